Source: an optimization exercise on an open RTL-to-GDS flow (aim: a short achievable clock period and few clock cycles). Production flows keep margins and buffers that such runs may drop.
In this exercise RTL edits were held to simulation tests only and were not proved equivalent to the original.
The runs stand in the order in which they began. Some may have run side by side, so a run need not build on the results above it, and the first need not be the original design.
The series may have gaps, and a smaller design here may also do less where the tests do not look.
Power figures rest on the tool's default switching activity, not on a simulated workload.

==> design.v <==
`default_nettype none
module cpu_alu (
    input wire [31:0] src_a,
    input wire [31:0] src_b,
    input wire [ 3:0] control,
    output reg signed [31:0] result,
    output reg carry,
    output reg borrow,
    output wire zero,
    output reg overflow,
    output wire neg,
    output reg lt
);
  wire signed [31:0] src_a_signed = src_a;
  wire signed [31:0] src_b_signed = src_b;
  wire [4:0] shamt = src_b[4:0];
  always @(*) begin
    carry    = 0;
    borrow   = 0;
    overflow = 0;
    lt       = 0;
    casez (control)
      4'b0000: {carry, result} = {1'b0, src_a} + {1'b0, src_b};
      4'b1000: begin
        {carry, result} = {1'b1, src_a} - {1'b0, src_b};
        borrow = ~carry;
        overflow = (src_a[31] != src_b[31]) && (result[31] != src_a[31]);
        lt = (result[31] ^ overflow);
      end
      4'b0001: result = src_a << shamt;
      4'b0010: result = {31'b0, src_a_signed < src_b_signed};
      4'b0011: result = {31'b0, src_a < src_b};
      4'b0100: result = src_a ^ src_b;
      4'b0101: result = src_a >> shamt;
      4'b1101: result = src_a_signed >>> shamt;
      4'b0110: result = src_a | src_b;
      4'b0111: result = src_a & src_b;
      4'b1001: result = src_a;
      4'b1010: result = src_b;
      4'b1111: result = 32'b0;
      default: result = 32'b0;
    endcase
  end
  assign zero = (result == 0);
  assign neg  = result[31];
endmodule
`default_nettype none
module cpu_imm_extend (
    input  wire [24:0] data,
    input  wire [ 2:0] imm_src,
    output reg  [31:0] imm_ext
);
  wire [11:0] imm_i = data[24:13];
  wire [11:0] imm_s = {data[24:18], data[4:0]};
  wire [12:0] imm_b = {data[24], data[0], data[23:18], data[4:1], 1'b0};
  wire [31:0] imm_u = {data[24:5], {12{1'b0}}};
  wire [20:0] imm_j = {data[24], data[12:5], data[13], data[23:14], 1'b0};
  always @(*) begin
    case (imm_src)
      3'd0: imm_ext = {{20{imm_i[11]}}, imm_i};
      3'd1: imm_ext = {{20{imm_s[11]}}, imm_s};
      3'd2: imm_ext = {{19{imm_b[12]}}, imm_b};
      3'd3: imm_ext = imm_u;
      3'd4: imm_ext = {{11{imm_j[20]}}, imm_j};
      default: imm_ext = 32'b0;
    endcase
  end
endmodule
`default_nettype none
module cpu_register_file (
    input wire clk,
    input wire rst_n,
    input wire [4:0] a1,
    input wire [4:0] a2,
    input wire [4:0] a3,
    input wire [31:0] wd3,
    input wire we3,
    output wire [31:0] rd1,
    output wire [31:0] rd2
);
  localparam REGS_SIZE = 32;
  reg [31:0] regs[0:REGS_SIZE-1];
  integer i;
  always @(negedge clk or negedge rst_n) begin
    if (!rst_n) begin
      for (i = 0; i < REGS_SIZE; i = i + 1) begin
        regs[i] <= 0;
      end
    end else begin
      if (we3 && a3 != 0) begin
        regs[a3] <= wd3;
      end
    end
  end
  assign rd1 = (a1 == 0) ? 0 : regs[a1];
  assign rd2 = (a2 == 0) ? 0 : regs[a2];
  generate
    genvar idx;
    for (idx = 0; idx < 32; idx = idx + 1) begin : g_register
      wire [31:0] val = regs[idx];
    end
  endgenerate
endmodule
`default_nettype none
module cpu_data_extend (
    input  wire [31:0] data,
    input  wire [ 2:0] control,
    output reg  [31:0] data_ext
);
  always @(*) begin
    case (control)
      3'b000:  data_ext = {{24{data[7]}}, data[7:0]};
      3'b001:  data_ext = {{16{data[15]}}, data[15:0]};
      3'b010:  data_ext = data;
      3'b100:  data_ext = {{24{1'b0}}, data[7:0]};
      3'b101:  data_ext = {{16{1'b0}}, data[15:0]};
      default: data_ext = 32'b0;
    endcase
  end
endmodule
`default_nettype none
module pl_control (
    input wire [6:0] op,
    input wire [2:0] funct3,
    input wire [6:0] funct7,
    input wire alu_zero,
    input wire alu_lt,
    input wire alu_borrow,
    output reg [2:0] branch_type,
    output reg [1:0] result_src,
    output reg [2:0] data_ext_control,
    output reg [3:0] mem_write,
    output reg [3:0] alu_control,
    output reg alu_src,
    output reg [2:0] imm_src,
    output reg reg_write
);
  always @(*) begin
    branch_type = 3'd0;
    data_ext_control = 3'b000;
    result_src = 2'd0;
    mem_write = 4'b0000;
    alu_control = 4'b1111;
    alu_src = 1'b0;
    imm_src = 3'd0;
    reg_write = 0;
    case (op)
      7'b0000011: begin   
        imm_src = 3'd0;
        alu_src = 1'b1;
        alu_control = 4'b0000;
        result_src = 2'd1;
        reg_write = 1;
        data_ext_control = funct3;
      end
      7'b0010011: begin   
        imm_src = 3'd0;
        alu_src = 1'b1;
        alu_control = {(funct3 == 3'b101) ? funct7[5] : 1'b0, funct3};
        result_src = 2'd0;
        reg_write = 1;
      end
      7'b0010111: begin   
        imm_src = 3'd3;
        result_src = 2'd2;
        reg_write = 1;
      end
      7'b0100011: begin   
        imm_src = 3'd1;
        alu_src = 1'b1;
        alu_control = 4'b0000;
        result_src = 2'd0;
        case (funct3)
          3'b000:  mem_write = 4'b0001;
          3'b001:  mem_write = 4'b0011;
          3'b010:  mem_write = 4'b1111;
          default: mem_write = 4'b0000;
        endcase
      end
      7'b0110011: begin   
        alu_src = 1'b0;
        alu_control = {funct7[5], funct3};
        result_src = 2'd0;
        reg_write = 1;
      end
      7'b0110111: begin   
        imm_src = 3'd3;
        alu_src = 1'b1;
        alu_control = 4'b1010;
        result_src = 2'd0;
        reg_write = 1;
      end
      7'b1100011: begin   
        imm_src = 3'd2;
        alu_src = 1'b0;
        alu_control = 4'b1000;
        branch_type = 3'd4;
      end
      7'b1100111: begin   
        imm_src = 3'd0;
        alu_src = 1'b1;
        alu_control = 4'b0000;
        branch_type = 3'd1;
        result_src = 2'd3;
        reg_write = 1;
      end
      7'b1101111: begin   
        imm_src = 3'd4;
        branch_type = 3'd2;
        result_src = 2'd3;
        reg_write = 1;
      end
      default: begin
        branch_type = 3'd3;
      end
    endcase
  end
endmodule
module pl_branch_logic (
    input wire [2:0] branch_type,
    input wire [2:0] funct3,
    input wire alu_zero,
    input wire alu_lt,
    input wire alu_borrow,
    output reg [1:0] pc_src
);
  always @(*) begin
    case (branch_type)
      3'd0: pc_src = 2'd0;
      3'd1: pc_src = 2'd2;
      3'd2: pc_src = 2'd1;
      3'd3: pc_src = 2'd3;
      3'd4: begin
        pc_src = 2'd0;
        case (funct3)
          3'b000:  if (alu_zero) pc_src = 2'd1;   
          3'b001:  if (!alu_zero) pc_src = 2'd1;   
          3'b100:  if (alu_lt) pc_src = 2'd1;   
          3'b101:  if (!alu_lt) pc_src = 2'd1;   
          3'b110:  if (alu_borrow) pc_src = 2'd1;   
          3'b111:  if (!alu_borrow) pc_src = 2'd1;   
          default: pc_src = 2'd0;
        endcase
      end
      default: pc_src = 2'd0;
    endcase
  end
endmodule
module pl_hazard_unit (
    input wire [4:0] rs1_e,
    input wire [4:0] rs2_e,
    input wire [4:0] rd_m,
    input wire [4:0] rd_w,
    input wire reg_write_m,
    input wire reg_write_w,
    output reg [1:0] forward_a_e,
    output reg [1:0] forward_b_e,
    input wire [4:0] rs1_d,
    input wire [4:0] rs2_d,
    input wire [4:0] rd_e,
    input wire [1:0] result_src_e,
    output wire stall_f,
    output wire stall_d,
    output wire flush_e,
    input wire [1:0] pc_src_e,
    output wire flush_d
);
  wire lw_stall = result_src_e == 2'd1 && (rs1_d == rd_e || rs2_d == rd_e);
  always @(*) begin
    forward_a_e = 2'd0;
    forward_b_e = 2'd0;
    if (rs1_e == rd_m && reg_write_m && rs1_e != 0) begin
      forward_a_e = 2'd2;
    end else if (rs1_e == rd_w && reg_write_w && rs1_e != 0) begin
      forward_a_e = 2'd1;
    end
    if (rs2_e == rd_m && reg_write_m && rs2_e != 0) begin
      forward_b_e = 2'd2;
    end else if (rs2_e == rd_w && reg_write_w && rs2_e != 0) begin
      forward_b_e = 2'd1;
    end
  end
  assign stall_f = lw_stall;
  assign stall_d = lw_stall;
  assign flush_d = pc_src_e != 2'd0;
  assign flush_e = lw_stall || pc_src_e != 2'd0;
endmodule
module pipelined_cpu (
    input wire clk,
    input wire rst_n,
    output wire [31:0] instr_addr,
    input  wire [31:0] instr_data,
    output wire [31:0] data_addr,
    output wire [31:0] data_wdata,
    output wire [ 3:0] data_wenable,
    input  wire [31:0] data_rdata
);
  wire [1:0] forward_a_e;
  wire [1:0] forward_b_e;
  wire stall_f;
  wire stall_d;
  wire flush_e;
  wire flush_d;
  pl_hazard_unit hazard_unit (
      .rs1_e(rs1_e),
      .rs2_e(rs2_e),
      .rd_m(rd_m),
      .rd_w(rd_w),
      .reg_write_m(reg_write_m),
      .reg_write_w(reg_write_w),
      .forward_a_e(forward_a_e),
      .forward_b_e(forward_b_e),
      .rs1_d(rs1_d),
      .rs2_d(rs2_d),
      .rd_e(rd_e),
      .result_src_e(result_src_e),
      .stall_f(stall_f),
      .stall_d(stall_d),
      .flush_e(flush_e),
      .pc_src_e(pc_src_e),
      .flush_d (flush_d)
  );
  reg [31:0] pc_f;
  always @(posedge clk or negedge rst_n) begin
    if (!rst_n) begin
      pc_f <= 0;
    end else if (!stall_f) begin
      pc_f <= pc_next;
    end
  end
  reg [31:0] pc_next;
  always @(*) begin
    case (pc_src_e)
      2'd0:    pc_next = pc_plus_4_f;
      2'd1:    pc_next = pc_target_e;
      2'd2:     pc_next = alu_result_e & ~1;
      2'd3: pc_next = pc_f;
      default:         pc_next = 32'b0;
    endcase
  end
  assign instr_addr = pc_f;
  wire [31:0] pc_plus_4_f = pc_f + 4;
  reg  [31:0] instr_d;
  reg  [31:0] pc_d;
  reg  [31:0] pc_plus_4_d;
  always @(posedge clk or negedge rst_n) begin
    if (!rst_n) begin
      instr_d <= 32'h00000013;   
      pc_d <= 32'b0;
      pc_plus_4_d <= 32'b0;
    end else if (flush_d) begin
      instr_d <= 32'h00000013;   
      pc_d <= 32'b0;
      pc_plus_4_d <= 32'b0;
    end else if (!stall_d) begin
      instr_d <= instr_data;
      pc_d <= pc_f;
      pc_plus_4_d <= pc_plus_4_f;
    end
  end
  wire [2:0] funct3_d = instr_d[14:12];
  wire [1:0] pc_src_d;
  wire [2:0] branch_type_d;
  wire [1:0] result_src_d;
  wire [3:0] mem_write_d;
  wire [2:0] data_ext_control_d;
  wire [3:0] alu_control_d;
  wire alu_src_d;
  wire [2:0] imm_src_d;
  wire reg_write_d;
  wire [4:0] rs1_d = instr_d[19:15];
  wire [4:0] rs2_d = instr_d[24:20];
  wire [4:0] rd_d = instr_d[11:7];
  wire [31:0] imm_ext_d;
  wire [31:0] rd1_d;
  wire [31:0] rd2_d;
  pl_control control (
      .op(instr_d[6:0]),
      .funct3(funct3_d),
      .funct7(instr_d[31:25]),
      .branch_type(branch_type_d),
      .result_src(result_src_d),
      .mem_write(mem_write_d),
      .data_ext_control(data_ext_control_d),
      .alu_control(alu_control_d),
      .alu_src(alu_src_d),
      .imm_src(imm_src_d),
      .reg_write(reg_write_d)
  );
  cpu_register_file register_file (
      .clk(clk),
      .rst_n(rst_n),
      .a1(rs1_d),
      .a2(rs2_d),
      .a3(rd_w),
      .we3(reg_write_w),
      .wd3(result_w),
      .rd1(rd1_d),
      .rd2(rd2_d)
  );
  cpu_imm_extend imm_extend (
      .data(instr_d[31:7]),
      .imm_src(imm_src_d),
      .imm_ext(imm_ext_d)
  );
  reg reg_write_e;
  reg [1:0] result_src_e;
  reg [3:0] mem_write_e;
  reg [2:0] data_ext_control_e;
  reg [3:0] alu_control_e;
  reg alu_src_e;
  reg [31:0] rd1_e;
  reg [31:0] rd2_e;
  reg [31:0] pc_e;
  reg [4:0] rs1_e;
  reg [4:0] rs2_e;
  reg [4:0] rd_e;
  reg [31:0] imm_ext_e;
  reg [31:0] pc_plus_4_e;
  reg [2:0] branch_type_e;
  reg [2:0] funct3_e;
  always @(posedge clk or negedge rst_n) begin
    if (!rst_n) begin
      reg_write_e <= 0;
      result_src_e <= 2'd0;
      mem_write_e <= 0;
      data_ext_control_e <= 4'b0000;
      alu_control_e <= 4'b0000;
      alu_src_e <= 1'b0;
      rd1_e <= 5'b0;
      rd2_e <= 5'b0;
      pc_e <= 32'b0;
      rs1_e <= 32'b0;
      rs2_e <= 32'b0;
      rd_e <= 5'b0;
      imm_ext_e <= 32'b0;
      pc_plus_4_e <= 32'b0;
      branch_type_e <= 3'd0;
      funct3_e <= 3'b000;
    end else if (flush_e) begin
      reg_write_e <= 0;
      result_src_e <= 2'd0;
      mem_write_e <= 0;
      data_ext_control_e <= 4'b0000;
      alu_control_e <= 4'b0000;
      alu_src_e <= 1'b0;
      rd1_e <= 5'b0;
      rd2_e <= 5'b0;
      pc_e <= 32'b0;
      rs1_e <= 32'b0;
      rs2_e <= 32'b0;
      rd_e <= 5'b0;
      imm_ext_e <= 32'b0;
      pc_plus_4_e <= 32'b0;
      branch_type_e <= 3'd0;
      funct3_e <= 3'b000;
    end else begin
      reg_write_e <= reg_write_d;
      result_src_e <= result_src_d;
      mem_write_e <= mem_write_d;
      data_ext_control_e <= data_ext_control_d;
      alu_control_e <= alu_control_d;
      alu_src_e <= alu_src_d;
      rd1_e <= rd1_d;
      rd2_e <= rd2_d;
      pc_e <= pc_d;
      rs1_e <= rs1_d;
      rs2_e <= rs2_d;
      rd_e <= rd_d;
      imm_ext_e <= imm_ext_d;
      pc_plus_4_e <= pc_plus_4_d;
      branch_type_e <= branch_type_d;
      funct3_e <= funct3_d;
    end
  end
  wire [31:0] pc_target_e = pc_e + imm_ext_e;
  wire [31:0] alu_result_e;
  wire alu_zero_e;
  wire alu_borrow_e;
  wire alu_lt_e;
  wire [1:0] pc_src_e;
  pl_branch_logic branch_logic (
      .branch_type(branch_type_e),
      .funct3(funct3_e),
      .alu_zero(alu_zero_e),
      .alu_borrow(alu_borrow_e),
      .alu_lt(alu_lt_e),
      .pc_src(pc_src_e)
  );
  reg [31:0] alu_src_a_e;
  reg [31:0] write_data_e;
  always @(*) begin
    case (forward_a_e)
      2'd0:      alu_src_a_e = rd1_e;
      2'd1: alu_src_a_e = result_w;
      2'd2: begin
        case (result_src_m)
          2'd0:       alu_src_a_e = alu_result_m;
          2'd2: alu_src_a_e = pc_target_m;
          2'd3:   alu_src_a_e = pc_plus_4_m;
          default:               alu_src_a_e = 32'b0;
        endcase
      end
      default:            alu_src_a_e = 32'b0;
    endcase
    case (forward_b_e)
      2'd0:      write_data_e = rd2_e;
      2'd1: write_data_e = result_w;
      2'd2: begin
        case (result_src_m)
          2'd0:       write_data_e = alu_result_m;
          2'd2: write_data_e = pc_target_m;
          2'd3:   write_data_e = pc_plus_4_m;
          default:               write_data_e = 32'b0;
        endcase
      end
      default:            write_data_e = 32'b0;
    endcase
  end
  wire [31:0] alu_src_b_e = alu_src_e == 1'b1 ? imm_ext_e : write_data_e;
  cpu_alu alu (
      .src_a  (alu_src_a_e),
      .src_b  (alu_src_b_e),
      .control(alu_control_e),
      .result(alu_result_e),
      .zero(alu_zero_e),
      .borrow(alu_borrow_e),
      .lt(alu_lt_e)
  );
  reg reg_write_m;
  reg [1:0] result_src_m;
  reg [3:0] mem_write_m;
  reg [2:0] data_ext_control_m;
  reg [31:0] alu_result_m;
  reg [31:0] write_data_m;
  reg [4:0] rd_m;
  reg [31:0] pc_target_m;
  reg [31:0] pc_plus_4_m;
  always @(posedge clk or negedge rst_n) begin
    if (!rst_n) begin
      reg_write_m <= 0;
      result_src_m <= 2'd0;
      mem_write_m <= 4'b0000;
      data_ext_control_m <= 4'b0000;
      alu_result_m <= 32'b0;
      write_data_m <= 32'b0;
      rd_m <= 5'b0;
      pc_target_m <= 32'b0;
      pc_plus_4_m <= 32'b0;
    end else begin
      reg_write_m <= reg_write_e;
      result_src_m <= result_src_e;
      mem_write_m <= mem_write_e;
      data_ext_control_m <= data_ext_control_e;
      alu_result_m <= alu_result_e;
      write_data_m <= write_data_e;
      rd_m <= rd_e;
      pc_target_m <= pc_target_e;
      pc_plus_4_m <= pc_plus_4_e;
    end
  end
  wire [31:0] read_data_m;
  assign data_addr = alu_result_m;
  assign data_wdata = write_data_m;
  assign data_wenable = mem_write_m;
  cpu_data_extend data_extend (
      .data(data_rdata),
      .control(data_ext_control_m),
      .data_ext(read_data_m)
  );
  reg reg_write_w;
  reg [1:0] result_src_w;
  reg [31:0] alu_result_w;
  reg [31:0] read_data_w;
  reg [4:0] rd_w;
  reg [31:0] pc_target_w;
  reg [31:0] pc_plus_4_w;
  always @(posedge clk or negedge rst_n) begin
    if (!rst_n) begin
      reg_write_w <= 0;
      result_src_w <= 2'd0;
      alu_result_w <= 32'b0;
      read_data_w <= 32'b0;
      rd_w <= 5'b0;
      pc_target_w <= 32'b0;
      pc_plus_4_w <= 32'b0;
    end else begin
      reg_write_w <= reg_write_m;
      result_src_w <= result_src_m;
      alu_result_w <= alu_result_m;
      read_data_w <= read_data_m;
      rd_w <= rd_m;
      pc_target_w <= pc_target_m;
      pc_plus_4_w <= pc_plus_4_m;
    end
  end
  reg [31:0] result_w;
  always @(*) begin
    case (result_src_w)
      2'd0:       result_w = alu_result_w;
      2'd1:      result_w = read_data_w;
      2'd2: result_w = pc_target_w;
      2'd3:   result_w = pc_plus_4_w;
      default:               result_w = 32'b0;
    endcase
  end
endmodule
==> run.sh <==
#!/bin/bash
# synth_recipe.tcl (not shown) runs the flow's synth.tcl, then flattens the netlist and writes it again
# the make line also repeats each setting of config.mk as NAME=value (left out here)
make -C /OpenROAD-flow-scripts/flow DESIGN_CONFIG=/design/flow/config.mk WORK_HOME=/design/flow/orfs CLKGATE_MAP_FILE= SYNTH_SCRIPT=/design/flow/synth_recipe.tcl finish
==> config.mk <==
export PLATFORM = sky130hd
export DESIGN_NAME = pipelined_cpu
export DESIGN_NICKNAME = pipelined_cpu
export VERILOG_FILES = /design/flow/design.v
export SDC_FILE = /design/flow/constraint.sdc
export NUM_CORES = 4
export LEC_CHECK = 0
export CAP_MARGIN = 20
export CORE_MARGIN = 2
export CORE_UTILIZATION = 40
export PLACE_DENSITY = 0.6
export SLEW_MARGIN = 20
==> constraint.sdc <==
create_clock -name core_clock -period 11.0 [get_ports {clk}]
set_input_delay 2.2000 -clock core_clock [delete_from_list [all_inputs] [get_ports {clk}]]
set_output_delay 2.2000 -clock core_clock [all_outputs]
set_load 0.01 [all_outputs]
==> results of run 1 <==
## sequential cells by signal (all words and copies together), names as in the netlist, 4 cells and up
signal and count:
pc_target_m 32, instr_d 32, alu_control_e 4, pc_d 30, alu_result_w 32, imm_ext_e 32
pc_plus_4_m 32, pc_e 30, rs1_e 5, pc_target_w 32, read_data_w 32, pc_plus_4_d 32
register_file.regs 992, alu_result_m 32, write_data_m 32, pc_plus_4_e 32, rs2_e 5, pc_plus_4_w 32
rd_w 5, rd_m 5, rd2_e 32, rd1_e 32, rd_e 5, pc_f 32
## power groups by stage
stage               Sequential (mW)  Clock, mW  Combinational (mW)
floorplan                      7.33          0                5.04
global placement               7.86          0                9.22
detailed placement             7.87          0                9.23
CTS                            7.77       5.96                9.26
global route                   7.87       6.19                10.1
finish                         7.82       5.94                9.83
## per-stage QoR
| stage | util | cell area [um2] |
|---|---|---|
| after CTS | 0.455 | 90800 |
| after detailed placement | 0.427 | 85100 |
| final | 0.456 | 91000 |
| after global placement | 0.427 | 85100 |
| after global routing | 0.456 | 90900 |
| after floorplan | - | 80100 |
## layout make-up
| cell class | count | area share |
|---|---|---|
| Sequential cell | 1589 | 0.437 |
| Multi-Input combinational cell | 6151 | 0.416 |
| Clock buffer | 237 | 0.0540 |
| Timing Repair Buffer | 429 | 0.0422 |
| Tap cell | 2656 | 0.0365 |
| Clock inverter | 73 | 0.00859 |
| Inverter | 121 | 0.00499 |
| Antenna cell | 30 | 0.000825 |
## worst max-delay path: cells and delay by family (launching register included)
family	cells	cell delay, ns
AO/OA/AOI/OAI	23	5.30
adder cells (fa/ha/maj)	3	1.23
buffers and inverters	3	1.01
flip-flops	1	0.43
multiplexers	1	0.20
AND/OR/NAND/NOR	8	2.31
## path summary, 6_finish.rpt
| kind | end | slack, ns | cells past startpoint |
|---|---|---|---|
| worst max register to register | pc_f[12] | 0.39 | 38 |
| worst min register to register | pc_plus_4_m[25] | 0.35 | 0 |
| min in group asynchronous | rd2_e[8] | 2.04 | 2 |
| worst max-delay path | pc_f[12] | 0.39 | 38 |
| max in group asynchronous | register_file.regs[1][23] | 2.83 | 2 |
| worst min-delay path | pc_plus_4_m[25] | 0.35 | 0 |
## what timing repair did
action / 4_1_cts / 5_1_grt
endpoints found under the setup margin: 0 / 99
buffers inserted: 0 / 0
hold endpoints to repair: 0 / 0
resized for setup: 0 / 5
## cells in the mapped netlist, drive strengths merged, types with 14 or more instances
cell type | number | area (um2)
inv | 118 | 443
and3 | 116 | 726
nor3 | 159 | 796
a221oi | 289 | 2540
o22ai | 44 | 275
nand3 | 202 | 1010
o2bb2ai | 33 | 289
o21bai | 14 | 105
o31ai | 27 | 203
or2 | 18 | 113
dfrtp | 594 | 14900
a22o | 257 | 2250
nor2b | 99 | 619
xor2 | 23 | 201
nand2b | 29 | 181
clkbuf | 680 | 2550
a22oi | 367 | 2760
ha | 133 | 1660
o21ai | 1243 | 6240
a21o | 19 | 143
nor2 | 446 | 1680
o221ai | 15 | 131
dfrtn | 992 | 24800
a31oi | 61 | 382
buf | 90 | 422
o211ai | 51 | 412
nand2 | 1297 | 4870
mux2 | 40 | 450
nor4 | 19 | 119
o21a | 19 | 143
a222oi | 80 | 801
mux2i | 192 | 1930
a21oi | 303 | 1520
nand4 | 164 | 1030
o211a | 37 | 370
xnor2 | 80 | 701
a211oi | 44 | 330
or3 | 51 | 319
## metal layers
metal / part of all wire / vias to the layer above / global-route usage
met4: 0.086 / 26 / 0.271
met1: 0.38 / 38100 / 0.511
met2: 0.40 / 6655 / 0.533
met3: 0.14 / 1976 / 0.148
li1: - / 31400 / -
met5: 0.00068 / - / 0.00396
## cells by family (layout without fill, tap and decap cells)
family	count (synthesis)	in the layout	share of synthesized area
other	0	30	0
buffers and inverters	891	860	0.0428
XOR/XNOR	103	103	0.0113
AND/OR/NAND/NOR	2648	2649	0.148
AO/OA/AOI/OAI	3028	3028	0.250
multiplexers	234	234	0.0302
flip-flops	1589	1589	0.496
adder cells (fa/ha/maj)	137	137	0.0218
==> impl_metrics.csv, run 1 <==
group,metric,value,unit
detailed_routing,drc,0,
sta,drv_slew,0,
power_and_ir_drop,pwr_density_cell,259,mW/mm2
floorplanning,dieArea,0.204,mm2
power_and_ir_drop,power_leakage,39.3,nW
power_and_ir_drop,ir_worst_vdd,179,uV
global_routing,grt_pass1_wl,569000,um
critical_path,path_common_cell,"a21oi_1",
sta,setup-tns-final,0,ns
floorplanning,row_count,164,
detailed_routing,vias_per_cell,6.92,
critical_path,worst_path_max_delay_cell,"or4_4",
placement,dp.cells,10900,
cells_and_area,seq_area,0.0398,mm2
power_and_ir_drop,power.share.switching,0.458,
floorplanning,die_w,452,um
critical_path,crit_start,"rs2_e[1]",
cts,clk_path_buf_depth,3,
flow_run,drv_cap,0,
detailed_routing,wl_per_cell,36.4,um
floorplanning,die_h,452,um
cells_and_area,multiInputGateArea,0.0378,mm2
sta,clock_skew,0.121,ns
placement,io_buffer_count,165,
logic_synthesis,yosysWarnings,9,
cts,numCtsBuffers,167,
logic_synthesis,async_flop_share,1.00,
sta,post-route-period-util,0.965,
logic_synthesis,synth-edff-count,0,
cells_and_area,syn2layout_area_growth,13.5,%
placement,hpwl,260000,um
global_routing,antenna_found_initial,28,
critical_path,worstReg2RegStart,"rs2_e[1]",
cells_and_area,final_common_cell,"nand2_1",
floorplanning,start_util,0.402,
cells_and_area,fillCellCount,19000,
detailed_routing,drt_iter0_drc,14800,
min_path,hp-class,"reg -> reg",
logic_synthesis,ys.flop_type,"dfrtn_1",
floorplanning,coreArea,0.199,mm2
cts,clock_latency,0.86,ns
sta,setup_viol,0,
min_path,min_from,"pc_plus_4_e[25]",
global_routing,grt_max_degree,179,
power_and_ir_drop,pwr-share-comb,0.417,
sta,min_period,10.61,ns
cts,clock_sinks,1589,
critical_path,worst-setup-path-type,"reg -> reg",
detailed_routing,num_vias,78100,
critical_path,start_kind,"flip-flop",
status,status,"finished clean",
cts,cts_tree,"yes",
power_and_ir_drop,pwr-share-seq,0.332,
power_and_ir_drop,intPower,12.8,mW
critical_path,crit_required,11.70,ns
sta,fmax,94.2,MHz
placement,dpl_worst_slack,0.641,ns
critical_path,slowest_delay,0.59,ns
placement,gp_congestion,0.992,
global_routing,grt_pass1_vias,72400,
sta,fin_hold_ws,0.346,ns
cts,htreeDepth,4,
power_and_ir_drop,p_sw,10.8,mW
sta,hold_viol,0,
cts,cts_root_buf,"clkbuf_16",
critical_path,endpoint_kind,"flip-flop",
global_routing,overflow,0,
logic_synthesis,ys_ff_latch,1589,
logic_synthesis,synth_cell_types,99,
power_and_ir_drop,clock_power_share,0.252,
power_and_ir_drop,total_power,23.6,mW
cells_and_area,layout-drive-gt1-share,0.0884,
global_routing,globalRouteTotalUtil,0.392,
logic_synthesis,syn_area_per_cell,9.29,um2
sta,slew_headroom,0.0877,
logic_synthesis,netlist_instances,8630,
sta,rsz0062_at_grt,"no",
sta,fin_ws,0.386,ns
cells_and_area,fin_cells,11300,
logic_synthesis,netlist_area,0.0801,mm2
floorplanning,ios,166,
sta,worst_slew_pin_slew,1.37,ns
detailed_routing,ant_nets,0,
cells_and_area,final_cell_mix,"nand2_1 (1277), o21ai_0 (1211), dfrtn_1 (992)",
detailed_routing,dr.pass1.iters,14,
detailed_routing,wl,411000,um
critical_path,cp.arrival,11.32,ns
cts,postCtsHoldBufs,0,
cts,clkSlewWorstSetupHoldPaths,0.06,ns
critical_path,cp_max_fo,41,
logic_synthesis,ys_seq_area_frac,0.496,
cells_and_area,fin_nets,8662,
Testbench counts, summed over its fixed seeds: cycles 586,315.
==> run 2: changes to the inputs <==
==> design.v (replaced) <==
`default_nettype none
module cpu_alu (
    input wire [31:0] src_a,
    input wire [31:0] src_b,
    input wire [ 3:0] control,
    output reg signed [31:0] result,
    output reg carry,
    output reg borrow,
    output wire zero,
    output reg overflow,
    output wire neg,
    output reg lt
);
  wire signed [31:0] src_a_signed = src_a;
  wire signed [31:0] src_b_signed = src_b;
  wire [4:0] shamt = src_b[4:0];
  always @(*) begin
    carry    = 0;
    borrow   = 0;
    overflow = 0;
    lt       = 0;
    casez (control)
      4'b0000: {carry, result} = {1'b0, src_a} + {1'b0, src_b};
      4'b1000: begin
        {carry, result} = {1'b1, src_a} - {1'b0, src_b};
        borrow = ~carry;
        overflow = (src_a[31] != src_b[31]) && (result[31] != src_a[31]);
        lt = (result[31] ^ overflow);
      end
      4'b0001: result = src_a << shamt;
      4'b0010: result = {31'b0, src_a_signed < src_b_signed};
      4'b0011: result = {31'b0, src_a < src_b};
      4'b0100: result = src_a ^ src_b;
      4'b0101: result = src_a >> shamt;
      4'b1101: result = src_a_signed >>> shamt;
      4'b0110: result = src_a | src_b;
      4'b0111: result = src_a & src_b;
      4'b1001: result = src_a;
      4'b1010: result = src_b;
      4'b1111: result = 32'b0;
      default: result = 32'b0;
    endcase
  end
  assign zero = (result == 0);
  assign neg  = result[31];
endmodule
`default_nettype none
module cpu_imm_extend (
    input  wire [24:0] data,
    input  wire [ 2:0] imm_src,
    output reg  [31:0] imm_ext
);
  wire [11:0] imm_i = data[24:13];
  wire [11:0] imm_s = {data[24:18], data[4:0]};
  wire [12:0] imm_b = {data[24], data[0], data[23:18], data[4:1], 1'b0};
  wire [31:0] imm_u = {data[24:5], {12{1'b0}}};
  wire [20:0] imm_j = {data[24], data[12:5], data[13], data[23:14], 1'b0};
  always @(*) begin
    case (imm_src)
      3'd0: imm_ext = {{20{imm_i[11]}}, imm_i};
      3'd1: imm_ext = {{20{imm_s[11]}}, imm_s};
      3'd2: imm_ext = {{19{imm_b[12]}}, imm_b};
      3'd3: imm_ext = imm_u;
      3'd4: imm_ext = {{11{imm_j[20]}}, imm_j};
      default: imm_ext = 32'b0;
    endcase
  end
endmodule
`default_nettype none
module cpu_register_file (
    input wire clk,
    input wire rst_n,
    input wire [4:0] a1,
    input wire [4:0] a2,
    input wire [4:0] a3,
    input wire [31:0] wd3,
    input wire we3,
    output wire [31:0] rd1,
    output wire [31:0] rd2
);
  localparam REGS_SIZE = 32;
  reg [31:0] regs[0:REGS_SIZE-1];
  integer i;
  always @(negedge clk or negedge rst_n) begin
    if (!rst_n) begin
      for (i = 0; i < REGS_SIZE; i = i + 1) begin
        regs[i] <= 0;
      end
    end else begin
      if (we3 && a3 != 0) begin
        regs[a3] <= wd3;
      end
    end
  end
  assign rd1 = (a1 == 0) ? 0 : regs[a1];
  assign rd2 = (a2 == 0) ? 0 : regs[a2];
  generate
    genvar idx;
    for (idx = 0; idx < 32; idx = idx + 1) begin : g_register
      wire [31:0] val = regs[idx];
    end
  endgenerate
endmodule
`default_nettype none
module cpu_data_extend (
    input  wire [31:0] data,
    input  wire [ 2:0] control,
    output reg  [31:0] data_ext
);
  always @(*) begin
    case (control)
      3'b000:  data_ext = {{24{data[7]}}, data[7:0]};
      3'b001:  data_ext = {{16{data[15]}}, data[15:0]};
      3'b010:  data_ext = data;
      3'b100:  data_ext = {{24{1'b0}}, data[7:0]};
      3'b101:  data_ext = {{16{1'b0}}, data[15:0]};
      default: data_ext = 32'b0;
    endcase
  end
endmodule
`default_nettype none
module pipelined_cpu (
    input wire clk,
    input wire rst_n,
    output wire [31:0] instr_addr,
    input  wire [31:0] instr_data,
    output wire [31:0] data_addr,
    output wire [31:0] data_wdata,
    output wire [ 3:0] data_wenable,
    input  wire [31:0] data_rdata
);
  localparam BTB_N = 16;
  localparam BTB_IW = 4;
  localparam BTB_TW = 8;
  reg  [29:0] pc_f;
  reg         v_d;
  reg  [31:0] instr_d;
  reg  [29:0] pc_d;
  reg         pt_d;
  reg  [29:0] ptgt_d;
  reg         v_e;
  reg  [31:0] a_e, b_e, sd_e;
  reg         fa_m_e, fa_w_e, fb_m_e, fb_w_e, fs_m_e, fs_w_e;
  reg         sub_e;
  reg         sel_add_e, sel_sll_e, sel_sr_e, sel_slt_e, sel_sltu_e;
  reg         sel_xor_e, sel_or_e, sel_and_e, sel_link_e;
  reg         sra_e;
  reg         br_e, jal_e, jalr_e;
  reg  [ 2:0] f3_e;
  reg         ld_e;
  reg  [ 3:0] st_e;
  reg  [ 4:0] rd_e;
  reg         wr_e;
  reg  [29:0] pc_e;
  reg  [29:0] link_e;
  reg  [29:0] tgt_e;
  reg         pt_e;
  reg  [29:0] ptgt_e;
  reg  [31:0] res_m;
  reg  [31:0] sd_m;
  reg  [ 3:0] wen_m;
  reg         ld_m;
  reg  [ 2:0] ldf_m;
  reg  [ 4:0] rd_m;
  reg         wr_m;
  reg         redir_m;
  reg         jalr_m;
  reg         taken_m;
  reg  [29:0] jt_m;
  reg  [29:0] tgt_m;
  reg  [29:0] link_m;
  reg         ctl_m;
  reg  [29:0] pc_m;
  reg  [31:0] res_w;
  reg  [ 4:0] rd_w;
  reg         wr_w;
  reg  [BTB_N-1:0] btb_v;
  reg  [BTB_TW-1:0] btb_tag[0:BTB_N-1];
  reg  [29:0] btb_tgt[0:BTB_N-1];
  reg  [ 1:0] btb_ctr[0:BTB_N-1];
  wire [BTB_IW-1:0] bi_f = pc_f[BTB_IW-1:0];
  wire [BTB_TW-1:0] bt_f = pc_f[BTB_IW+BTB_TW-1:BTB_IW];
  wire bhit_f = btb_v[bi_f] && btb_tag[bi_f] == bt_f && btb_ctr[bi_f][1];
  wire [29:0] btgt_f = btb_tgt[bi_f];
  wire [BTB_IW-1:0] bi_m = pc_m[BTB_IW-1:0];
  wire [BTB_TW-1:0] bt_m = pc_m[BTB_IW+BTB_TW-1:BTB_IW];
  wire bmatch_m = btb_v[bi_m] && btb_tag[bi_m] == bt_m;
  wire [1:0] bctr_m = btb_ctr[bi_m];
  genvar gi;
  generate
    for (gi = 0; gi < BTB_N; gi = gi + 1) begin : g_btb
      always @(posedge clk or negedge rst_n) begin
        if (!rst_n) begin
          btb_v[gi] <= 1'b0;
          btb_tag[gi] <= {BTB_TW{1'b0}};
          btb_tgt[gi] <= 30'b0;
          btb_ctr[gi] <= 2'b00;
        end else if (ctl_m && bi_m == gi) begin
          if (taken_m) begin
            btb_v[gi] <= 1'b1;
            btb_tag[gi] <= bt_m;
            btb_tgt[gi] <= tgt_m;
            if (bmatch_m) btb_ctr[gi] <= (bctr_m == 2'b11) ? 2'b11 : bctr_m + 2'b01;
            else btb_ctr[gi] <= 2'b10;
          end else if (bmatch_m) begin
            btb_ctr[gi] <= (bctr_m == 2'b00) ? 2'b00 : bctr_m - 2'b01;
          end
        end
      end
    end
  endgenerate
  wire stall_d;
  wire [29:0] pc4_f = pc_f + 30'd1;
  wire [29:0] pred_f = bhit_f ? btgt_f : pc4_f;
  wire [29:0] redir_pc = jalr_m ? jt_m : (taken_m ? tgt_m : link_m);
  always @(posedge clk or negedge rst_n) begin
    if (!rst_n) pc_f <= 30'b0;
    else if (redir_m) pc_f <= redir_pc;
    else if (!stall_d) pc_f <= pred_f;
  end
  assign instr_addr = {pc_f, 2'b00};
  always @(posedge clk or negedge rst_n) begin
    if (!rst_n) begin
      v_d <= 1'b0;
      instr_d <= 32'b0;
      pc_d <= 30'b0;
      pt_d <= 1'b0;
      ptgt_d <= 30'b0;
    end else if (redir_m) begin
      v_d <= 1'b0;
    end else if (!stall_d) begin
      v_d <= 1'b1;
      instr_d <= instr_data;
      pc_d <= pc_f;
      pt_d <= bhit_f;
      ptgt_d <= btgt_f;
    end
  end
  wire [6:0] op_d = instr_d[6:0];
  wire [2:0] f3_d = instr_d[14:12];
  wire       f7b_d = instr_d[30];
  wire [4:0] rs1_d = instr_d[19:15];
  wire [4:0] rs2_d = instr_d[24:20];
  wire [4:0] rd_d = instr_d[11:7];
  wire is_load = op_d == 7'b0000011;
  wire is_store = op_d == 7'b0100011;
  wire is_opimm = op_d == 7'b0010011;
  wire is_op = op_d == 7'b0110011;
  wire is_lui = op_d == 7'b0110111;
  wire is_auipc = op_d == 7'b0010111;
  wire is_br = op_d == 7'b1100011;
  wire is_jal = op_d == 7'b1101111;
  wire is_jalr = op_d == 7'b1100111;
  wire use1_d = is_load | is_store | is_opimm | is_op | is_br | is_jalr;
  wire use2_d = is_op | is_br | is_store;
  wire wr_d = v_d & (is_load | is_opimm | is_op | is_lui | is_auipc | is_jal | is_jalr) & (rd_d != 5'd0);
  wire [31:0] imm_i = {{20{instr_d[31]}}, instr_d[31:20]};
  wire [31:0] imm_s = {{20{instr_d[31]}}, instr_d[31:25], instr_d[11:7]};
  wire [31:0] imm_b = {{19{instr_d[31]}}, instr_d[31], instr_d[7], instr_d[30:25], instr_d[11:8], 1'b0};
  wire [31:0] imm_u = {instr_d[31:12], 12'b0};
  wire [31:0] imm_j = {{11{instr_d[31]}}, instr_d[31], instr_d[19:12], instr_d[20], instr_d[30:21], 1'b0};
  wire [31:0] imm_d = is_store ? imm_s : (is_lui | is_auipc) ? imm_u : imm_i;
  wire [31:0] boff_d = is_jal ? imm_j : imm_b;
  wire [31:0] tgt_d = {pc_d, 2'b00} + boff_d;
  reg [31:0] rf[1:31];
  generate
    for (gi = 1; gi < 32; gi = gi + 1) begin : g_rf
      always @(posedge clk or negedge rst_n) begin
        if (!rst_n) rf[gi] <= 32'b0;
        else if (wr_w && rd_w == gi) rf[gi] <= res_w;
      end
    end
  endgenerate
  wire [31:0] rf1 = (rs1_d == 5'd0) ? 32'b0 : rf[rs1_d];
  wire [31:0] rf2 = (rs2_d == 5'd0) ? 32'b0 : rf[rs2_d];
  wire [31:0] rv1_d = (wr_w && rd_w == rs1_d) ? res_w : rf1;
  wire [31:0] rv2_d = (wr_w && rd_w == rs2_d) ? res_w : rf2;
  wire m1_e = wr_e && rd_e == rs1_d;
  wire m2_e = wr_e && rd_e == rs2_d;
  wire m1_m = wr_m && rd_m == rs1_d;
  wire m2_m = wr_m && rd_m == rs2_d;
  assign stall_d = v_d && ld_e && ((use1_d && m1_e) || (use2_d && m2_e));
  wire a_rs1 = !(is_lui | is_auipc | is_jal);
  wire b_rs2 = is_op | is_br;
  wire alu_sub = is_br | (is_op & f7b_d & f3_d == 3'b000) | ((is_op | is_opimm) & (f3_d == 3'b010 || f3_d == 3'b011));
  wire alu_class = is_op | is_opimm;
  always @(posedge clk or negedge rst_n) begin
    if (!rst_n) begin
      v_e <= 1'b0;
      a_e <= 32'b0;
      b_e <= 32'b0;
      sd_e <= 32'b0;
      fa_m_e <= 1'b0;
      fa_w_e <= 1'b0;
      fb_m_e <= 1'b0;
      fb_w_e <= 1'b0;
      fs_m_e <= 1'b0;
      fs_w_e <= 1'b0;
      sub_e <= 1'b0;
      sel_add_e <= 1'b0;
      sel_sll_e <= 1'b0;
      sel_sr_e <= 1'b0;
      sel_slt_e <= 1'b0;
      sel_sltu_e <= 1'b0;
      sel_xor_e <= 1'b0;
      sel_or_e <= 1'b0;
      sel_and_e <= 1'b0;
      sel_link_e <= 1'b0;
      sra_e <= 1'b0;
      br_e <= 1'b0;
      jal_e <= 1'b0;
      jalr_e <= 1'b0;
      f3_e <= 3'b0;
      ld_e <= 1'b0;
      st_e <= 4'b0;
      rd_e <= 5'b0;
      wr_e <= 1'b0;
      pc_e <= 30'b0;
      link_e <= 30'b0;
      tgt_e <= 30'b0;
      pt_e <= 1'b0;
      ptgt_e <= 30'b0;
    end else begin
      a_e <= is_lui ? 32'b0 : (is_auipc | is_jal) ? {pc_d, 2'b00} : rv1_d;
      b_e <= b_rs2 ? rv2_d : imm_d;
      sd_e <= rv2_d;
      fa_m_e <= a_rs1 & m1_e;
      fa_w_e <= a_rs1 & !m1_e & m1_m;
      fb_m_e <= b_rs2 & m2_e;
      fb_w_e <= b_rs2 & !m2_e & m2_m;
      fs_m_e <= m2_e;
      fs_w_e <= !m2_e & m2_m;
      sub_e <= alu_sub;
      sel_add_e <= (!alu_class & !is_jal & !is_jalr) | (alu_class & f3_d == 3'b000);
      sel_sll_e <= alu_class & f3_d == 3'b001;
      sel_sr_e <= alu_class & f3_d == 3'b101;
      sel_slt_e <= alu_class & f3_d == 3'b010;
      sel_sltu_e <= alu_class & f3_d == 3'b011;
      sel_xor_e <= alu_class & f3_d == 3'b100;
      sel_or_e <= alu_class & f3_d == 3'b110;
      sel_and_e <= alu_class & f3_d == 3'b111;
      sel_link_e <= is_jal | is_jalr;
      sra_e <= f7b_d;
      f3_e <= f3_d;
      ld_e <= is_load;
      st_e <= !is_store ? 4'b0000 : f3_d[1] ? 4'b1111 : f3_d[0] ? 4'b0011 : 4'b0001;
      rd_e <= rd_d;
      pc_e <= pc_d;
      link_e <= pc_d + 30'd1;
      tgt_e <= tgt_d[31:2];
      ptgt_e <= ptgt_d;
      if (redir_m || stall_d || !v_d) begin
        v_e <= 1'b0;
        wr_e <= 1'b0;
        br_e <= 1'b0;
        jal_e <= 1'b0;
        jalr_e <= 1'b0;
        pt_e <= 1'b0;
        st_e <= 4'b0;
        ld_e <= 1'b0;
      end else begin
        v_e <= 1'b1;
        wr_e <= wr_d;
        br_e <= is_br;
        jal_e <= is_jal;
        jalr_e <= is_jalr;
        pt_e <= pt_d;
      end
    end
  end
  wire [31:0] opa = fa_m_e ? res_m : fa_w_e ? res_w : a_e;
  wire [31:0] opb = fb_m_e ? res_m : fb_w_e ? res_w : b_e;
  wire [31:0] opsd = fs_m_e ? res_m : fs_w_e ? res_w : sd_e;
  wire [31:0] opbx = opb ^ {32{sub_e}};
  wire [32:0] sum = {1'b0, opa} + {1'b0, opbx} + {32'b0, sub_e};
  wire ltu = !sum[32];
  wire lt = (opa[31] ^ opb[31]) ? opa[31] : ltu;
  wire eq = opa == opb;
  wire [4:0] shamt = opb[4:0];
  wire [31:0] sll = opa << shamt;
  wire signed [32:0] sr_in = {sra_e & opa[31], opa};
  wire [32:0] sr_out = sr_in >>> shamt;
  wire [31:0] sr = sr_out[31:0];
  wire [31:0] res_e =
      ({32{sel_add_e}} & sum[31:0]) |
      ({32{sel_sll_e}} & sll) |
      ({32{sel_sr_e}} & sr) |
      ({32{sel_slt_e}} & {31'b0, lt}) |
      ({32{sel_sltu_e}} & {31'b0, ltu}) |
      ({32{sel_xor_e}} & (opa ^ opb)) |
      ({32{sel_or_e}} & (opa | opb)) |
      ({32{sel_and_e}} & (opa & opb)) |
      ({32{sel_link_e}} & {link_e, 2'b00});
  reg cond_e;
  always @(*) begin
    case (f3_e)
      3'b000:  cond_e = eq;
      3'b001:  cond_e = !eq;
      3'b100:  cond_e = lt;
      3'b101:  cond_e = !lt;
      3'b110:  cond_e = ltu;
      3'b111:  cond_e = !ltu;
      default: cond_e = 1'b0;
    endcase
  end
  wire taken_e = jal_e | (br_e & cond_e);
  wire tgt_ok_e = ptgt_e == tgt_e;
  wire mis_e = v_e & (jalr_e | (taken_e ? !(pt_e & tgt_ok_e) : pt_e));
  always @(posedge clk or negedge rst_n) begin
    if (!rst_n) begin
      res_m <= 32'b0;
      sd_m <= 32'b0;
      wen_m <= 4'b0;
      ld_m <= 1'b0;
      ldf_m <= 3'b0;
      rd_m <= 5'b0;
      wr_m <= 1'b0;
      redir_m <= 1'b0;
      jalr_m <= 1'b0;
      taken_m <= 1'b0;
      jt_m <= 30'b0;
      tgt_m <= 30'b0;
      link_m <= 30'b0;
      ctl_m <= 1'b0;
      pc_m <= 30'b0;
    end else begin
      res_m <= res_e;
      sd_m <= opsd;
      ld_m <= ld_e;
      ldf_m <= f3_e;
      rd_m <= rd_e;
      jalr_m <= jalr_e;
      taken_m <= taken_e;
      jt_m <= sum[31:2];
      tgt_m <= tgt_e;
      link_m <= link_e;
      pc_m <= pc_e;
      if (redir_m) begin
        wen_m <= 4'b0;
        wr_m <= 1'b0;
        redir_m <= 1'b0;
        ctl_m <= 1'b0;
      end else begin
        wen_m <= st_e;
        wr_m <= wr_e;
        redir_m <= mis_e;
        ctl_m <= v_e & (br_e | jal_e);
      end
    end
  end
  assign data_addr = res_m;
  assign data_wdata = sd_m;
  assign data_wenable = wen_m;
  reg [31:0] ldv_m;
  always @(*) begin
    case (ldf_m)
      3'b000:  ldv_m = {{24{data_rdata[7]}}, data_rdata[7:0]};
      3'b001:  ldv_m = {{16{data_rdata[15]}}, data_rdata[15:0]};
      3'b100:  ldv_m = {24'b0, data_rdata[7:0]};
      3'b101:  ldv_m = {16'b0, data_rdata[15:0]};
      default: ldv_m = data_rdata;
    endcase
  end
  always @(posedge clk or negedge rst_n) begin
    if (!rst_n) begin
      res_w <= 32'b0;
      rd_w <= 5'b0;
      wr_w <= 1'b0;
    end else begin
      res_w <= ld_m ? ldv_m : res_m;
      rd_w <= rd_m;
      wr_w <= wr_m;
    end
  end
endmodule
--- a/config.mk
+++ b/config.mk
@@ -7,2 +7,3 @@
 export LEC_CHECK = 0
+export ABC_CLOCK_PERIOD_IN_PS = 3500
 export CAP_MARGIN = 20
@@ -11,2 +12,3 @@
 export PLACE_DENSITY = 0.6
+export SETUP_SLACK_MARGIN = 5
 export SLEW_MARGIN = 20
==> impl_metrics.csv, run 2 <==
group,metric,value,unit
status,status,"finished clean",
logic_synthesis,synth_area_leaders,"dfrtp_1 (50%), mux2_2 (17%), a22oi_1 (3.8%), mux2i_1 (2.7%), nand2_1 (2.6%)",
sta,fmax,197,MHz
logic_synthesis,netlist_instances,9741,
placement,gp_congestion,0.966,
global_routing,antenna_found_initial,26,
placement,io_buffer_count,163,
logic_synthesis,synth_cell_types,97,
sta,drv_slew,0,
sta,post-route-period-util,0.462,
placement,hpwl,295000,um
floorplanning,coreArea,0.276,mm2
critical_path,worst_path_max_delay_cell,"a21oi_1",
floorplanning,start_util,0.402,
cells_and_area,syn2layout_area_growth,12.5,%
global_routing,grt_pass1_vias,88900,
cts,htreeDepth,4,
sta,slew_headroom,0.107,
critical_path,cp.arrival,5.89,ns
flow_run,drv_cap,0,
sta,fin_hold_ws,0.347,ns
detailed_routing,wl,505000,um
cells_and_area,final_cell_area,0.125,mm2
critical_path,crit_required,11.81,ns
power_and_ir_drop,power_leakage,57.3,nW
cells_and_area,final_cell_mix,"dfrtp_1 (2201), mux2_2 (1677), nand2_1 (753)",
cts,clock_sinks,2226,
cts,postCtsHoldBufs,0,
critical_path,path_delay_family,"simple AND/OR/NAND/NOR gates",
logic_synthesis,yosysWarnings,37,
power_and_ir_drop,ir_worst_vdd,158,uV
logic_synthesis,ys_seq_area_frac,0.501,
critical_path,worstPathCellList,"buf_4, nand2b_1, nor2_4, buf_4, a222oi_1, nand3_1, nor3_1, a21oi_1, mux2_2, nor2_1, a21oi_1",
sta,rsz0062_at_grt,"no",
global_routing,grt_pass1_wl,701000,um
critical_path,slowest_delay,0.94,ns
logic_synthesis,ys.flop_type,"dfrtp_1",
critical_path,cp_max_fo,22,
cells_and_area,top_register,"rf",
cells_and_area,top_regs,"rf (992), btb_tgt (480), btb_tag (128)",
global_routing,grt_max_degree,182,
logic_synthesis,synth-edff-count,0,
sta,setup_viol,0,
logic_synthesis,synth_most_common_cell,"dfrtp_1",
sta,min_period,5.08,ns
logic_synthesis,syn_area_per_cell,11.4,um2
logic_synthesis,synth_largest_area_cell,"dfrtp_1",
logic_synthesis,yosysTopAreaCellShare,0.501,
cells_and_area,fin_nets,9711,
cts,postCtsSetupBuffers,0,
cts,clock_latency,0.97,ns
sta,clock_skew,0.108,ns
detailed_routing,vias_per_cell,6.89,
floorplanning,die_h,531,um
logic_synthesis,async_flop_share,1.00,
detailed_routing,wl_per_cell,37.6,um
floorplanning,die_w,531,um
critical_path,cp_num_buf_inv,2,
logic_synthesis,synth_common_cells,"dfrtp_1 (2226), mux2_2 (1677), nand2_1 (767)",
placement,placed_area,0.117,mm2
cells_and_area,layout-drive-gt1-share,0.264,
floorplanning,row_count,193,
cts,numCtsBuffers,243,
cts,cts_root_buf,"clkbuf_16",
cts,cts_tree,"yes",
detailed_routing,dr.pass1.iters,10,
critical_path,rrSetupSlack,5.92,ns
min_path,hp-class,"reg -> reg",
cells_and_area,final_common_cell,"dfrtp_1",
floorplanning,ios,166,
detailed_routing,drc,0,
logic_synthesis,netlist_area,0.111,mm2
detailed_routing,num_vias,92500,
cells_and_area,largest_reg_flops,992,
cts,clkSlewWorstSetupHoldPaths,0.07,ns
sta,setup-tns-final,0,ns
logic_synthesis,ys_ff_latch,2226,
critical_path,endpoint_kind,"flip-flop",
global_routing,globalRouteTotalUtil,0.349,
sta,hold_viol,0,
detailed_routing,drt_iter0_drc,15700,
power_and_ir_drop,pwr_density_cell,184,mW/mm2
cts,clk_path_buf_depth,4,
detailed_routing,ant_nets,0,
critical_path,start_kind,"flip-flop",
floorplanning,dieArea,0.282,mm2
cts,cts.repair.resized,0,
sta,worst_slew_pin_slew,1.34,ns
global_routing,overflow,0,
critical_path,worst-setup-path-type,"reg -> reg",
run 2: cell count changes in the layout (fill, tap and decap cells not counted), sizes merged, moves of 104 or more:
cell,delta
a22oi,+192
mux2i,+110
o21ai,-968
dfrtp,+1632
nand2,-530
dfrtn,-992
mux2,+1648
clkbuf,+104
run 2: where the power goes:
group / internal [mW] / switching (mW) / leakage [nW]
registers: 8.84 / 1.24 / 30.1
clock network: 4.95 / 3.57 / 4.02
logic: 1.29 / 3.15 / 23.2
total: 15.1 / 7.97 / 57.3
run 2: cell type report:
class                      count  area (um2)
tap                         3705        4640
clock buffer                 341        6950
inverter                     113         424
antenna                       15        37.5
timing repair buffer         418        3690
fill                       25400      151000
multi-input combinational   6511       52300
clock inverter                93        1230
sequential                  2226       55700
run 2: logic make-up (layout without fill, tap and decap cells):
logic type,Yosys count,count (layout),share of synthesized area
AOI/OAI and AO/OA,2332,2332,0.154
DFF,2226,2226,0.501
muxes,2007,2007,0.202
and+or+nand+nor,1840,1840,0.0770
buffers and inverters,1005,965,0.0356
xor gates and xnor gates,198,198,0.0156
adders and majority gates,132,132,0.0150
other,1,17,0.0000337
run 2: worst paths after layout:
| check | start | to | depth (start not counted) |
|---|---|---|---|
| max | instr_d[20] | b_e[12] | 11 |
| min | pc_e[9] | pc_m[9] | 0 |
| max reg2reg | instr_d[20] | b_e[12] | 11 |
| min reg2reg | pc_e[9] | pc_m[9] | 0 |
| max in group asynchronous | rst_n | res_w[28] | 3 |
| min in group asynchronous | rst_n | rf[30][14] | 1 |
run 2: per-stage QoR:
step,util,power [mW],instances,setup slack (ns)
3_3_place_gp,0.422,14.4,13000,6.04
2_1_floorplan,-,12.0,9742,6.53
5_1_grt,0.452,23.6,13400,5.53
3_5_place_dp,0.422,14.4,13000,6.01
6_report,0.452,23.1,13400,5.92
4_1_cts,0.452,22.9,13400,5.96
run 2: routing by layer:
layer	track usage	up-vias	share of wire
met2	0.489	7382	0.41
met1	0.461	47300	0.39
li1	-	35900	-
met3	0.122	1929	0.13
met5	0.00222	-	0.00027
met4	0.210	16	0.075
run 2: worst register-to-register path: stages, from the launching register on:
cell and delay [ns]:
dfrtp_2 0.34, buf_4 0.43, nand2b_1 0.55, nor2_4 0.84, buf_4 0.77, a222oi_1 0.23
nand3_1 0.12, nor3_1 0.05, a21oi_1 0.94, mux2_2 0.46, nor2_1 0.07, a21oi_1 0.14
Testbench counts for the RTL of run 2, summed over its fixed seeds: cycles 492,762.
==> run 3: changes to the inputs <==
--- a/design.v
+++ b/design.v
@@ -137,2 +137,3 @@
   reg  [31:0] instr_d;
+  reg  [31:1] rs1oh_d, rs2oh_d;
   reg  [29:0] pc_d;
@@ -142,3 +143,4 @@
   reg  [31:0] a_e, b_e, sd_e;
-  reg         fa_m_e, fa_w_e, fb_m_e, fb_w_e, fs_m_e, fs_w_e;
+  reg  [31:0] sha_e;
+  reg  [ 4:0] shb_e;
   reg         sub_e;
@@ -173,2 +175,4 @@
   reg  [29:0] pc_m;
+  wire [31:0] res_e;
+  wire [31:0] wnext_m;
   reg  [31:0] res_w;
@@ -221,2 +225,6 @@
   assign instr_addr = {pc_f, 2'b00};
+  wire [31:0] rs1oh_full = 32'b1 << instr_data[19:15];
+  wire [31:0] rs2oh_full = 32'b1 << instr_data[24:20];
+  wire [31:1] rs1oh_f = rs1oh_full[31:1];
+  wire [31:1] rs2oh_f = rs2oh_full[31:1];
   always @(posedge clk or negedge rst_n) begin
@@ -225,2 +233,4 @@
       instr_d <= 32'b0;
+      rs1oh_d <= 31'b0;
+      rs2oh_d <= 31'b0;
       pc_d <= 30'b0;
@@ -233,2 +243,4 @@
       instr_d <= instr_data;
+      rs1oh_d <= rs1oh_f;
+      rs2oh_d <= rs2oh_f;
       pc_d <= pc_f;
@@ -262,4 +274,5 @@
   wire [31:0] imm_d = is_store ? imm_s : (is_lui | is_auipc) ? imm_u : imm_i;
-  wire [31:0] boff_d = is_jal ? imm_j : imm_b;
-  wire [31:0] tgt_d = {pc_d, 2'b00} + boff_d;
+  wire [31:0] tgtb_d = {pc_d, 2'b00} + imm_b;
+  wire [31:0] tgtj_d = {pc_d, 2'b00} + imm_j;
+  wire [31:0] tgt_d = is_jal ? tgtj_d : tgtb_d;
   reg [31:0] rf[1:31];
@@ -273,4 +286,12 @@
   endgenerate
-  wire [31:0] rf1 = (rs1_d == 5'd0) ? 32'b0 : rf[rs1_d];
-  wire [31:0] rf2 = (rs2_d == 5'd0) ? 32'b0 : rf[rs2_d];
+  reg [31:0] rf1, rf2;
+  integer ri;
+  always @(*) begin
+    rf1 = 32'b0;
+    rf2 = 32'b0;
+    for (ri = 1; ri < 32; ri = ri + 1) begin
+      rf1 = rf1 | ({32{rs1oh_d[ri]}} & rf[ri]);
+      rf2 = rf2 | ({32{rs2oh_d[ri]}} & rf[ri]);
+    end
+  end
   wire [31:0] rv1_d = (wr_w && rd_w == rs1_d) ? res_w : rf1;
@@ -286,2 +307,3 @@
   wire alu_class = is_op | is_opimm;
+  wire is_shift = alu_class & (f3_d == 3'b001 || f3_d == 3'b101);
   always @(posedge clk or negedge rst_n) begin
@@ -292,8 +314,4 @@
       sd_e <= 32'b0;
-      fa_m_e <= 1'b0;
-      fa_w_e <= 1'b0;
-      fb_m_e <= 1'b0;
-      fb_w_e <= 1'b0;
-      fs_m_e <= 1'b0;
-      fs_w_e <= 1'b0;
+      sha_e <= 32'b0;
+      shb_e <= 5'b0;
       sub_e <= 1'b0;
@@ -323,11 +341,7 @@
     end else begin
-      a_e <= is_lui ? 32'b0 : (is_auipc | is_jal) ? {pc_d, 2'b00} : rv1_d;
-      b_e <= b_rs2 ? rv2_d : imm_d;
-      sd_e <= rv2_d;
-      fa_m_e <= a_rs1 & m1_e;
-      fa_w_e <= a_rs1 & !m1_e & m1_m;
-      fb_m_e <= b_rs2 & m2_e;
-      fb_w_e <= b_rs2 & !m2_e & m2_m;
-      fs_m_e <= m2_e;
-      fs_w_e <= !m2_e & m2_m;
+      a_e <= (a_rs1 & m1_e) ? res_e : is_lui ? 32'b0 : (is_auipc | is_jal) ? {pc_d, 2'b00} : m1_m ? wnext_m : rv1_d;
+      b_e <= (b_rs2 & m2_e) ? res_e : !b_rs2 ? imm_d : m2_m ? wnext_m : rv2_d;
+      sd_e <= m2_e ? res_e : m2_m ? wnext_m : rv2_d;
+      sha_e <= !is_shift ? 32'b0 : m1_e ? res_e : m1_m ? wnext_m : rv1_d;
+      shb_e <= !is_shift ? 5'b0 : !b_rs2 ? imm_d[4:0] : m2_e ? res_e[4:0] : m2_m ? wnext_m[4:0] : rv2_d[4:0];
       sub_e <= alu_sub;
@@ -370,5 +384,5 @@
   end
-  wire [31:0] opa = fa_m_e ? res_m : fa_w_e ? res_w : a_e;
-  wire [31:0] opb = fb_m_e ? res_m : fb_w_e ? res_w : b_e;
-  wire [31:0] opsd = fs_m_e ? res_m : fs_w_e ? res_w : sd_e;
+  wire [31:0] opa = a_e;
+  wire [31:0] opb = b_e;
+  wire [31:0] opsd = sd_e;
   wire [31:0] opbx = opb ^ {32{sub_e}};
@@ -378,8 +392,8 @@
   wire eq = opa == opb;
-  wire [4:0] shamt = opb[4:0];
-  wire [31:0] sll = opa << shamt;
-  wire signed [32:0] sr_in = {sra_e & opa[31], opa};
+  wire [4:0] shamt = shb_e;
+  wire [31:0] sll = sha_e << shamt;
+  wire signed [32:0] sr_in = {sra_e & sha_e[31], sha_e};
   wire [32:0] sr_out = sr_in >>> shamt;
   wire [31:0] sr = sr_out[31:0];
-  wire [31:0] res_e =
+  assign res_e =
       ({32{sel_add_e}} & sum[31:0]) |
@@ -463,2 +477,3 @@
   end
+  assign wnext_m = ld_m ? ldv_m : res_m;
   always @(posedge clk or negedge rst_n) begin
@@ -469,3 +484,3 @@
     end else begin
-      res_w <= ld_m ? ldv_m : res_m;
+      res_w <= wnext_m;
       rd_w <= rd_m;
==> flow/run.sh (new file) <==
#!/bin/bash
set -euo pipefail
bash standard.sh SETUP_SLACK_MARGIN=7 finish > standard_flow.log 2>&1
==> standard.sh (new file) <==
#!/bin/bash
# synth_recipe.tcl (not shown) runs the flow's synth.tcl, then flattens the netlist and writes it again
# the make line also repeats each setting of config.mk as NAME=value (left out here)
make -C /OpenROAD-flow-scripts/flow DESIGN_CONFIG=/design/flow/config.mk WORK_HOME=/design/flow/orfs CLKGATE_MAP_FILE= SYNTH_SCRIPT=/design/flow/synth_recipe.tcl "${@:-finish}"
--- a/config.mk
+++ b/config.mk
@@ -12,3 +12,2 @@
 export PLACE_DENSITY = 0.6
-export SETUP_SLACK_MARGIN = 5
 export SLEW_MARGIN = 20
removed: run.sh
==> impl_metrics.csv, run 3 <==
group,metric,value,unit
power_and_ir_drop,ir_worst_vdd,171,uV
floorplanning,coreArea,0.282,mm2
sta,post-route-period-util,0.385,
floorplanning,die_h,536,um
critical_path,cp_num_buf_inv,2,
critical_path,cp.arrival,5.04,ns
critical_path,path_common_cell,"o21ai_0",
cells_and_area,final_cell_area,0.128,mm2
sta,drv_slew,0,
logic_synthesis,syn_area_per_cell,11.7,um2
placement,gp_congestion,0.996,
sta,setup_viol,0,
cts,numCtsBuffers,244,
logic_synthesis,async_flop_share,1.00,
floorplanning,dieArea,0.287,mm2
detailed_routing,drc,0,
cells_and_area,largest_reg_flops,992,
critical_path,cp.depth,12,
cts,cts_tree,"yes",
sta,min_period,4.24,ns
logic_synthesis,synth-edff-count,0,
critical_path,worstReg2RegStart,"instr_d[24]",
detailed_routing,vias_per_cell,6.93,
logic_synthesis,netlist_instances,9673,
logic_synthesis,ys.flop_type,"dfrtp_1",
critical_path,worst_path_max_delay_cell,"dfrtp_1",
cts,clock_sinks,2319,
logic_synthesis,synth_largest_area_cell,"dfrtp_1",
critical_path,endpoint_kind,"flip-flop",
power_and_ir_drop,power_leakage,59.0,nW
critical_path,reg2reg_depth,12,
power_and_ir_drop,pwr_density_cell,181,mW/mm2
detailed_routing,dr.pass1.iters,11,
cells_and_area,top_register,"rf",
critical_path,crit_start,"instr_d[24]",
global_routing,overflow,0,
logic_synthesis,ys_seq_area_frac,0.513,
critical_path,worstReg2RegEnd,"b_e[16]",
placement,dpl_worst_slack,5.44,ns
cts,clock_latency,0.98,ns
floorplanning,die_w,536,um
logic_synthesis,synth_cell_types,92,
critical_path,crit_required,11.80,ns
critical_path,cp-endpoint,"b_e[16]",
critical_path,start_kind,"flip-flop",
placement,placed_area,0.118,mm2
cells_and_area,top_regs,"rf (992), btb_tgt (480), btb_tag (128)",
cts,clkSlewWorstSetupHoldPaths,0.06,ns
detailed_routing,ant_nets,0,
logic_synthesis,synth_most_common_cell,"dfrtp_1",
sta,rsz0062_at_grt,"yes",
logic_synthesis,yosysTopAreaCellShare,0.513,
critical_path,slowest_delay,0.62,ns
sta,fmax,236,MHz
logic_synthesis,yosysWarnings,5,
cells_and_area,fin_cells,13400,
placement,io_buffer_count,163,
critical_path,cp_max_fo,35,
min_path,hp-class,"reg -> reg",
logic_synthesis,synth_area_leaders,"dfrtp_1 (51%), mux2_2 (17%), a221oi_1 (3.5%), a22o_1 (3.5%), clkbuf_1 (2.2%)",
sta,fin_ws,6.76,ns
cts,cts_root_buf,"clkbuf_16",
cts,htreeDepth,4,
global_routing,grt_pass1_vias,90100,
logic_synthesis,netlist_area,0.113,mm2
placement,dp.cells,12900,
detailed_routing,drt_iter0_drc,15100,
floorplanning,ios,166,
floorplanning,start_util,0.402,
detailed_routing,num_vias,93200,
detailed_routing,wl,508000,um
cells_and_area,syn2layout_area_growth,13.4,%
logic_synthesis,ys_ff_latch,2319,
critical_path,worst-setup-path-type,"reg -> reg",
cells_and_area,layout-drive-gt1-share,0.284,
cells_and_area,final_common_cell,"dfrtp_1",
cells_and_area,final_cell_mix,"dfrtp_1 (2199), mux2_2 (1669), nand2_1 (627)",
sta,worst_slew_pin_slew,1.30,ns
global_routing,globalRouteTotalUtil,0.345,
logic_synthesis,synth_common_cells,"dfrtp_1 (2319), mux2_2 (1669), clkbuf_1 (660)",
placement,hpwl,294000,um
sta,clock_skew,0.0972,ns
critical_path,worstPathCellList,"xor2_1, nor4_1, nand3_4, buf_4, buf_8, nand4_1, o22ai_4, nor2_1, a21oi_1, o21ai_0, o211ai_1, o21ai_0",
sta,setup-tns-final,0,ns
detailed_routing,wl_per_cell,37.8,um
flow_run,drv_cap,0,
sta,slew_headroom,0.131,
global_routing,grt_max_degree,183,
global_routing,antenna_found_initial,27,
critical_path,path_delay_family,"compound AO/OA/AOI/OAI gates",
sta,hold_viol,0,
cts,clk_path_buf_depth,4,
critical_path,rrSetupSlack,6.76,ns
floorplanning,row_count,195,
power_and_ir_drop,total_power,23.3,mW
global_routing,grt_pass1_wl,709000,um
cells_and_area,fin_nets,9697,
status,status,"finished clean",
[run 3: cell types whose count changed in the layout (fill, tap and decap cells not counted), moves of 61 or more]
| cell | delta |
|---|---|
| a22o_1 | +197 |
| clkdlybuf4s50_1 | -98 |
| nor2_4 | -65 |
| a22oi_1 | -274 |
| and3_1 | +61 |
| mux2i_1 | -145 |
| nand2_1 | -126 |
| a221oi_1 | +169 |
| o22ai_1 | +74 |
| a21oi_1 | -100 |
| nor2_1 | +109 |
| dlygate4sd2_1 | +88 |
[run 3: final cells by class]
cell class | count | area (um2)
Antenna cell | 18 | 45.0
Clock buffer | 344 | 7140
Clock inverter | 90 | 1140
Fill cell | 25500 | 153000
Inverter | 151 | 569
Multi-Input combinational cell | 6331 | 52200
Sequential cell | 2319 | 58300
Tap cell | 3743 | 4680
Timing Repair Buffer | 453 | 4340
[run 3: per-stage QoR]
step,util,hold WS (ns)
2_1_floorplan,-,0.331
3_3_place_gp,0.420,0.334
3_5_place_dp,0.420,0.335
4_1_cts,0.453,0.337
5_1_grt,0.455,0.343
6_report,0.456,0.341
[run 3: logic make-up after synthesis]
family / count (synthesis) / synth area share
buffers and inverters: 1027 / 0.0347
flip-flops: 2319 / 0.513
adder cells (fa/ha/maj): 131 / 0.0146
AND/OR/NAND/NOR: 1792 / 0.0757
AO/OA/AOI/OAI: 2329 / 0.156
XOR/XNOR: 187 / 0.0145
other: 1 / 0.0000331
multiplexers: 1887 / 0.192
[run 3: metal layers]
layer,track usage,up-vias,share of wire
met1,0.455,47700,0.38
met2,0.486,7347,0.41
met4,0.220,8,0.081
met3,0.115,2109,0.13
met5,0.00416,-,0.00017
li1,-,36100,-
[run 3: report_power, final]
group          total [mW]  switching (mW)  internal [mW]
Clock                8.67            3.73           4.94
Sequential           10.5            1.30           9.18
Combinational        4.11            2.78           1.33
[run 3: timing repair]
item,in CTS,in global routing
endpoints found under the setup margin,462,271
pin swaps,10,11
resized for setup,280,87
gates cloned,8,0
buffers inserted,52,28
hold buffers,0,0
[run 3: how the worst min path moves through the flow]
stage | from | to | slack, ns | cells past startpoint
after floorplan | pc_e[0] | pc_m[0] | 0.33 | 0
after global placement | pc_e[3] | pc_m[3] | 0.33 | 0
after detailed placement | pc_e[1] | pc_m[1] | 0.33 | 0
after CTS | ptgt_d[0] | ptgt_e[0] | 0.34 | 0
after global routing | sd_e[6] | sd_m[6] | 0.34 | 0
final | sd_e[4] | sd_m[4] | 0.34 | 0
Testbench counts for the RTL of run 3, summed over its fixed seeds: cycles 492,762.
==> run 4: changes to the inputs <==
--- a/design.v
+++ b/design.v
@@ -137,2 +137,3 @@
   reg  [31:0] instr_d;
+  reg  [29:0] off_d;
   reg  [31:1] rs1oh_d, rs2oh_d;
@@ -161,2 +162,3 @@
   reg  [31:0] res_m;
+  reg  [31:0] addr_m;
   reg  [31:0] sd_m;
@@ -166,2 +168,3 @@
   reg  [ 4:0] rd_m;
+  reg  [31:1] rdoh_m;
   reg         wr_m;
@@ -177,5 +180,2 @@
   wire [31:0] wnext_m;
-  reg  [31:0] res_w;
-  reg  [ 4:0] rd_w;
-  reg         wr_w;
   reg  [BTB_N-1:0] btb_v;
@@ -184,6 +184,15 @@
   reg  [ 1:0] btb_ctr[0:BTB_N-1];
-  wire [BTB_IW-1:0] bi_f = pc_f[BTB_IW-1:0];
+  reg  [BTB_N-1:0] bsel_f;
   wire [BTB_TW-1:0] bt_f = pc_f[BTB_IW+BTB_TW-1:BTB_IW];
-  wire bhit_f = btb_v[bi_f] && btb_tag[bi_f] == bt_f && btb_ctr[bi_f][1];
-  wire [29:0] btgt_f = btb_tgt[bi_f];
+  reg  [BTB_N-1:0] bh_f;
+  reg  [29:0] btgt_f;
+  integer bj;
+  always @(*) begin
+    btgt_f = 30'b0;
+    for (bj = 0; bj < BTB_N; bj = bj + 1) begin
+      bh_f[bj] = bsel_f[bj] && btb_v[bj] && btb_ctr[bj][1] && btb_tag[bj] == bt_f;
+      btgt_f = btgt_f | ({30{bh_f[bj]}} & btb_tgt[bj]);
+    end
+  end
+  wire bhit_f = |bh_f;
   wire [BTB_IW-1:0] bi_m = pc_m[BTB_IW-1:0];
@@ -219,8 +228,23 @@
   wire [29:0] redir_pc = jalr_m ? jt_m : (taken_m ? tgt_m : link_m);
+  wire [29:0] pc_next = redir_m ? redir_pc : pred_f;
+  wire [BTB_N-1:0] bsel_next = {{(BTB_N-1){1'b0}}, 1'b1} << pc_next[BTB_IW-1:0];
   always @(posedge clk or negedge rst_n) begin
-    if (!rst_n) pc_f <= 30'b0;
-    else if (redir_m) pc_f <= redir_pc;
-    else if (!stall_d) pc_f <= pred_f;
+    if (!rst_n) begin
+      pc_f <= 30'b0;
+      bsel_f <= {{(BTB_N-1){1'b0}}, 1'b1};
+    end else if (redir_m || !stall_d) begin
+      pc_f <= pc_next;
+      bsel_f <= bsel_next;
+    end
+  end
+  reg [29:0] iaddr_q;
+  always @(posedge clk) begin
+    if (!rst_n) iaddr_q <= 30'b0;
+    else if (redir_m || !stall_d) iaddr_q <= pc_next;
   end
-  assign instr_addr = {pc_f, 2'b00};
+  assign instr_addr = {iaddr_q, 2'b00};
+  wire [31:0] offb_f = {{19{instr_data[31]}}, instr_data[31], instr_data[7], instr_data[30:25], instr_data[11:8], 1'b0};
+  wire [31:0] offj_f = {{11{instr_data[31]}}, instr_data[31], instr_data[19:12], instr_data[20], instr_data[30:21], 1'b0};
+  wire [31:0] off_full_f = instr_data[3] ? offj_f : offb_f;
+  wire [29:0] off_f = off_full_f[31:2];
   wire [31:0] rs1oh_full = 32'b1 << instr_data[19:15];
@@ -233,2 +257,3 @@
       instr_d <= 32'b0;
+      off_d <= 30'b0;
       rs1oh_d <= 31'b0;
@@ -243,2 +268,3 @@
       instr_d <= instr_data;
+      off_d <= off_f;
       rs1oh_d <= rs1oh_f;
@@ -274,5 +300,3 @@
   wire [31:0] imm_d = is_store ? imm_s : (is_lui | is_auipc) ? imm_u : imm_i;
-  wire [31:0] tgtb_d = {pc_d, 2'b00} + imm_b;
-  wire [31:0] tgtj_d = {pc_d, 2'b00} + imm_j;
-  wire [31:0] tgt_d = is_jal ? tgtj_d : tgtb_d;
+  wire [29:0] tgt_d = pc_d + off_d;
   reg [31:0] rf[1:31];
@@ -282,3 +306,3 @@
         if (!rst_n) rf[gi] <= 32'b0;
-        else if (wr_w && rd_w == gi) rf[gi] <= res_w;
+        else if (wr_m && rdoh_m[gi]) rf[gi] <= wnext_m;
       end
@@ -296,4 +320,4 @@
   end
-  wire [31:0] rv1_d = (wr_w && rd_w == rs1_d) ? res_w : rf1;
-  wire [31:0] rv2_d = (wr_w && rd_w == rs2_d) ? res_w : rf2;
+  wire [31:0] rv1_d = rf1;
+  wire [31:0] rv2_d = rf2;
   wire m1_e = wr_e && rd_e == rs1_d;
@@ -342,3 +366,3 @@
       a_e <= (a_rs1 & m1_e) ? res_e : is_lui ? 32'b0 : (is_auipc | is_jal) ? {pc_d, 2'b00} : m1_m ? wnext_m : rv1_d;
-      b_e <= (b_rs2 & m2_e) ? res_e : !b_rs2 ? imm_d : m2_m ? wnext_m : rv2_d;
+      b_e <= (b_rs2 & m2_e) ? (res_e ^ {32{alu_sub}}) : (!b_rs2 ? imm_d : m2_m ? wnext_m : rv2_d) ^ {32{alu_sub}};
       sd_e <= m2_e ? res_e : m2_m ? wnext_m : rv2_d;
@@ -363,3 +387,3 @@
       link_e <= pc_d + 30'd1;
-      tgt_e <= tgt_d[31:2];
+      tgt_e <= tgt_d;
       ptgt_e <= ptgt_d;
@@ -384,2 +408,3 @@
   end
+  wire [31:0] rdoh_e = 32'b1 << rd_e;
   wire [31:0] opa = a_e;
@@ -387,7 +412,6 @@
   wire [31:0] opsd = sd_e;
-  wire [31:0] opbx = opb ^ {32{sub_e}};
-  wire [32:0] sum = {1'b0, opa} + {1'b0, opbx} + {32'b0, sub_e};
+  wire [32:0] sum = {1'b0, opa} + {1'b0, opb} + {32'b0, sub_e};
   wire ltu = !sum[32];
-  wire lt = (opa[31] ^ opb[31]) ? opa[31] : ltu;
-  wire eq = opa == opb;
+  wire lt = (opa[31] ^ opb[31]) ? ltu : opa[31];
+  wire eq = &(opa ^ opb);
   wire [4:0] shamt = shb_e;
@@ -425,3 +449,2 @@
       res_m <= 32'b0;
-      sd_m <= 32'b0;
       wen_m <= 4'b0;
@@ -430,2 +453,3 @@
       rd_m <= 5'b0;
+      rdoh_m <= 31'b0;
       wr_m <= 1'b0;
@@ -441,3 +465,2 @@
       res_m <= res_e;
-      sd_m <= opsd;
       ld_m <= ld_e;
@@ -445,2 +468,3 @@
       rd_m <= rd_e;
+      rdoh_m <= rdoh_e[31:1];
       jalr_m <= jalr_e;
@@ -464,3 +488,7 @@
   end
-  assign data_addr = res_m;
+  always @(posedge clk) begin
+    if (ld_e || st_e != 4'b0) addr_m <= sum[31:0];
+    sd_m <= opsd;
+  end
+  assign data_addr = addr_m;
   assign data_wdata = sd_m;
@@ -478,13 +506,2 @@
   assign wnext_m = ld_m ? ldv_m : res_m;
-  always @(posedge clk or negedge rst_n) begin
-    if (!rst_n) begin
-      res_w <= 32'b0;
-      rd_w <= 5'b0;
-      wr_w <= 1'b0;
-    end else begin
-      res_w <= wnext_m;
-      rd_w <= rd_m;
-      wr_w <= wr_m;
-    end
-  end
 endmodule
==> flow/run.sh (replaced) <==
#!/bin/bash
set -euo pipefail
bash standard.sh SETUP_SLACK_MARGIN=7.3 finish > standard_flow.log 2>&1
==> impl_metrics.csv, run 4 <==
group,metric,value,unit
status,status,"finished clean",
logic_synthesis,ys.flop_type,"dfrtp_1",
sta,slew_headroom,0.102,
sta,hold_viol,0,
cts,cts_root_buf,"clkbuf_16",
sta,drv_slew,0,
global_routing,globalRouteTotalUtil,0.365,
detailed_routing,wl_per_cell,36.8,um
power_and_ir_drop,p_sw,12.7,mW
power_and_ir_drop,power_leakage,60.0,nW
logic_synthesis,synth_common_cells,"dfrtp_1 (2307), nand2_1 (1654), o21ai_0 (1226)",
critical_path,cp-endpoint,"b_e[9]",
floorplanning,row_count,195,
logic_synthesis,yosysTopAreaCellShare,0.508,
critical_path,cp.depth,11,
power_and_ir_drop,clock_power_share,0.292,
cells_and_area,final_common_cell,"dfrtp_1",
logic_synthesis,syn_area_per_cell,10.5,um2
cts,clkSlewWorstSetupHoldPaths,0.06,ns
logic_synthesis,ys_seq_area_frac,0.527,
logic_synthesis,synth-edff-count,32,
floorplanning,dieArea,0.289,mm2
placement,hpwl,333000,um
detailed_routing,dr.pass1.iters,15,
cells_and_area,final_core_util,0.464,
logic_synthesis,netlist_area,0.114,mm2
placement,gp_congestion,1.01,
critical_path,start_kind,"flip-flop",
critical_path,worstReg2RegEnd,"b_e[9]",
power_and_ir_drop,pwr-share-seq,0.430,
detailed_routing,wl,539000,um
cts,clock_sinks,2402,
critical_path,cp_num_buf_inv,2,
logic_synthesis,synth_largest_area_cell,"dfrtp_1",
logic_synthesis,async_flop_share,0.961,
logic_synthesis,ys_ff_latch,2402,
detailed_routing,drt_iter0_drc,16400,
placement,io_buffer_count,163,
global_routing,grt_pass1_wl,746000,um
flow_run,drv_cap,0,
logic_synthesis,synth_area_leaders,"dfrtp_1 (51%), mux2_2 (6.6%), nand2_1 (5.5%), o21ai_0 (5.4%), a22oi_1 (3.1%)",
global_routing,grt_pass1_vias,94900,
sta,worst_slew_pin_slew,1.34,ns
cts,cts_tree,"yes",
sta,fin_hold_ws,0.344,ns
sta,fmax,259,MHz
cts,clk_path_buf_depth,4,
sta,clock_skew,0.107,ns
floorplanning,ios,166,
cells_and_area,fillCellCount,25800,
logic_synthesis,synth_cell_types,100,
power_and_ir_drop,intPower,19.4,mW
critical_path,worst-setup-path-type,"reg -> reg",
critical_path,slowest_delay,0.80,ns
power_and_ir_drop,total_power,32.1,mW
critical_path,cp_max_fo,14,
cells_and_area,top_regs,"rf (992), btb_tgt (480), btb_tag (128)",
floorplanning,die_w,537,um
critical_path,endpoint_kind,"flip-flop",
critical_path,rrSetupSlack,7.14,ns
floorplanning,start_util,0.403,
global_routing,antenna_found_initial,44,
sta,post-route-period-util,0.351,
floorplanning,die_h,537,um
critical_path,reg2reg_depth,11,
cells_and_area,multiInputGateArea,0.0515,mm2
critical_path,crit_start,"rs2oh_d[5]",
detailed_routing,num_vias,99400,
global_routing,overflow,0,
critical_path,worst_path_max_delay_cell,"nor3_1",
logic_synthesis,synth_most_common_cell,"dfrtp_1",
sta,setup-tns-final,0,ns
logic_synthesis,yosysWarnings,5,
power_and_ir_drop,pwr-share-comb,0.279,
min_path,min_path_cells,0,
cells_and_area,final_cell_mix,"dfrtp_1 (2227), nand2_1 (1614), o21ai_0 (1186)",
global_routing,grt_max_degree,188,
critical_path,worstPathCellList,"buf_4, buf_4, a22o_1, a221oi_1, nand3_1, nor3_1, mux2i_1, nand2_1, nor3_1, a211oi_1, nand2_1",
critical_path,crit_required,11.70,ns
sta,rsz0062_at_grt,"yes",
floorplanning,coreArea,0.283,mm2
cells_and_area,fin_nets,10900,
cts,numCtsBuffers,271,
cells_and_area,largest_reg_flops,992,
power_and_ir_drop,ir_worst_vdd,151,uV
detailed_routing,drc,0,
cells_and_area,layout-drive-gt1-share,0.190,
cells_and_area,seq_area,0.0601,mm2
min_path,hp-class,"reg -> reg",
logic_synthesis,netlist_instances,10800,
critical_path,worstReg2RegStart,"rs2oh_d[5]",
detailed_routing,vias_per_cell,6.78,
critical_path,cp.arrival,4.56,ns
cells_and_area,fin_cells,14700,
cts,htreeDepth,5,
power_and_ir_drop,pwr_density_cell,245,mW/mm2
critical_path,path_delay_family,"simple AND/OR/NAND/NOR gates",
power_and_ir_drop,power.share.switching,0.397,
placement,dp.cells,14100,
sta,setup_viol,0,
cells_and_area,syn2layout_area_growth,15.1,%
cells_and_area,top_register,"rf",
cts,clock_latency,0.91,ns
sta,min_period,3.86,ns
detailed_routing,ant_nets,0,
[run 4: final cells by class]
cell class                 instances  share of cell area
antenna                           30            0.000573
clock buffer                     389              0.0610
clock inverter                    80             0.00766
inverter                         142             0.00417
multi-input combinational       7337               0.393
sequential                      2402               0.459
tap                             3743              0.0358
timing repair buffer             539              0.0383
timing repair inverter             1           0.0000382
[run 4: layer usage]
layer	vias up	track usage	part of all wire
met4	18	0.227	0.078
li1	39400	-	-
met3	2252	0.141	0.14
met2	8000	0.513	0.41
met5	-	0.00987	0.00026
met1	49700	0.469	0.37
[run 4: cell families (layout without fill, tap and decap cells)]
| family | Yosys count | in the layout | share of synthesized area |
|---|---|---|---|
| compound gates | 3156 | 3160 | 0.189 |
| xor+xnor | 322 | 322 | 0.0248 |
| fa+ha+maj | 98 | 98 | 0.0110 |
| buf+inv | 1065 | 1151 | 0.0374 |
| flops | 2402 | 2402 | 0.527 |
| mux | 951 | 951 | 0.100 |
| other cells | 1 | 32 | 0.0000330 |
| simple gates | 2803 | 2804 | 0.111 |
[run 4: power by group through the flow]
stage                     Clock [mW]  Combinational, mW  Sequential [mW]
after floorplan                    0               4.69             12.4
after global placement             0               7.81             13.6
after detailed placement           0               7.96             13.7
after CTS                       9.40               8.32             13.6
after global routing            9.77               9.38             13.9
final                           9.37               8.94             13.8
[run 4: worst min-delay path by stage]
stage	from	endpoint	slack, ns
floorplan	sd_e[0]	sd_m[0]	0.32
finish	sd_e[7]	sd_m[7]	0.34
global route	sd_e[7]	sd_m[7]	0.35
CTS	sd_e[7]	sd_m[7]	0.34
detailed placement	sd_e[2]	sd_m[2]	0.33
global placement	sd_e[0]	sd_m[0]	0.33
[run 4: timing repair]
item,in CTS,in global routing
endpoints found under the setup margin,862,1017
setup buffers,30,35
resized for setup,510,163
pin swaps,15,20
hold buffers,0,0
cloned,8,6
[run 4: per-stage QoR]
stage | setup slack, ns | instance area, um2
CTS | 7.19 | 130000
detailed placement | 5.98 | 119000
global route | 7.19 | 131000
finish | 7.14 | 131000
global placement | 6.00 | 119000
floorplan | 7.13 | 114000
[run 4: worst register-to-register path: stages, from the launching register on]
cell and delay [ns]:
dfrtp_2 0.70, buf_4 0.37, buf_4 0.32, a22o_1 0.32, a221oi_1 0.25, nand3_1 0.12, nor3_1 0.80, mux2i_1 0.27
nand2_1 0.17, nor3_1 0.07, a211oi_1 0.25, nand2_1 0.09
Testbench counts for the RTL of run 4, summed over its fixed seeds: cycles 492,762.
==> run 5: changes to the inputs <==
--- a/design.v
+++ b/design.v
@@ -134,2 +134,3 @@
   localparam BTB_TW = 8;
+  localparam BTB_GW = 12;   
   reg  [29:0] pc_f;
@@ -139,2 +140,3 @@
   reg  [31:1] rs1oh_d, rs2oh_d;
+  reg  [31:1] rs1oh_hi_d, rs2oh_hi_d;
   reg  [29:0] pc_d;
@@ -182,4 +184,7 @@
   reg  [BTB_TW-1:0] btb_tag[0:BTB_N-1];
-  reg  [29:0] btb_tgt[0:BTB_N-1];
+  reg  [BTB_GW-1:0] btb_tgt[0:BTB_N-1];
   reg  [ 1:0] btb_ctr[0:BTB_N-1];
+  reg  [ 4:0] btb_cur[0:BTB_N-1];
+  reg  [ 4:0] btb_trip[0:BTB_N-1];
+  reg  [BTB_N-1:0] btb_conf;
   reg  [BTB_N-1:0] bsel_f;
@@ -187,9 +192,13 @@
   reg  [BTB_N-1:0] bh_f;
-  reg  [29:0] btgt_f;
+  reg  [BTB_GW-1:0] btgt_lo_f;
+  reg  [BTB_N-1:0] bsel_tgt_f;
   integer bj;
   always @(*) begin
-    btgt_f = 30'b0;
+    btgt_lo_f = {BTB_GW{1'b0}};
+    bsel_tgt_f = {BTB_N{1'b0}};
     for (bj = 0; bj < BTB_N; bj = bj + 1) begin
-      bh_f[bj] = bsel_f[bj] && btb_v[bj] && btb_ctr[bj][1] && btb_tag[bj] == bt_f;
-      btgt_f = btgt_f | ({30{bh_f[bj]}} & btb_tgt[bj]);
+      bh_f[bj] = bsel_f[bj] && btb_v[bj] && btb_ctr[bj][1] &&
+                 !(btb_conf[bj] && btb_cur[bj] == btb_trip[bj]) && btb_tag[bj] == bt_f;
+      btgt_lo_f = btgt_lo_f | ({BTB_GW{bh_f[bj]}} & btb_tgt[bj]);
+      bsel_tgt_f = bsel_tgt_f | ({BTB_N{bh_f[bj]}} & ({{(BTB_N-1){1'b0}}, 1'b1} << btb_tgt[bj][BTB_IW-1:0]));
     end
@@ -197,6 +206,25 @@
   wire bhit_f = |bh_f;
+  wire [29:0] btgt_f = {pc_f[29:BTB_GW], btgt_lo_f};
   wire [BTB_IW-1:0] bi_m = pc_m[BTB_IW-1:0];
   wire [BTB_TW-1:0] bt_m = pc_m[BTB_IW+BTB_TW-1:BTB_IW];
-  wire bmatch_m = btb_v[bi_m] && btb_tag[bi_m] == bt_m;
-  wire [1:0] bctr_m = btb_ctr[bi_m];
+  wire [BTB_IW-1:0] bi_e = pc_e[BTB_IW-1:0];
+  wire [BTB_TW-1:0] bt_e = pc_e[BTB_IW+BTB_TW-1:BTB_IW];
+  wire bmatch_e = btb_v[bi_e] && btb_tag[bi_e] == bt_e;
+  wire [1:0] bctr_e = btb_ctr[bi_e];
+  reg bmatch_m;
+  reg [1:0] bctr_m;
+  reg [4:0] bcur_m, btrip_m;
+  always @(posedge clk or negedge rst_n) begin
+    if (!rst_n) begin
+      bmatch_m <= 1'b0;
+      bctr_m <= 2'b00;
+      bcur_m <= 5'b0;
+      btrip_m <= 5'b0;
+    end else begin
+      bmatch_m <= bmatch_e;
+      bctr_m <= bctr_e;
+      bcur_m <= btb_cur[bi_e];
+      btrip_m <= btb_trip[bi_e];
+    end
+  end
   genvar gi;
@@ -208,4 +236,7 @@
           btb_tag[gi] <= {BTB_TW{1'b0}};
-          btb_tgt[gi] <= 30'b0;
+          btb_tgt[gi] <= {BTB_GW{1'b0}};
           btb_ctr[gi] <= 2'b00;
+          btb_cur[gi] <= 5'b0;
+          btb_trip[gi] <= 5'b0;
+          btb_conf[gi] <= 1'b0;
         end else if (ctl_m && bi_m == gi) begin
@@ -214,7 +245,17 @@
             btb_tag[gi] <= bt_m;
-            btb_tgt[gi] <= tgt_m;
-            if (bmatch_m) btb_ctr[gi] <= (bctr_m == 2'b11) ? 2'b11 : bctr_m + 2'b01;
-            else btb_ctr[gi] <= 2'b10;
+            btb_tgt[gi] <= tgt_m[BTB_GW-1:0];
+            if (bmatch_m) begin
+              btb_ctr[gi] <= (bctr_m == 2'b11) ? 2'b11 : bctr_m + 2'b01;
+              btb_cur[gi] <= (bcur_m == 5'd31) ? 5'd31 : bcur_m + 5'd1;
+            end else begin
+              btb_ctr[gi] <= 2'b10;
+              btb_cur[gi] <= 5'd1;
+              btb_trip[gi] <= 5'd0;
+              btb_conf[gi] <= 1'b0;
+            end
           end else if (bmatch_m) begin
             btb_ctr[gi] <= (bctr_m == 2'b00) ? 2'b00 : bctr_m - 2'b01;
+            btb_cur[gi] <= 5'd0;
+            btb_trip[gi] <= bcur_m;
+            btb_conf[gi] <= bcur_m == btrip_m;
           end
@@ -228,4 +269,10 @@
   wire [29:0] redir_pc = jalr_m ? jt_m : (taken_m ? tgt_m : link_m);
-  wire [29:0] pc_next = redir_m ? redir_pc : pred_f;
-  wire [BTB_N-1:0] bsel_next = {{(BTB_N-1){1'b0}}, 1'b1} << pc_next[BTB_IW-1:0];
+  wire flush_f;
+  wire mis_fast;
+  wire [29:0] fast_pc;
+  wire [BTB_N-1:0] bsel_fast;
+  wire [29:0] pc_next = redir_m ? redir_pc : mis_fast ? fast_pc : pred_f;
+  wire [BTB_N-1:0] bsel_redir = {{(BTB_N-1){1'b0}}, 1'b1} << redir_pc[BTB_IW-1:0];
+  wire [BTB_N-1:0] bsel_step = {bsel_f[BTB_N-2:0], bsel_f[BTB_N-1]};
+  wire [BTB_N-1:0] bsel_next = redir_m ? bsel_redir : mis_fast ? bsel_fast : bhit_f ? bsel_tgt_f : bsel_step;
   always @(posedge clk or negedge rst_n) begin
@@ -234,3 +281,3 @@
       bsel_f <= {{(BTB_N-1){1'b0}}, 1'b1};
-    end else if (redir_m || !stall_d) begin
+    end else if (flush_f || !stall_d) begin
       pc_f <= pc_next;
@@ -242,3 +289,3 @@
     if (!rst_n) iaddr_q <= 30'b0;
-    else if (redir_m || !stall_d) iaddr_q <= pc_next;
+    else if (flush_f || !stall_d) iaddr_q <= pc_next;
   end
@@ -253,2 +300,8 @@
   wire [31:1] rs2oh_f = rs2oh_full[31:1];
+  always @(posedge clk) begin
+    if (!stall_d) begin
+      rs1oh_hi_d <= rs1oh_f;
+      rs2oh_hi_d <= rs2oh_f;
+    end
+  end
   always @(posedge clk or negedge rst_n) begin
@@ -263,13 +316,14 @@
       ptgt_d <= 30'b0;
-    end else if (redir_m) begin
-      v_d <= 1'b0;
-    end else if (!stall_d) begin
-      v_d <= 1'b1;
-      instr_d <= instr_data;
-      off_d <= off_f;
-      rs1oh_d <= rs1oh_f;
-      rs2oh_d <= rs2oh_f;
-      pc_d <= pc_f;
-      pt_d <= bhit_f;
-      ptgt_d <= btgt_f;
+    end else begin
+      if (flush_f) v_d <= 1'b0;
+      else if (!stall_d) v_d <= 1'b1;
+      if (!stall_d) begin
+        instr_d <= instr_data;
+        off_d <= off_f;
+        rs1oh_d <= rs1oh_f;
+        rs2oh_d <= rs2oh_f;
+        pc_d <= pc_f;
+        pt_d <= bhit_f;
+        ptgt_d <= btgt_f;
+      end
     end
@@ -316,4 +370,4 @@
     for (ri = 1; ri < 32; ri = ri + 1) begin
-      rf1 = rf1 | ({32{rs1oh_d[ri]}} & rf[ri]);
-      rf2 = rf2 | ({32{rs2oh_d[ri]}} & rf[ri]);
+      rf1 = rf1 | ({{16{rs1oh_hi_d[ri]}}, {16{rs1oh_d[ri]}}} & rf[ri]);
+      rf2 = rf2 | ({{16{rs2oh_hi_d[ri]}}, {16{rs2oh_d[ri]}}} & rf[ri]);
     end
@@ -322,7 +376,31 @@
   wire [31:0] rv2_d = rf2;
-  wire m1_e = wr_e && rd_e == rs1_d;
-  wire m2_e = wr_e && rd_e == rs2_d;
-  wire m1_m = wr_m && rd_m == rs1_d;
-  wire m2_m = wr_m && rd_m == rs2_d;
-  assign stall_d = v_d && ld_e && ((use1_d && m1_e) || (use2_d && m2_e));
+  reg m1_e, m2_e, m1_m, m2_m, stall_q;
+  wire [6:0] op_f = instr_data[6:0];
+  wire [4:0] rs1_f = instr_data[19:15];
+  wire [4:0] rs2_f = instr_data[24:20];
+  wire use1_f = op_f == 7'b0000011 || op_f == 7'b0100011 || op_f == 7'b0010011 ||
+                op_f == 7'b0110011 || op_f == 7'b1100011 || op_f == 7'b1100111;
+  wire use2_f = op_f == 7'b0110011 || op_f == 7'b1100011 || op_f == 7'b0100011;
+  always @(posedge clk or negedge rst_n) begin
+    if (!rst_n) begin
+      m1_e <= 1'b0;
+      m2_e <= 1'b0;
+      m1_m <= 1'b0;
+      m2_m <= 1'b0;
+      stall_q <= 1'b0;
+    end else if (stall_d) begin
+      m1_e <= 1'b0;
+      m2_e <= 1'b0;
+      m1_m <= wr_e && rd_e == rs1_d;
+      m2_m <= wr_e && rd_e == rs2_d;
+      stall_q <= 1'b0;
+    end else begin
+      m1_e <= wr_d && rd_d == rs1_f;
+      m2_e <= wr_d && rd_d == rs2_f;
+      m1_m <= wr_e && rd_e == rs1_f;
+      m2_m <= wr_e && rd_e == rs2_f;
+      stall_q <= wr_d && is_load && ((use1_f && rd_d == rs1_f) || (use2_f && rd_d == rs2_f));
+    end
+  end
+  assign stall_d = stall_q && v_d;
   wire a_rs1 = !(is_lui | is_auipc | is_jal);
@@ -389,3 +467,3 @@
       ptgt_e <= ptgt_d;
-      if (redir_m || stall_d || !v_d) begin
+      if (flush_f || stall_d || !v_d) begin
         v_e <= 1'b0;
@@ -446,2 +524,10 @@
   wire mis_e = v_e & (jalr_e | (taken_e ? !(pt_e & tgt_ok_e) : pt_e));
+  wire late_e = jalr_e | (br_e & f3_e[2]);
+  wire taken_fast = jal_e | (br_e & (eq ^ f3_e[0]));
+  assign mis_fast = !redir_m & v_e & !late_e & (taken_fast ? !(pt_e & tgt_ok_e) : pt_e);
+  assign flush_f = redir_m | mis_fast;
+  assign fast_pc = taken_fast ? tgt_e : link_e;
+  wire [BTB_N-1:0] bsel_ftgt = {{(BTB_N-1){1'b0}}, 1'b1} << tgt_e[BTB_IW-1:0];
+  wire [BTB_N-1:0] bsel_flink = {{(BTB_N-1){1'b0}}, 1'b1} << link_e[BTB_IW-1:0];
+  assign bsel_fast = taken_fast ? bsel_ftgt : bsel_flink;
   always @(posedge clk or negedge rst_n) begin
@@ -483,3 +569,3 @@
         wr_m <= wr_e;
-        redir_m <= mis_e;
+        redir_m <= mis_e & late_e;
         ctl_m <= v_e & (br_e | jal_e);
@@ -489,3 +575,3 @@
   always @(posedge clk) begin
-    if (ld_e || st_e != 4'b0) addr_m <= sum[31:0];
+    addr_m <= sum[31:0];
     sd_m <= opsd;
==> flow/run.sh (replaced) <==
#!/bin/bash
set -euo pipefail
bash standard.sh SETUP_SLACK_MARGIN=7.4 finish > standard_flow.log 2>&1
--- a/config.mk
+++ b/config.mk
@@ -7,7 +7,6 @@
 export LEC_CHECK = 0
-export ABC_CLOCK_PERIOD_IN_PS = 3500
 export CAP_MARGIN = 20
 export CORE_MARGIN = 2
-export CORE_UTILIZATION = 40
-export PLACE_DENSITY = 0.6
+export CORE_UTILIZATION = 45
+export PLACE_DENSITY = 0.65
 export SLEW_MARGIN = 20
==> impl_metrics.csv, run 5 <==
group,metric,value,unit
status,status,"finished clean",
power_and_ir_drop,p_sw,8.35,mW
logic_synthesis,netlist_instances,11200,
critical_path,cp_num_buf_inv,2,
min_path,min_from,"sd_e[10]",
critical_path,crit_start,"pc_f[9]",
placement,io_buffer_count,163,
sta,slew_headroom,0.0864,
power_and_ir_drop,pwr_density_cell,192,mW/mm2
min_path,hp-class,"reg -> reg",
cells_and_area,fin_nets,11300,
sta,post-route-period-util,0.343,
logic_synthesis,async_flop_share,0.934,
sta,fmax,265,MHz
cts,htreeDepth,5,
floorplanning,die_h,506,um
floorplanning,coreArea,0.251,mm2
cts,cts_tree,"yes",
global_routing,globalRouteTotalUtil,0.404,
cells_and_area,fin_cells,14700,
detailed_routing,ant_nets,0,
sta,clock_skew,0.0790,ns
critical_path,endpoint_kind,"flip-flop",
detailed_routing,drc,0,
cts,clock_latency,0.98,ns
sta,worst_slew_pin_slew,1.36,ns
cells_and_area,layout-drive-gt1-share,0.174,
logic_synthesis,ys.flop_type,"dfrtp_1",
cts,clock_sinks,2347,
power_and_ir_drop,power_leakage,57.9,nW
critical_path,worstPathCellList,"buf_6, xnor2_1, nand4_1, or2_2, nor3_4, buf_4, nand2_1, nor2_2, a32oi_1, nand3_1, nor3_1, o21ai_0",
logic_synthesis,netlist_area,0.113,mm2
placement,placed_area,0.118,mm2
power_and_ir_drop,total_power,24.9,mW
placement,gp_congestion,1.04,
cells_and_area,final_common_cell,"dfrtp_1",
detailed_routing,dr.pass1.iters,10,
cells_and_area,largest_reg_flops,992,
logic_synthesis,synth_common_cells,"dfrtp_1 (2190), nand2_1 (1635), o21ai_0 (1347)",
cts,numCtsBuffers,275,
sta,drv_slew,0,
logic_synthesis,ys_ff_latch,2347,
placement,dp.cells,14100,
detailed_routing,drt_iter0_drc,17700,
global_routing,antenna_found_initial,49,
floorplanning,row_count,184,
logic_synthesis,synth_most_common_cell,"dfrtp_1",
global_routing,overflow,0,
power_and_ir_drop,intPower,16.5,mW
power_and_ir_drop,power.share.switching,0.335,
logic_synthesis,synth_cell_types,98,
detailed_routing,wl,533000,um
critical_path,cp_max_fo,21,
logic_synthesis,synth-edff-count,62,
detailed_routing,vias_per_cell,6.98,
cts,postCtsHoldBufs,0,
logic_synthesis,synth_largest_area_cell,"dfrtp_1",
logic_synthesis,synth_area_leaders,"dfrtp_1 (48%), o21ai_0 (5.9%), nand2_1 (5.4%), mux2_2 (5.1%), a22oi_1 (3.3%)",
critical_path,worst-setup-path-type,"reg -> reg",
cells_and_area,final_cell_mix,"dfrtp_1 (2168), nand2_1 (1586), o21ai_0 (1317)",
floorplanning,ios,166,
floorplanning,dieArea,0.256,mm2
critical_path,slowest_delay,0.53,ns
power_and_ir_drop,pwr-share-comb,0.198,
critical_path,cp.arrival,4.66,ns
placement,hpwl,341000,um
cts,clkSlewWorstSetupHoldPaths,0.06,ns
logic_synthesis,syn_area_per_cell,10.1,um2
cells_and_area,final_cell_area,0.130,mm2
cts,clk_path_buf_depth,4,
critical_path,path_delay_family,"simple AND/OR/NAND/NOR gates",
sta,rsz0062_at_grt,"yes",
detailed_routing,num_vias,103000,
power_and_ir_drop,clock_power_share,0.365,
logic_synthesis,ys_seq_area_frac,0.517,
global_routing,grt_max_degree,176,
critical_path,worstReg2RegStart,"pc_f[9]",
global_routing,grt_pass1_wl,743000,um
power_and_ir_drop,pwr-share-seq,0.437,
floorplanning,start_util,0.452,
logic_synthesis,yosysTopAreaCellShare,0.484,
sta,setup-tns-final,0,ns
cts,cts_root_buf,"clkbuf_16",
logic_synthesis,yosysWarnings,7,
placement,dpl_worst_slack,5.56,ns
critical_path,start_kind,"flip-flop",
flow_run,drv_cap,0,
cells_and_area,syn2layout_area_growth,14.5,%
cells_and_area,top_regs,"rf (992), btb_tgt (192), btb_tag (128)",
detailed_routing,wl_per_cell,36.2,um
cells_and_area,top_register,"rf",
floorplanning,die_w,506,um
sta,hold_viol,0,
sta,fin_ws,7.22,ns
sta,setup_viol,0,
power_and_ir_drop,ir_worst_vdd,169,uV
critical_path,crit_required,11.88,ns
sta,min_period,3.78,ns
critical_path,worst_path_max_delay_cell,"nor2_2",
global_routing,grt_pass1_vias,97900,
run 5: worst paths after layout:
path | endpoint | slack (ns) | cells past startpoint
min in group asynchronous | btb_trip[5][4] | 1.16 | 1
max in group asynchronous | rf[9][28] | 7.63 | 3
min | sd_m[10] | 0.34 | 0
min reg2reg | sd_m[10] | 0.34 | 0
max reg2reg | bsel_f[6] | 7.22 | 12
max | bsel_f[6] | 7.22 | 12
run 5: final cells by class:
type | instances | area, um2
Tap cell | 3348 | 4190
Fill cell | 22200 | 121000
Multi-Input combinational cell | 7779 | 52300
Timing Repair Buffer | 566 | 5130
Clock inverter | 79 | 927
Sequential cell | 2347 | 58700
Antenna cell | 54 | 135
Clock buffer | 390 | 7820
Inverter | 140 | 538
run 5: logic make-up (layout without fill, tap and decap cells):
kind of cell / Yosys count / after routing / share of synthesized area
AO/OA/AOI/OAI: 3416 / 3421 / 0.199
AND/OR/NAND/NOR: 3110 / 3112 / 0.123
flip-flops: 2347 / 2347 / 0.517
buffers and inverters: 1125 / 1175 / 0.0392
multiplexers: 732 / 733 / 0.0787
XOR/XNOR: 411 / 411 / 0.0318
adder cells (fa/ha/maj): 100 / 100 / 0.0112
other: 1 / 56 / 0.0000331
run 5: per-layer routing:
metal / track usage / vias to the layer above / part of all wire
met1: 0.500 / 50600 / 0.35
met3: 0.159 / 2720 / 0.14
li1: - / 40700 / -
met2: 0.570 / 8580 / 0.41
met5: 0.00926 / - / 0.00064
met4: 0.291 / 22 / 0.092
run 5: metrics by stage:
stage	hold WS (ns)	utilization
after floorplan	0.324	-
after global placement	0.326	0.471
after detailed placement	0.329	0.472
after CTS	0.337	0.511
after global routing	0.348	0.517
final	0.341	0.517
run 5: repair_timing:
action                     CTS  global route
pin swaps                   19            43
setup endpoints to repair  525          1290
buffers inserted            39            38
gates resized for setup    686           197
cloned                       4            10
run 5: power groups by stage:
stage	logic, mW	clock network [mW]	registers, mW
floorplan	2.55	0	10.3
global placement	4.36	0	10.8
detailed placement	4.44	0	10.9
CTS	4.52	9.10	10.8
global route	5.14	9.48	10.9
finish	4.93	9.10	10.9
Testbench counts for the RTL of run 5, summed over its fixed seeds: cycles 478,929.
==> run 6: changes to the inputs <==
==> flow/run.sh (replaced) <==
#!/bin/bash
set -euo pipefail
bash standard.sh SETUP_SLACK_MARGIN=8 finish > standard_flow.log 2>&1
==> impl_metrics.csv, run 6 <==
group,metric,value,unit
status,status,"finished clean",
critical_path,cp.arrival,4.50,ns
placement,dpl_worst_slack,5.60,ns
sta,post-route-period-util,0.336,
logic_synthesis,yosysWarnings,7,
logic_synthesis,synth_xor_area_frac,0.0318,
critical_path,endpoint_kind,"flip-flop",
detailed_routing,wl_per_cell,37.1,um
global_routing,grt_pass1_wl,776000,um
critical_path,rrSetupSlack,7.30,ns
sta,min_period,3.70,ns
logic_synthesis,synth_common_cells,"dfrtp_1 (2190), nand2_1 (1635), o21ai_0 (1347)",
logic_synthesis,synthSimpleGateAreaFrac,0.123,
floorplanning,coreArea,0.251,mm2
sta,drv_slew,0,
cells_and_area,largest_reg_flops,992,
power_and_ir_drop,clock_power_share,0.346,
power_and_ir_drop,intPower,17.4,mW
sta,slew_headroom,0.0636,
logic_synthesis,ys.flop_type,"dfrtp_1",
placement,io_buffer_count,163,
logic_synthesis,synth_area_leaders,"dfrtp_1 (48%), o21ai_0 (5.9%), nand2_1 (5.4%), mux2_2 (5.1%), a22oi_1 (3.3%)",
logic_synthesis,synth_top_family_by_area,"compound AO/OA/AOI/OAI gates",
logic_synthesis,synth-edff-count,62,
cts,clock_sinks,2347,
global_routing,globalRouteTotalUtil,0.423,
placement,hpwl,339000,um
cts,htreeDepth,5,
global_routing,grt_max_degree,153,
critical_path,cp_max_fo,11,
detailed_routing,drc,0,
logic_synthesis,ys_seq_area_frac,0.517,
logic_synthesis,netlist_area,0.113,mm2
critical_path,worst_path_max_delay_cell,"nor3_1",
min_path,hp-class,"reg -> reg",
floorplanning,ios,166,
floorplanning,die_h,506,um
sta,setup_viol,0,
logic_synthesis,synth_compound_area_frac,0.199,
sta,fmax,270,MHz
logic_synthesis,async_flop_share,0.934,
cells_and_area,top_regs,"rf (992), btb_tgt (192), btb_tag (128)",
power_and_ir_drop,total_power,26.5,mW
critical_path,start_kind,"flip-flop",
power_and_ir_drop,power.share.switching,0.344,
global_routing,grtUsageMet3,0.186,
sta,clock_skew,0.0860,ns
cts,clk_path_buf_depth,4,
critical_path,worstPathCellList,"buf_4, a22o_1, a221oi_1, nand4_1, nor3_1, a21oi_2, mux2_4, a21o_1, xnor2_1",
detailed_routing,drt_iter0_drc,18700,
logic_synthesis,netlist_instances,11200,
sta,worst_slew_pin_slew,1.39,ns
power_and_ir_drop,pwr-share-seq,0.413,
floorplanning,row_count,184,
detailed_routing,num_vias,107000,
flow_run,drv_cap,0,
placement,gp_congestion,1.02,
cts,clkSlewWorstSetupHoldPaths,0.06,ns
power_and_ir_drop,pwr-share-comb,0.241,
cells_and_area,fin_nets,11700,
logic_synthesis,ys_ff_latch,2347,
cells_and_area,syn2layout_area_growth,23.3,%
global_routing,antenna_found_initial,41,
global_routing,use_met2,0.590,
cts,cts_tree,"yes",
critical_path,path_delay_family,"simple AND/OR/NAND/NOR gates",
critical_path,slowest_delay,1.09,ns
power_and_ir_drop,pwr_density_cell,190,mW/mm2
sta,hold_viol,0,
logic_synthesis,synth_cell_types,98,
logic_synthesis,synth_most_common_cell,"dfrtp_1",
placement,placed_area,0.119,mm2
cts,numCtsBuffers,276,
sta,fin_hold_ws,0.342,ns
global_routing,grt_pass1_vias,101000,
global_routing,overflow,0,
critical_path,crit_required,11.80,ns
power_and_ir_drop,ir_worst_vdd,200,uV
sta,fin_ws,7.30,ns
logic_synthesis,synth_largest_area_cell,"dfrtp_1",
power_and_ir_drop,p_sw,9.12,mW
cells_and_area,top_register,"rf",
logic_synthesis,yosysTopAreaCellShare,0.484,
detailed_routing,ant_nets,0,
detailed_routing,wl,561000,um
cells_and_area,final_common_cell,"dfrtp_1",
cts,clock_latency,0.98,ns
cts,cts_root_buf,"clkbuf_16",
sta,rsz0062_at_grt,"yes",
power_and_ir_drop,power_leakage,62.0,nW
sta,setup-tns-final,0,ns
global_routing,grt.busiest_layer,"met2",
logic_synthesis,syn_area_per_cell,10.1,um2
critical_path,worst-setup-path-type,"reg -> reg",
logic_synthesis,synthMuxAreaShare,0.0787,
logic_synthesis,synthAdderAreaFrac,0.0112,
cells_and_area,final_cell_area,0.140,mm2
floorplanning,start_util,0.452,
cells_and_area,layout-drive-gt1-share,0.261,
floorplanning,die_w,506,um
critical_path,cp_num_buf_inv,1,
cells_and_area,final_cell_mix,"dfrtp_1 (2139), nand2_1 (1531), o21ai_0 (848)",
detailed_routing,dr.pass1.iters,11,
floorplanning,dieArea,0.256,mm2
detailed_routing,vias_per_cell,7.07,
cts,postCtsHoldBufs,0,
global_routing,global_route.usage.met1,0.517,
## run 6: cell counts after synthesis
No cell type changed its count.
## run 6: worst paths after layout
| kind | from | end | depth (start not counted) |
|---|---|---|---|
| max reg2reg | rs2oh_hi_d[4] | b_e[16] | 9 |
| min in group asynchronous | rst_n | pc_f[1] | 1 |
| min reg2reg | sd_e[27] | sd_m[27] | 0 |
| min | sd_e[27] | sd_m[27] | 0 |
| max in group asynchronous | rst_n | b_e[19] | 3 |
| max | rs2oh_hi_d[4] | b_e[16] | 9 |
## run 6: area by class of cell
class,count,area [um2]
tap,3348,4190
fill,21100,111000
timing repair inverter,1,20.0
inverter,140,563
sequential,2347,58800
clock inverter,74,831
antenna,34,85.1
clock buffer,391,7990
timing repair buffer,997,10200
multi-input combinational,7796,57200
## run 6: stage by stage
step                utilization  std cells
detailed placement        0.473      14100
floorplan                     -      11200
CTS                       0.543      15000
finish                    0.557      15100
global route              0.557      15100
global placement          0.473      14100
## run 6: cells by family after synthesis
| logic type | after synthesis |
|---|---|
| xor gates and xnor gates | 411 |
| other | 1 |
| and+or+nand+nor | 3110 |
| buffers and inverters | 1125 |
| muxes | 732 |
| adders and majority gates | 100 |
| AOI/OAI and AO/OA | 3416 |
| DFF | 2347 |
## run 6: timing repair
action | in CTS | in global routing
endpoints found under the setup margin | 2656 | 1225
pin swaps | 361 | 272
cloned | 42 | 13
gates resized for setup | 1693 | 508
setup buffers | 362 | 125
## run 6: per-layer routing
metal	part of all wire	up-vias
met5	0.0014	-
met4	0.095	40
met3	0.15	3061
met2	0.41	9568
met1	0.35	52500
li1	-	41800
## run 6: power groups by stage
| stage | Clock, mW | Combinational, mW | Sequential [mW] |
|---|---|---|---|
| after floorplan | 0 | 2.79 | 10.3 |
| after global placement | 0 | 4.46 | 10.8 |
| after detailed placement | 0 | 4.51 | 10.9 |
| after CTS | 9.13 | 5.55 | 10.8 |
| after global routing | 9.52 | 6.58 | 11.0 |
| final | 9.17 | 6.40 | 10.9 |
==> run 7: changes to the inputs <==
==> flow/run.sh (replaced) <==
#!/bin/bash
set -euo pipefail
bash standard.sh SETUP_SLACK_MARGIN=8 MATCH_CELL_FOOTPRINT=0 finish > standard_flow.log 2>&1
==> impl_metrics.csv, run 7 <==
group,metric,value,unit
min_path,min_path_cells,0,
critical_path,reg2reg_depth,18,
power_and_ir_drop,power_leakage,61.2,nW
logic_synthesis,syn_area_per_cell,10.1,um2
cells_and_area,fillCellCount,21300,
sta,setup-tns-final,0,ns
sta,fin_hold_ws,0.277,ns
floorplanning,die_w,506,um
logic_synthesis,async_flop_share,0.934,
floorplanning,start_util,0.452,
detailed_routing,wl,554000,um
detailed_routing,wl_per_cell,36.8,um
power_and_ir_drop,p_sw,8.96,mW
logic_synthesis,yosysWarnings,7,
global_routing,globalRouteTotalUtil,0.419,
logic_synthesis,ys_seq_area_frac,0.517,
cts,numCtsBuffers,239,
sta,setup_viol,0,
detailed_routing,num_vias,105000,
critical_path,cp.arrival,1.49,ns
critical_path,worstPathCellList,"buf_6",
detailed_routing,ant_nets,0,
placement,hpwl,339000,um
power_and_ir_drop,power.share.switching,0.344,
logic_synthesis,ys_ff_latch,2347,
cells_and_area,fin_nets,11600,
sta,hold_viol,0,
flow_run,drv_cap,0,
critical_path,worst-setup-path-type,"reg -> out",
cells_and_area,final_common_cell,"dfrtp_1",
cts,clkSlewWorstSetupHoldPaths,0.07,ns
global_routing,grt_pass1_vias,101000,
cells_and_area,top_regs,"rf (992), btb_tgt (192), btb_tag (128)",
logic_synthesis,synth-edff-count,62,
critical_path,endpoint_kind,"output pin",
cells_and_area,final_core_util,0.550,
sta,clock_skew,0.0889,ns
sta,slew_headroom,0.140,
critical_path,cp_num_buf_inv,1,
status,status,"finished clean",
cells_and_area,largest_reg_flops,992,
critical_path,cp.depth,1,
critical_path,path_delay_family,"flip-flops",
cts,clock_sinks,2347,
placement,dp.cells,14100,
floorplanning,row_count,184,
critical_path,slowest_delay,0.44,ns
detailed_routing,drc,0,
sta,min_period,3.69,ns
logic_synthesis,synth_cell_types,98,
detailed_routing,dr.pass1.iters,13,
logic_synthesis,synth_largest_area_cell,"dfrtp_1",
cells_and_area,syn2layout_area_growth,21.9,%
global_routing,overflow,0,
detailed_routing,drt_iter0_drc,17800,
min_path,hp-class,"reg -> reg",
power_and_ir_drop,pwr-share-comb,0.238,
power_and_ir_drop,ir_worst_vdd,184,uV
critical_path,start_kind,"flip-flop",
critical_path,worst_path_max_delay_cell,"dfxtp_4",
cells_and_area,top_register,"rf",
cts,cts_root_buf,"clkbuf_16",
cts,clk_path_buf_depth,3,
floorplanning,die_h,506,um
logic_synthesis,ys.flop_type,"dfrtp_1",
detailed_routing,vias_per_cell,6.99,
floorplanning,coreArea,0.251,mm2
global_routing,grt_max_degree,134,
global_routing,grt_pass1_wl,769000,um
logic_synthesis,netlist_area,0.113,mm2
cells_and_area,final_cell_mix,"dfrtp_1 (2142), nand2_1 (1546), o21ai_0 (1050)",
logic_synthesis,synth_area_leaders,"dfrtp_1 (48%), o21ai_0 (5.9%), nand2_1 (5.4%), mux2_2 (5.1%), a22oi_1 (3.3%)",
sta,fin_ws,7.31,ns
floorplanning,dieArea,0.256,mm2
logic_synthesis,synth_common_cells,"dfrtp_1 (2190), nand2_1 (1635), o21ai_0 (1347)",
global_routing,antenna_found_initial,44,
critical_path,cp_max_fo,1,
cells_and_area,layout-drive-gt1-share,0.248,
logic_synthesis,yosysTopAreaCellShare,0.484,
sta,post-route-period-util,0.336,
cts,htreeDepth,4,
placement,io_buffer_count,163,
logic_synthesis,netlist_instances,11200,
sta,fmax,271,MHz
critical_path,crit_required,8.80,ns
logic_synthesis,synth_most_common_cell,"dfrtp_1",
power_and_ir_drop,pwr-share-seq,0.418,
cts,clock_latency,0.94,ns
placement,dpl_worst_slack,5.59,ns
sta,worst_slew_pin_slew,1.28,ns
cts,cts_tree,"yes",
floorplanning,ios,166,
placement,gp_congestion,1.02,
power_and_ir_drop,clock_power_share,0.344,
power_and_ir_drop,pwr_density_cell,189,mW/mm2
sta,rsz0062_at_grt,"yes",
sta,drv_slew,0,
cells_and_area,fin_cells,15100,
power_and_ir_drop,intPower,17.1,mW
run 7: changes by cell type in the layout (fill, tap and decap cells not counted), moves of 16 or more:
cell | before | now
o21ai_0 | 848 | 1050
o21ai_1 | 420 | 220
buf_6 | 267 | 228
nand2_4 | 35 | 12
clkbuf_1 | 57 | 38
diode_2 | 34 | 52
buf_12 | 43 | 59
run 7: worst paths after layout:
check	from	endpoint	slack, ns
setup / recovery	sd_m[11]	data_wdata[11]	7.31
hold / removal	sd_e[30]	sd_m[30]	0.28
setup reg to reg	b_e[17]	iaddr_q[7]	7.38
hold reg to reg	sd_e[30]	sd_m[30]	0.28
max in group asynchronous	rst_n	pc_f[0]	8.08
min in group asynchronous	rst_n	btb_tgt[15][0]	1.24
run 7: routing by layer:
layer	track usage	vias to the layer above	part of all wire	wire, um
li1	-	41500	-	-
met1	0.513	51900	0.35	192000
met2	0.586	8932	0.40	225000
met3	0.170	2985	0.14	80300
met4	0.323	30	0.10	56900
met5	0.0148	-	0.00098	543
run 7: area by class of cell:
type | count | area (um2) | share of cell area
diodes | 52 | 130 | 0.000942
repair inverters | 1 | 16.3 | 0.000118
flip-flops and latches | 2347 | 58800 | 0.425
repair buffers | 959 | 9910 | 0.0717
well taps | 3348 | 4190 | 0.0303
multi-input cells | 7781 | 55800 | 0.404
clock inverters | 112 | 1660 | 0.0120
inverters | 140 | 562 | 0.00407
clock buffers | 336 | 7050 | 0.0510
run 7: logic make-up (layout without fill, tap and decap cells):
| kind of cell | count (synthesis) | in the layout | share of synthesized area |
|---|---|---|---|
| compound gates | 3416 | 3422 | 0.199 |
| simple gates | 3110 | 3111 | 0.123 |
| flops | 2347 | 2347 | 0.517 |
| buf+inv | 1125 | 1548 | 0.0392 |
| mux | 732 | 735 | 0.0787 |
| xor+xnor | 411 | 411 | 0.0318 |
| fa+ha+maj | 100 | 100 | 0.0112 |
| other cells | 1 | 54 | 0.0000331 |
run 7: stage by stage:
stage	total power [mW]	area, um2
after floorplan	13.0	114000
after global placement	15.2	119000
after detailed placement	15.3	119000
after CTS	25.2	135000
after global routing	26.7	138000
final	26.1	138000
run 7: what timing repair did:
item | in CTS | in global routing
gates resized for setup | 1424 | 397
cloned | 46 | 6
hold buffers | 0 | 0
endpoints found under the setup margin | 2800 | 1451
buffers inserted | 314 | 119
pin swaps | 259 | 206
run 7: power by group through the flow:
stage | combinational (mW) | clock [mW] | sequential [mW]
2_1_floorplan | 2.73 | 0 | 10.3
3_3_place_gp | 4.40 | 0 | 10.8
3_5_place_dp | 4.47 | 0 | 10.9
4_1_cts | 5.52 | 8.95 | 10.8
5_1_grt | 6.40 | 9.32 | 10.9
6_report | 6.19 | 8.97 | 10.9
==> run 8: changes to the inputs <==
--- a/config.mk
+++ b/config.mk
@@ -9,4 +9,4 @@
 export CORE_MARGIN = 2
-export CORE_UTILIZATION = 45
-export PLACE_DENSITY = 0.65
+export CORE_UTILIZATION = 40
+export PLACE_DENSITY = 0.6
 export SLEW_MARGIN = 20
==> impl_metrics.csv, run 8 <==
group,metric,value,unit
logic_synthesis,synthMuxAreaShare,0.0787,
logic_synthesis,async_flop_share,0.934,
cells_and_area,top_regs,"rf (992), btb_tgt (192), btb_tag (128)",
power_and_ir_drop,clock_power_share,0.350,
critical_path,cp.depth,1,
cts,clock_latency,1.01,ns
detailed_routing,dr.pass1.iters,10,
logic_synthesis,synthSimpleGateAreaFrac,0.123,
global_routing,globalRouteTotalUtil,0.385,
placement,gp_congestion,1.02,
power_and_ir_drop,p_sw,9.32,mW
floorplanning,dieArea,0.288,mm2
power_and_ir_drop,power_leakage,62.0,nW
cts,clock_sinks,2347,
logic_synthesis,ys_seq_area_frac,0.517,
critical_path,crit_required,8.80,ns
floorplanning,die_w,536,um
critical_path,worstPathCellList,"buf_6",
critical_path,reg2reg_depth,17,
cts,cts_root_buf,"clkbuf_16",
detailed_routing,drt_iter0_drc,17400,
sta,setup_viol,0,
min_path,min_from,"sd_e[0]",
global_routing,grt_pass1_wl,787000,um
power_and_ir_drop,ir_worst_vdd,124,uV
power_and_ir_drop,pwr_density_cell,192,mW/mm2
power_and_ir_drop,power.share.switching,0.347,
critical_path,slowest_delay,0.41,ns
global_routing,overflow,0,
sta,drv_slew,0,
logic_synthesis,synth-edff-count,62,
logic_synthesis,synth_cell_types,98,
detailed_routing,wl_per_cell,36.8,um
sta,setup-tns-final,0,ns
logic_synthesis,ys.flop_type,"dfrtp_1",
placement,hpwl,351000,um
global_routing,grt_max_degree,140,
min_path,hp-class,"reg -> reg",
critical_path,cp_max_fo,1,
logic_synthesis,yosysTopAreaCellShare,0.484,
global_routing,antenna_found_initial,44,
floorplanning,start_util,0.402,
flow_run,drv_cap,0,
sta,fin_hold_ws,0.345,ns
critical_path,start_kind,"flip-flop",
logic_synthesis,syn_area_per_cell,10.1,um2
cts,cts_tree,"yes",
floorplanning,coreArea,0.282,mm2
critical_path,worstReg2RegStart,"sub_e",
logic_synthesis,synth_largest_area_cell,"dfrtp_1",
logic_synthesis,netlist_instances,11200,
logic_synthesis,ys_ff_latch,2347,
sta,fin_ws,7.29,ns
logic_synthesis,synth_most_common_cell,"dfrtp_1",
sta,hold_viol,0,
logic_synthesis,yosysWarnings,7,
critical_path,cp_num_buf_inv,1,
power_and_ir_drop,intPower,17.5,mW
critical_path,path_delay_family,"flip-flops",
placement,placed_area,0.119,mm2
floorplanning,die_h,536,um
critical_path,cp.arrival,1.51,ns
status,status,"finished clean",
cts,clk_path_buf_depth,4,
logic_synthesis,synth_top_family_by_area,"compound AO/OA/AOI/OAI gates",
cts,clkSlewWorstSetupHoldPaths,0.06,ns
logic_synthesis,synth_xor_area_frac,0.0318,
detailed_routing,wl,572000,um
cells_and_area,largest_reg_flops,992,
min_path,min_path_cells,0,
power_and_ir_drop,pwr-share-comb,0.243,
cts,numCtsBuffers,268,
power_and_ir_drop,pwr-share-seq,0.407,
sta,clock_skew,0.137,ns
cells_and_area,layout-drive-gt1-share,0.257,
sta,slew_headroom,0.104,
cells_and_area,fin_nets,11700,
placement,io_buffer_count,163,
cts,postCtsHoldBufs,0,
cells_and_area,final_cell_mix,"dfrtp_1 (2133), nand2_1 (1556), o21ai_0 (1021)",
cells_and_area,final_common_cell,"dfrtp_1",
sta,fmax,270,MHz
floorplanning,ios,166,
critical_path,endpoint_kind,"output pin",
logic_synthesis,synthAdderAreaFrac,0.0112,
cts,htreeDepth,5,
cells_and_area,top_register,"rf",
sta,worst_slew_pin_slew,1.34,ns
detailed_routing,ant_nets,0,
detailed_routing,vias_per_cell,6.81,
critical_path,worst_path_max_delay_cell,"dfxtp_4",
cells_and_area,final_core_util,0.497,
logic_synthesis,synth_common_cells,"dfrtp_1 (2190), nand2_1 (1635), o21ai_0 (1347)",
floorplanning,row_count,195,
logic_synthesis,synth_compound_area_frac,0.199,
cells_and_area,syn2layout_area_growth,23.6,%
critical_path,worst-setup-path-type,"reg -> out",
critical_path,crit_start,"sd_m[8]",
global_routing,grt_pass1_vias,101000,
sta,rsz0062_at_grt,"yes",
placement,dpl_worst_slack,5.79,ns
detailed_routing,num_vias,106000,
cells_and_area,final_cell_area,0.140,mm2
sta,min_period,3.71,ns
detailed_routing,drc,0,
sta,post-route-period-util,0.337,
logic_synthesis,netlist_area,0.113,mm2
logic_synthesis,synth_area_leaders,"dfrtp_1 (48%), o21ai_0 (5.9%), nand2_1 (5.4%), mux2_2 (5.1%), a22oi_1 (3.3%)",
-- run 8: cell counts after synthesis --
Identical to the previous run, type by type.
-- run 8: what timing repair did --
| item | 4_1_cts | 5_1_grt |
|---|---|---|
| resized for setup | 1515 | 497 |
| pin swaps | 283 | 219 |
| cloned | 51 | 8 |
| endpoints found under the setup margin | 2797 | 1094 |
| hold endpoints to repair | 0 | 0 |
| setup buffers | 330 | 148 |
-- run 8: cell families (layout without fill, tap and decap cells) --
group / after synthesis / in the layout
flops: 2347 / 2347
fa+ha+maj: 100 / 100
xor+xnor: 411 / 411
other cells: 1 / 59
buf+inv: 1125 / 1615
simple gates: 3110 / 3117
mux: 732 / 735
compound gates: 3416 / 3425
-- run 8: routing by layer --
layer,vias to the layer above,track usage,share of wire
met3,2875,0.151,0.14
met1,52400,0.473,0.35
li1,41700,-,-
met4,28,0.276,0.092
met2,8876,0.548,0.41
met5,-,0.0135,0.0012
-- run 8: per-stage QoR --
stage          power (mW)  instances
6_report             26.9      15600
5_1_grt              27.5      15500
4_1_cts              25.9      15300
3_5_place_dp         15.5      14500
3_3_place_gp         15.4      14500
2_1_floorplan        13.0      11200
-- run 8: cell type report --
type / count / area (um2)
sequential: 2347 / 58800
fill: 25100 / 142000
timing repair buffer: 987 / 10200
clock inverter: 103 / 1320
inverter: 140 / 569
multi-input combinational: 7790 / 56600
antenna: 57 / 143
clock buffer: 384 / 7770
timing repair inverter: 1 / 16.3
tap: 3743 / 4680
-- run 8: final timing paths --
| path | to | slack [ns] |
|---|---|---|
| worst max-delay path | data_wdata[8] | 7.29 |
| worst min-delay path | sd_m[0] | 0.34 |
| worst max register to register | shb_e[0] | 7.44 |
| worst min register to register | sd_m[0] | 0.34 |
| max in group asynchronous | res_m[12] | 8.11 |
| min in group asynchronous | btb_ctr[9][0] | 1.22 |
-- run 8: power by group through the flow --
stage               Sequential [mW]  Combinational, mW  Clock (mW)
detailed placement             10.9               4.54           0
CTS                            10.8               5.63        9.39
global placement               10.9               4.48           0
global route                   11.0               6.73        9.76
finish                         10.9               6.52        9.40
floorplan                      10.3               2.73           0
==> run 9: changes to the inputs <==
==> flow/run.sh (replaced) <==
#!/bin/bash
set -euo pipefail
bash standard.sh SETUP_SLACK_MARGIN=8.5 MATCH_CELL_FOOTPRINT=0 finish > standard_flow.log 2>&1
--- a/config.mk
+++ b/config.mk
@@ -9,4 +9,4 @@
 export CORE_MARGIN = 2
-export CORE_UTILIZATION = 40
-export PLACE_DENSITY = 0.6
+export CORE_UTILIZATION = 45
+export PLACE_DENSITY = 0.65
 export SLEW_MARGIN = 20
==> impl_metrics.csv, run 9 <==
group,metric,value,unit
sta,hold_viol,0,
floorplanning,ios,166,
logic_synthesis,yosysTopAreaCellShare,0.484,
sta,slew_headroom,-0.162,
cts,clkSlewWorstSetupHoldPaths,0.06,ns
global_routing,antenna_found_initial,51,
logic_synthesis,synth_common_cells,"dfrtp_1 (2190), nand2_1 (1635), o21ai_0 (1347)",
cts,clock_latency,1.00,ns
detailed_routing,wl,581000,um
sta,setup_viol,0,
logic_synthesis,ys.flop_type,"dfrtp_1",
cells_and_area,largest_reg_flops,992,
cells_and_area,final_core_util,0.586,
cells_and_area,final_cell_mix,"dfrtp_1 (2123), nand2_1 (1516), o21ai_0 (533)",
sta,clock_skew,0.101,ns
power_and_ir_drop,pwr-share-seq,0.385,
detailed_routing,vias_per_cell,7.16,
cells_and_area,top_regs,"rf (992), btb_tgt (192), btb_tag (128)",
power_and_ir_drop,power_leakage,64.6,nW
logic_synthesis,syn_area_per_cell,10.1,um2
flow_run,drv_cap,1,
critical_path,cp_max_fo,20,
detailed_routing,wl_per_cell,37.7,um
power_and_ir_drop,ir_worst_vdd,177,uV
global_routing,overflow,0,
cells_and_area,final_cell_area,0.147,mm2
logic_synthesis,synth-edff-count,62,
sta,min_period,3.81,ns
detailed_routing,num_vias,110000,
cells_and_area,syn2layout_area_growth,29.7,%
cts,numCtsBuffers,276,
power_and_ir_drop,power.share.switching,0.354,
logic_synthesis,ys_seq_area_frac,0.517,
cts,cts_tree,"yes",
sta,post-route-period-util,0.347,
floorplanning,die_w,506,um
global_routing,globalRouteTotalUtil,0.431,
power_and_ir_drop,clock_power_share,0.324,
critical_path,cp.arrival,4.67,ns
global_routing,grt_max_degree,151,
sta,fin_ws,7.19,ns
floorplanning,row_count,184,
sta,rsz0062_at_grt,"yes",
sta,fmax,262,MHz
min_path,hp-class,"reg -> reg",
cts,clock_sinks,2347,
cells_and_area,fin_nets,12000,
cells_and_area,final_common_cell,"dfrtp_1",
power_and_ir_drop,pwr_density_cell,194,mW/mm2
status,so_faults,"capacitance limit, slew limit",
global_routing,grt_pass1_vias,104000,
power_and_ir_drop,intPower,18.4,mW
logic_synthesis,ys_ff_latch,2347,
placement,placed_area,0.119,mm2
placement,dpl_worst_slack,6.04,ns
cts,clk_path_buf_depth,4,
logic_synthesis,synth_cell_types,98,
logic_synthesis,synth_largest_area_cell,"dfrtp_1",
critical_path,worst-setup-path-type,"reg -> reg",
status,status,"failed layout checks",
critical_path,endpoint_kind,"flip-flop",
logic_synthesis,synth_most_common_cell,"dfrtp_1",
detailed_routing,dr.pass1.iters,15,
placement,io_buffer_count,163,
cells_and_area,layout-drive-gt1-share,0.328,
floorplanning,coreArea,0.251,mm2
detailed_routing,ant_nets,0,
detailed_routing,drt_iter0_drc,19900,
logic_synthesis,synth_area_leaders,"dfrtp_1 (48%), o21ai_0 (5.9%), nand2_1 (5.4%), mux2_2 (5.1%), a22oi_1 (3.3%)",
detailed_routing,drc,0,
global_routing,grt_pass1_wl,791000,um
cts,htreeDepth,5,
critical_path,crit_required,11.85,ns
sta,worst_slew_pin_slew,1.74,ns
placement,gp_congestion,1.06,
logic_synthesis,yosysWarnings,7,
logic_synthesis,async_flop_share,0.934,
power_and_ir_drop,p_sw,10.1,mW
logic_synthesis,netlist_area,0.113,mm2
logic_synthesis,netlist_instances,11200,
sta,setup-tns-final,0,ns
sta,drv_slew,2,
cts,cts_root_buf,"clkbuf_16",
cells_and_area,top_register,"rf",
placement,hpwl,338000,um
critical_path,start_kind,"flip-flop",
floorplanning,start_util,0.452,
floorplanning,dieArea,0.256,mm2
sta,fin_hold_ws,0.351,ns
floorplanning,die_h,506,um
power_and_ir_drop,pwr-share-comb,0.292,
==> run 9: kinds of logic (layout without fill, tap and decap cells) <==
family | Yosys count | in the layout | share of synthesized area
XOR/XNOR | 411 | 411 | 0.0318
AO/OA/AOI/OAI | 3416 | 3432 | 0.199
AND/OR/NAND/NOR | 3110 | 3119 | 0.123
other | 1 | 49 | 0.0000331
adder cells (fa/ha/maj) | 100 | 100 | 0.0112
buffers and inverters | 1125 | 1855 | 0.0392
multiplexers | 732 | 736 | 0.0787
flip-flops | 2347 | 2347 | 0.517
==> run 9: through the flow <==
step / instances / total power, mW
4_1_cts: 15100 / 26.7
6_report: 15400 / 28.5
2_1_floorplan: 11200 / 13.1
3_5_place_dp: 14100 / 15.5
5_1_grt: 15400 / 29.0
3_3_place_gp: 14100 / 15.4
==> run 9: power groups by stage <==
stage / logic, mW / registers (mW) / clock network (mW)
after floorplan: 2.82 / 10.3 / 0
after global placement: 4.49 / 10.9 / 0
after detailed placement: 4.56 / 10.9 / 0
after CTS: 6.70 / 10.8 / 9.19
after global routing: 8.43 / 11.0 / 9.57
final: 8.32 / 11.0 / 9.24
==> run 9: critical path, stage by stage (launching register included) <==
cell	delay, ns
dfrtp_1	0.39
nand3_1	0.28
or3_1	0.63
and2_1	0.51
a21oi_1	1.42
nor2_1	0.14
a21oi_2	0.19
xnor2_1	0.14
==> run 9: metal layers <==
metal  global-route usage  part of all wire
met1                0.504              0.33
met2                0.597              0.40
met3                0.207              0.16
met4                0.349              0.11
met5               0.0352            0.0029
==> run 9: area by class of cell <==
class,count,area (um2)
sequential,2347,58800
clock inverter,73,788
multi-input combinational,7800,60100
clock buffer,397,8060
timing repair buffer,1244,14300
timing repair inverter,1,16.3
fill,20000,104000
tap,3348,4190
inverter,140,572
antenna,47,118
==> run 9: final timing paths <==
kind | from | to | slack, ns | cells past startpoint
worst max-delay path | instr_d[0] | b_e[26] | 7.19 | 7
worst min-delay path | sd_e[12] | sd_m[12] | 0.35 | 0
worst max register to register | instr_d[0] | b_e[26] | 7.19 | 7
worst min register to register | sd_e[12] | sd_m[12] | 0.35 | 0
max in group asynchronous | rst_n | rf[27][4] | 8.50 | 3
min in group asynchronous | rst_n | rf[16][8] | 1.13 | 1
==> run 9: repair_timing <==
item	in CTS	in global routing
setup endpoints to repair	3684	2157
pin swaps	661	492
cloned	95	26
hold buffers	0	0
buffers inserted	458	209
resized for setup	2365	1048
==> run 10: changes to the inputs <==
==> flow/run.sh (replaced) <==
#!/bin/bash
set -euo pipefail
bash standard.sh SETUP_SLACK_MARGIN=8 MATCH_CELL_FOOTPRINT=0 finish > standard_flow.log 2>&1
--- a/config.mk
+++ b/config.mk
@@ -9,4 +9,4 @@
 export CORE_MARGIN = 2
-export CORE_UTILIZATION = 45
-export PLACE_DENSITY = 0.65
+export CORE_UTILIZATION = 55
+export PLACE_DENSITY = 0.7
 export SLEW_MARGIN = 20
==> impl_metrics.csv, run 10 <==
group,metric,value,unit
detailed_routing,ant_nets,0,
cells_and_area,largest_reg_flops,992,
floorplanning,coreArea,0.205,mm2
sta,setup-tns-final,0,ns
logic_synthesis,netlist_area,0.113,mm2
min_path,min_from,"sd_e[0]",
power_and_ir_drop,pwr_density_cell,191,mW/mm2
logic_synthesis,synth_area_leaders,"dfrtp_1 (48%), o21ai_0 (5.9%), nand2_1 (5.4%), mux2_2 (5.1%), a22oi_1 (3.3%)",
detailed_routing,drt_iter0_drc,19900,
critical_path,crit_required,8.80,ns
cts,cts_root_buf,"clkbuf_16",
cells_and_area,final_common_cell,"dfrtp_1",
floorplanning,die_w,458,um
critical_path,worstPathCellList,"buf_6",
critical_path,cp_max_fo,1,
logic_synthesis,netlist_instances,11200,
logic_synthesis,synthAdderAreaFrac,0.0112,
detailed_routing,wl,547000,um
logic_synthesis,synth_compound_area_frac,0.199,
critical_path,start_kind,"flip-flop",
critical_path,reg2reg_depth,11,
cells_and_area,top_register,"rf",
logic_synthesis,ys_ff_latch,2347,
logic_synthesis,synth-edff-count,62,
logic_synthesis,synthSimpleGateAreaFrac,0.123,
global_routing,antenna_found_initial,66,
sta,fin_hold_ws,0.341,ns
sta,post-route-period-util,0.334,
global_routing,grt_pass1_wl,757000,um
logic_synthesis,ys_seq_area_frac,0.517,
cells_and_area,syn2layout_area_growth,20.9,%
critical_path,slowest_delay,0.41,ns
global_routing,grt_pass1_vias,101000,
min_path,hold_end,"sd_m[0]",
cts,numCtsBuffers,237,
min_path,hp-class,"reg -> reg",
cts,clock_latency,0.94,ns
detailed_routing,num_vias,107000,
placement,gp_congestion,1.05,
placement,hpwl,334000,um
cells_and_area,fillCellCount,15300,
sta,setup_viol,0,
floorplanning,ios,166,
sta,fmax,272,MHz
floorplanning,dieArea,0.210,mm2
cts,cts_tree,"yes",
critical_path,rrSetupSlack,7.41,ns
cts,clkSlewWorstSetupHoldPaths,0.07,ns
critical_path,worstReg2RegEnd,"st_e[1]",
critical_path,cp.arrival,1.48,ns
critical_path,endpoint_kind,"output pin",
logic_synthesis,async_flop_share,0.934,
logic_synthesis,synth_common_cells,"dfrtp_1 (2190), nand2_1 (1635), o21ai_0 (1347)",
logic_synthesis,synthMuxAreaShare,0.0787,
critical_path,crit_start,"sd_m[9]",
power_and_ir_drop,ir_worst_vdd,187,uV
cts,htreeDepth,4,
cells_and_area,final_cell_mix,"dfrtp_1 (2148), nand2_1 (1538), o21ai_0 (1039)",
floorplanning,die_h,458,um
cts,postCtsHoldBufs,0,
logic_synthesis,synth_top_family_by_area,"compound AO/OA/AOI/OAI gates",
logic_synthesis,yosysTopAreaCellShare,0.484,
min_path,min_path_cells,0,
logic_synthesis,ys.flop_type,"dfrtp_1",
logic_synthesis,synth_largest_area_cell,"dfrtp_1",
sta,drv_slew,0,
status,status,"finished clean",
critical_path,worst-setup-path-type,"reg -> out",
sta,hold_viol,0,
sta,clock_skew,0.0812,ns
detailed_routing,drc,0,
sta,slew_headroom,0.122,
floorplanning,start_util,0.553,
flow_run,drv_cap,0,
detailed_routing,dr.pass1.iters,14,
floorplanning,row_count,166,
global_routing,globalRouteTotalUtil,0.506,
sta,worst_slew_pin_slew,1.32,ns
logic_synthesis,synth_cell_types,98,
critical_path,worstReg2RegStart,"f3_e[2]",
sta,rsz0062_at_grt,"yes",
detailed_routing,wl_per_cell,37.9,um
critical_path,path_delay_family,"flip-flops",
cells_and_area,layout-drive-gt1-share,0.245,
cts,clk_path_buf_depth,3,
global_routing,overflow,0,
critical_path,cp_num_buf_inv,1,
global_routing,grt_max_degree,155,
cells_and_area,fin_nets,11600,
cts,clock_sinks,2347,
power_and_ir_drop,power_leakage,61.1,nW
logic_synthesis,synth_xor_area_frac,0.0318,
sta,min_period,3.68,ns
logic_synthesis,syn_area_per_cell,10.1,um2
logic_synthesis,yosysWarnings,7,
detailed_routing,vias_per_cell,7.45,
cells_and_area,top_regs,"rf (992), btb_tgt (192), btb_tag (128)",
logic_synthesis,synth_most_common_cell,"dfrtp_1",
placement,io_buffer_count,163,
critical_path,worst_path_max_delay_cell,"dfxtp_4",
-- run 10: worst max-delay path by stage --
stage / to / slack [ns] / depth (start not counted)
2_1_floorplan: b_e[30] / 7.19 / 8
3_3_place_gp: b_e[29] / 6.09 / 11
3_5_place_dp: pc_f[29] / 6.00 / 11
4_1_cts: data_wdata[9] / 7.33 / 1
5_1_grt: data_wenable[2] / 7.32 / 1
6_report: data_wdata[9] / 7.32 / 1
-- run 10: layout make-up --
cell class,instances,area [um2],area share
flip-flops and latches,2347,58800,0.429
multi-input cells,7786,55900,0.408
repair buffers,949,9700,0.0708
clock buffers,338,6900,0.0504
well taps,2688,3360,0.0246
clock inverters,112,1640,0.0120
inverters,140,558,0.00407
diodes,53,133,0.000968
-- run 10: power by group --
part	internal, mW	total (mW)	switching, mW
clock	5.12	8.90	3.79
combinational	2.36	6.32	3.96
sequential	9.61	10.9	1.27
total	17.1	26.1	9.01
-- run 10: cell families after synthesis --
family | Yosys count
compound gates | 3416
simple gates | 3110
flops | 2347
mux | 732
other cells | 1
xor+xnor | 411
buf+inv | 1125
fa+ha+maj | 100
-- run 10: repair_timing --
item                        CTS  global route
setup buffers               282           157
pin swaps                   276           233
setup endpoints to repair  2793          1429
resized for setup          1431           416
cloned                       39             7
-- run 10: metrics by stage --
stage          worst slack (ns)  total power [mW]  instances  instance area, um2  utilization
2_1_floorplan              7.19              13.0      11200              114000            -
3_3_place_gp               6.09              15.2      13400              118000        0.575
3_5_place_dp               6.00              15.3      13400              118000        0.575
4_1_cts                    7.33              25.1      14200              134000        0.652
5_1_grt                    7.32              26.6      14400              137000        0.669
6_report                   7.32              26.1      14400              137000        0.669
-- run 10: per-layer routing --
layer  track usage  part of all wire  vias up
met3         0.220              0.16     3449
met2         0.693              0.40    10200
met5        0.0299            0.0021        -
met1         0.617              0.33    52100
li1              -                 -    41600
met4         0.403              0.11       55

==> static timing again, ports no longer ideal <==
The results above use ideal ports. As a check the final layouts listed here were re-extracted and re-timed, cells and wires unchanged. Step 1 (the two cells are an assumption about what drives the block):
set clk [get_ports {clk}]
set_driving_cell -lib_cell sky130_fd_sc_hd__clkbuf_16 $clk
set_driving_cell -lib_cell sky130_fd_sc_hd__buf_2 [delete_from_list [all_inputs] $clk]
Step 2, shift: input delay + t, output delay - t, t = (earliest + latest rising clock arrival at the registers) / 2. This alone moves slack from input paths to output paths. Three values: ideal, step 1, step 2; two values: the first two.
run | t, ns | slack for setup (ns) | worst setup path after step 2 | worst slew at a driven data input, ns
run 2 | 1.016 | 5.918 / 5.918 / 5.918 | register to register | 0.11
run 3 | 1.040 | 6.764 / 6.764 / 5.817 | input to register | 0.21
run 4 | 0.968 | 7.142 / 7.142 / 6.463 | input to register | 0.15
run 5 | 1.028 | 7.222 / 7.222 / 6.372 | input to register | 0.26
run 6 | 1.044 | 7.300 / 7.208 / 6.558 | input to register | 0.27
run 7 | 1.014 | 7.306 / 7.192 / 6.655 | input to register | 0.28
run 8 | 1.031 | 7.293 / 7.203 / 6.757 | input to register | 0.24
run 9 | 1.050 | 7.185 / 7.161 / 6.656 | input to register | 0.44
run 10 | 0.991 | 7.322 / 7.232 / 6.522 | input to register | 0.28
For run 3, which loses most, drivers alone change the setup slack by 0.000 ns; drivers and shift together by -0.947 ns.
